This design comes from an exercise in tuning for small area on the open sky130 flow, not from production work.
Where RTL was checked, it was by simulation tests only, not by an equivalence proof against the original.
Runs are listed by start time; runs that overlapped did not see each other's results, and the first one shown may already differ from the original design.
Some runs may be left out. An edit can pass the tests and still lose a function that they never use.
The RTL of runs 2, 7 and 8 was laid out without a check of its function.
Power figures rest on the tool's default switching activity, not on a simulated workload.

### flow/design.v
module IncrementalEncoder ( clk, A, B, I, Position, DataBus, Reset, SetCPR, SetPosition, EnableIndex );
	parameter buswidth = 32;
	input wire clk;
	input wire A, B, I;					 
	input wire Reset;					 
	input wire SetCPR;					 
	input wire SetPosition;				 
	input wire EnableIndex;				 
	input wire [buswidth-1:0] DataBus;	 
	output reg signed [buswidth-1:0] Position;		 
	reg [buswidth-1:0] CPR;		 
	reg CPR_enabled;			 
	reg A_q, B_q, I_q;
	wire dA = A ^ A_q;
	wire dB = B ^ B_q;
	wire cw  = (dA & ~dB & (A == B)) | (dB & ~dA & (A != B));
	wire ccw = (dA & ~dB & (A != B)) | (dB & ~dA & (A == B));
	wire index = I & ~I_q & EnableIndex;
	always @ (posedge clk) begin
		A_q <= A;
		B_q <= B;
		I_q <= I;
		if (Reset) begin
			Position <= 0;
			CPR <= 0;
			CPR_enabled <= 0;
		end else begin
			if (SetCPR) begin
				CPR <= DataBus;
				CPR_enabled <= 1'b1;
			end
			if (SetPosition)
				Position <= DataBus;
			else if (index)
				Position <= 0;	 
			else if (cw) begin
				if (CPR_enabled && (Position == CPR - 1))
					Position <= 0;
				else
					Position <= Position + 1;
			end else if (ccw) begin
				if (CPR_enabled && (Position == 0))
					Position <= CPR - 1;
				else
					Position <= Position - 1;
			end
		end
	end
endmodule
module Heracles_encoders (
	input wire clk,
	input wire Reset,
	input wire A1, input wire B1, input wire I1,
	input wire A2, input wire B2, input wire I2,
	input wire A3, input wire B3, input wire I3,
	input wire A4, input wire B4, input wire I4,
	input wire [15:0] DataBus,
	input wire SetCPR,
	input wire SetPosition,
	input wire EnableIndex,
	output wire [15:0] Position1,
	output wire [15:0] Position2,
	output wire [15:0] Position3,
	output wire [15:0] Position4
	);
	IncrementalEncoder #(16) E1(.clk(clk), .A(A1), .B(B1), .I(I1), .Position(Position1), .DataBus(DataBus), .Reset(Reset), .SetCPR(SetCPR), .SetPosition(SetPosition), .EnableIndex(EnableIndex));
	IncrementalEncoder #(16) E2(.clk(clk), .A(A2), .B(B2), .I(I2), .Position(Position2), .DataBus(DataBus), .Reset(Reset), .SetCPR(SetCPR), .SetPosition(SetPosition), .EnableIndex(EnableIndex));
	IncrementalEncoder #(16) E3(.clk(clk), .A(A3), .B(B3), .I(I3), .Position(Position3), .DataBus(DataBus), .Reset(Reset), .SetCPR(SetCPR), .SetPosition(SetPosition), .EnableIndex(EnableIndex));
	IncrementalEncoder #(16) E4(.clk(clk), .A(A4), .B(B4), .I(I4), .Position(Position4), .DataBus(DataBus), .Reset(Reset), .SetCPR(SetCPR), .SetPosition(SetPosition), .EnableIndex(EnableIndex));
endmodule
### flow/run.sh
#!/bin/bash
# synth_recipe.tcl (not shown) runs the flow's synth.tcl, then flattens the netlist and writes it again
# the make line also repeats each setting of config.mk as NAME=value (left out here)
make -C /OpenROAD-flow-scripts/flow DESIGN_CONFIG=/design/flow/config.mk WORK_HOME=/design/flow/orfs CLKGATE_MAP_FILE= SYNTH_SCRIPT=/design/flow/synth_recipe.tcl finish
### flow/config.mk
export PLATFORM = sky130hd
export DESIGN_NAME = Heracles_encoders
export DESIGN_NICKNAME = Heracles_encoders
export VERILOG_FILES = /design/flow/design.v
export SDC_FILE = /design/flow/constraint.sdc
export NUM_CORES = 4
export LEC_CHECK = 0
export CAP_MARGIN = 20
export CORE_MARGIN = 2
export CORE_UTILIZATION = 40
export SLEW_MARGIN = 20
### flow/constraint.sdc
create_clock -name core_clock -period 5.0 [get_ports {clk}]
set_input_delay 1.0000 -clock core_clock [delete_from_list [all_inputs] [get_ports {clk}]]
set_output_delay 1.0000 -clock core_clock [all_outputs]
set_load 0.01 [all_outputs]
==> impl_metrics.py, run 1 <==
metrics = {
    "synthesis": {
        "syn_avg_cell_area_um2": 7.14,
        "synthTopCellsByCount": "nor2_1, clkbuf_1, nand2_1, dfxtp_1, a21oi_1",
        "synth_area_um2": 9270,
        "ys_ff_latch": 93,
        "synthMostInstantiatedCell": "nor2_1",
        "synth_top_area_share_pct": 20.1,
        "synth-edff-count": 0,
        "syn_nets": 1348,
        "yosys_warnings": 1,
        "synth_top_flop_cell": "dfxtp_1",
        "ys_seq_area_share_pct": 20.1,
        "yosysUniqueCellTypes": 79,
        "synth_area_leader_cell": "dfxtp_1",
        "synth_area_leaders": "dfxtp_1, xnor2_1, nor2_1",
        "async_reset_ff_share_pct": 0,
        "netlist_instances": 1298,
    },
    "routing": {
        "routed_wl_mm": 39.5,
        "dr.first_iter.drc_count": 1393,
        "routedWlPerCell_um": 24.6,
        "viasPerCell": 6.58,
        "drc": 0,
        "ant_nets": 0,
        "num_vias": 10600,
        "drtPass1Iterations": 8,
    },
    "cts": {
        "hold_buffers": 0,
        "numCtsBuffers": 9,
        "clock-sinks": 93,
        "cts_setup_buffers": 0,
        "cts_max_level": 3,
        "cts.repair.resized": 0,
        "clk_path_buf_depth": 2,
        "cts_root_buffer": "clkbuf_16",
        "clock_latency_ps": 370,
        "path_clk_slew_ps": 80,
        "cts_tree": "done",
    },
    "grt": {
        "grt_max_degree": 51,
        "grtUsageTotal_pct": 32.3,
        "grt_pass1_vias": 9461,
        "antenna_found_initial": 0,
        "overflow": 0,
        "grt_pass1_wl_mm": 59.9,
    },
    "pwr": {
        "max-vdd-ir-drop_mv": 0.165,
        "leakagePower_nw": 3.88,
        "p_per_area_nw_per_um2": 312,
        "finalPower_mw": 3.32,
    },
    "floorplanning": {
        "start_util_pct": 40.8,
        "pin_count": 97,
        "die_width_um": 156,
        "core_um2": 22700,
        "die_area_um2": 24400,
        "rows": 55,
        "die_y_um": 156,
    },
    "sta": {
        "relSlewSlack_pct": 30.7,
        "tightest_slew_ps": 1020,
        "min_period_over_period_pct": 84.4,
        "clock_skew_ps": 10.3,
        "tns_ps": 0,
        "setup_violations": 0,
        "hold_violations": 0,
        "max_freq_mhz": 237,
        "fin_hold_ws_ps": 575,
        "finalMaxSlewViolations": 0,
        "worst_slack_ps": 778,
        "period_needed_ps": 4220,
        "rsz0062_at_grt": "no",
    },
    "min_path": {
        "hp-class": "flip-flop to flip-flop",
    },
    "final_layout": {
        "fin_nets": 1361,
        "syn_to_final_growth_pct": 14.7,
        "final_area_um2": 10600,
        "layout-drive-gt1-share_pct": 6.16,
        "regArea_um2": 1860,
        "multi_input_area_um2": 6740,
        "fillers": 2354,
    },
    "worst_setup_path": {
        "crit_arrival_ps": 4460,
        "end_kind": "flip-flop",
        "max_stage_delay_ps": 920,
        "required_ps": 5230,
        "cp.buffers_inverters": 1,
        "startpoint_type": "flip-flop",
        "path_max_fanout": 16,
        "crit_slowest_cell": "nor4_1",
        "path_delay_family": "simple AND/OR/NAND/NOR gates",
        "crit_type": "flip-flop to flip-flop",
        "cp_cell_sequence": "nor4_1 > and3_1 > xnor2_1 > buf_4 > xnor2_1 > or4_1 > or4_1 > a311oi_1 > o22ai_1",
    },
    "place": {
        "place_congestion": 0.972,
        "placed_area_um2": 10300,
        "numPortBuffers": 96,
        "pre_cts_ws_ps": 848,
        "hpwl_mm": 28.0,
    },
    "job": {
        "maxCapViolations": 0,
    },
    "outcome": {
        "status": "timing/DRC/antenna clean",
    },
}
==> worst reg2reg max path: cells and delay by family, from the launching register on <==
kind,cells,cell delay [ps]
XOR/XNOR,2,210
buffers and inverters,1,190
flip-flops,1,470
AND/OR/NAND/NOR,4,2740
AO/OA/AOI/OAI,2,490
==> cells in the final DEF, fill, tap and decap left out, types with 7 or more instances in the layout <==
master and instances:
xnor2_1 79, o22ai_1 19, o2111ai_1 7, a31oi_1 15, dfxtp_1 93, xor2_1 52, nor2_1 125, and2_1 9
nand2b_1 9, clkdlybuf4s50_1 94, clkbuf_16 9, a211o_1 7, nor2b_1 7, buf_4 34, mux2_2 7, o21ai_0 80
a311oi_1 23, xnor3_1 8, ha_1 17, or3_1 14, or4_1 19, a211oi_1 23, nand2_1 100, o221ai_1 10
nor4_1 23, mux2i_1 20, nor3_1 42, and3_1 14, nand3_1 70, o211ai_1 9, a21oi_1 89, a221oi_1 12
nand4_1 26, inv_1 43
==> per-stage QoR <==
| step | std cells | util (%) |
|---|---|---|
| after global placement | 1585 | 45.5 |
| after CTS | 1601 | 46.8 |
| after global routing | 1601 | 46.8 |
| final | 1603 | 46.8 |
| after detailed placement | 1585 | 45.5 |
| after floorplan | 1298 | - |
==> final timing paths <==
check / start / end / slack (ps) / cells past startpoint
max: E3.CPR[9] / E4.Position[1] / 780 / 9
min: E3.CPR[1] / E3.CPR[1] / 570 / 2
max reg2reg: E3.CPR[9] / E4.Position[1] / 780 / 9
min reg2reg: E3.CPR[1] / E3.CPR[1] / 570 / 2
==> area by class of cell <==
cell class	instances	area share, %
sequential	93	17.5
inverter	43	1.52
clock inverter	4	0.282
multi-input combinational	1034	63.4
antenna	2	0.0471
timing repair buffer	130	11.3
clock buffer	12	2.51
tap	285	3.35
==> logic make-up (layout without fill, tap and decap cells) <==
family                   count (synthesis)  in the layout  share of synthesized area (%)
other                                    0              2                              0
flip-flops                              93             93                           20.1
adder cells (fa/ha/maj)                 17             17                           2.30
buffers and inverters                  171            189                           7.36
multiplexers                            27             27                           3.01
XOR/XNOR                               140            140                           14.4
AO/OA/AOI/OAI                          356            356                           25.8
AND/OR/NAND/NOR                        494            494                           27.0
==> routing by layer <==
metal / vias to the layer above / share of wire [%] / GRT usage (%)
li1: 4798 / - / -
met1: 5055 / 42 / 45.7
met2: 614 / 43 / 47.1
met3: 83 / 11 / 6.51
met4: 0 / 4.1 / 14.7
met5: - / 0 / 0
==> where the power goes <==
group | total [mW] | switching (mW) | internal (mW)
clock network | 0.732 | 0.351 | 0.382
registers | 1.07 | 0.254 | 0.820
logic | 1.51 | 0.850 | 0.661
total | 3.32 | 1.45 | 1.86
==> registers in the layout (all words and copies together), names as in the netlist, 16 cells and up <==
register / cells
E2.Position: 16
E3.Position: 16
E1.Position: 16
E4.Position: 16
E3.CPR: 16
==> run 2, diff against run 1 <==
==> flow/design.v (replaced) <==
module IncrementalEncoder ( clk, A, B, I, Position, Load, Idle, EnableIndex, CPRm1, CPR_enabled );
	input wire clk;
	input wire A, B, I;
	input wire [15:0] Load;
	input wire Idle;
	input wire EnableIndex;
	input wire [15:0] CPRm1;
	input wire CPR_enabled;
	output reg [15:0] Position;
	reg A_q, AB_q, I_q;
	wire AB = A ^ B;
	wire step = AB ^ AB_q;
	wire ccw;
	enc_xnor2 u_dir (.A(A_q), .B(B), .Y(ccw));
	wire index = I & ~I_q & EnableIndex;
	wire live = Idle & ~index;
	wire [16:0] t, nt;
	wire [15:0] nxt;	 
	wire [15:0] eq;		 
	assign t[0] = step;
	genvar i;
	generate
		for (i = 0; i < 16; i = i + 1) begin : bit_
			wire q;
			if (i % 2 == 0) begin : even
				enc_xor2  u_q (.A(Position[i]), .B(ccw), .Y(q));		 
				enc_nand2 u_c (.A(t[i]), .B(q), .Y(nt[i+1]));
				enc_xor2  u_x (.A(Position[i]), .B(t[i]), .Y(nxt[i]));
			end else begin : odd
				enc_xnor2 u_q (.A(Position[i]), .B(ccw), .Y(q));		 
				enc_nor2  u_c (.A(nt[i]), .B(q), .Y(t[i+1]));
				enc_xnor2 u_x (.A(Position[i]), .B(nt[i]), .Y(nxt[i]));
			end
			enc_xnor2 u_e (.A(Position[i]), .B(CPRm1[i]), .Y(eq[i]));
		end
	endgenerate
	wire [3:0] neq4;
	enc_nand4 u_e0 (.A(eq[0]),  .B(eq[1]),  .C(eq[2]),  .D(eq[3]),  .Y(neq4[0]));
	enc_nand4 u_e1 (.A(eq[4]),  .B(eq[5]),  .C(eq[6]),  .D(eq[7]),  .Y(neq4[1]));
	enc_nand4 u_e2 (.A(eq[8]),  .B(eq[9]),  .C(eq[10]), .D(eq[11]), .Y(neq4[2]));
	enc_nand4 u_e3 (.A(eq[12]), .B(eq[13]), .C(eq[14]), .D(eq[15]), .Y(neq4[3]));
	wire at_top;
	enc_nor4 u_eq (.A(neq4[0]), .B(neq4[1]), .C(neq4[2]), .D(neq4[3]), .Y(at_top));
	wire wrap_dn = ccw & t[16];				 
	wire wrap_up = step & ~ccw & at_top;	 
	wire wrap = live & CPR_enabled & wrap_dn;
	wire keep = live & ~(CPR_enabled & (wrap_dn | wrap_up));	 
	wire [15:0] d;
	generate
		for (i = 0; i < 16; i = i + 1) begin : mux_
			enc_ao221 u_m (.A1(keep), .A2(nxt[i]), .B1(wrap), .B2(CPRm1[i]), .C1(Load[i]), .X(d[i]));
		end
	endgenerate
	always @ (posedge clk) begin
		A_q <= A;
		AB_q <= AB;
		I_q <= I;
		Position <= d;
	end
endmodule
module enc_xor2 (input wire A, input wire B, output wire Y);
	assign Y = A ^ B;
endmodule
module enc_xnor2 (input wire A, input wire B, output wire Y);
	assign Y = ~(A ^ B);
endmodule
module enc_nand2 (input wire A, input wire B, output wire Y);
	assign Y = ~(A & B);
endmodule
module enc_nor2 (input wire A, input wire B, output wire Y);
	assign Y = ~(A | B);
endmodule
module enc_nand4 (input wire A, input wire B, input wire C, input wire D, output wire Y);
	assign Y = ~(A & B & C & D);
endmodule
module enc_nor4 (input wire A, input wire B, input wire C, input wire D, output wire Y);
	assign Y = ~(A | B | C | D);
endmodule
module enc_ao221 (input wire A1, input wire A2, input wire B1, input wire B2, input wire C1, output wire X);
	assign X = (A1 & A2) | (B1 & B2) | C1;
endmodule
module Heracles_encoders (
	input wire clk,
	input wire Reset,
	input wire A1, input wire B1, input wire I1,
	input wire A2, input wire B2, input wire I2,
	input wire A3, input wire B3, input wire I3,
	input wire A4, input wire B4, input wire I4,
	input wire [15:0] DataBus,
	input wire SetCPR,
	input wire SetPosition,
	input wire EnableIndex,
	output wire [15:0] Position1,
	output wire [15:0] Position2,
	output wire [15:0] Position3,
	output wire [15:0] Position4
	);
	reg [15:0] CPRm1;
	reg CPR_enabled;
	always @ (posedge clk) begin
		if (SetCPR)
			CPRm1 <= DataBus - 16'd1;
		CPR_enabled <= !Reset && (CPR_enabled || SetCPR);
	end
	wire [15:0] Load = DataBus & {16{SetPosition & ~Reset}};
	wire Idle = ~Reset & ~SetPosition;
	IncrementalEncoder E1(.clk(clk), .A(A1), .B(B1), .I(I1), .Position(Position1), .Load(Load), .Idle(Idle), .EnableIndex(EnableIndex), .CPRm1(CPRm1), .CPR_enabled(CPR_enabled));
	IncrementalEncoder E2(.clk(clk), .A(A2), .B(B2), .I(I2), .Position(Position2), .Load(Load), .Idle(Idle), .EnableIndex(EnableIndex), .CPRm1(CPRm1), .CPR_enabled(CPR_enabled));
	IncrementalEncoder E3(.clk(clk), .A(A3), .B(B3), .I(I3), .Position(Position3), .Load(Load), .Idle(Idle), .EnableIndex(EnableIndex), .CPRm1(CPRm1), .CPR_enabled(CPR_enabled));
	IncrementalEncoder E4(.clk(clk), .A(A4), .B(B4), .I(I4), .Position(Position4), .Load(Load), .Idle(Idle), .EnableIndex(EnableIndex), .CPRm1(CPRm1), .CPR_enabled(CPR_enabled));
endmodule
==> flow/flow/run.sh (new file) <==
#!/bin/bash
# Layout flow: the standard flow (standard.sh) with two changes:
#  - synthesis maps the logic with an area-oriented ABC script (flow/abc_area.script)
#    instead of ORFS's speed script; everything else in synthesis is unchanged, so the
#    registers are those of the standard synthesis;
#  - the ports are buffered with the smallest buffer (buf_1).
# Each tool's output goes to the ORFS logs under orfs/logs and to flow_*.log here.
set -euo pipefail
W=$PWD
# ORFS synth.tcl with the ABC script replaced
sed "s#^source \$::env(SCRIPTS_DIR)/synth_preamble.tcl#source \$::env(SCRIPTS_DIR)/synth_preamble.tcl\nset abc_args [lreplace \$abc_args 1 1 $W/flow/abc_area.script]#" \
  $FLOW_HOME/scripts/synth.tcl > $W/flow_synth.tcl
grep -q "flow/abc_area.script" $W/flow_synth.tcl
# The standard flow's synthesis wrapper, sourcing the script above
sed "s#source \$::env(SCRIPTS_DIR)/synth.tcl#source $W/flow_synth.tcl#" $W/synth_recipe.tcl > $W/flow_synth_recipe.tcl
grep -q "flow_synth.tcl" $W/flow_synth_recipe.tcl
sed "s#SYNTH_SCRIPT=[^ ]*#SYNTH_SCRIPT=$W/flow_synth_recipe.tcl#" $W/standard.sh > $W/flow_standard.sh
grep -q "flow_synth_recipe.tcl" $W/flow_standard.sh
export BUFFER_PORTS_ARGS="-buffer_cell sky130_fd_sc_hd__buf_1"
bash $W/flow_standard.sh > $W/flow_standard.log 2>&1
==> flow/flow/abc_area.script (new file) <==
strash
&get -n
&fraig -x
&put
scorr
dc2
strash
&get -n
&dch -f
&nf -R 1000
&put
==> flow/standard.sh (new file) <==
#!/bin/bash
# synth_recipe.tcl (not shown) runs the flow's synth.tcl, then flattens the netlist and writes it again
# the make line also repeats each setting of config.mk as NAME=value (left out here)
make -C /OpenROAD-flow-scripts/flow DESIGN_CONFIG=/design/flow/config.mk WORK_HOME=/design/flow/orfs CLKGATE_MAP_FILE= SYNTH_SCRIPT=/design/flow/synth_recipe.tcl "${@:-finish}"
--- a/flow/config.mk
+++ b/flow/config.mk
@@ -8,4 +8,6 @@
 export CAP_MARGIN = 20
 export CORE_MARGIN = 2
 export CORE_UTILIZATION = 40
+export CTS_BUF_LIST = sky130_fd_sc_hd__clkbuf_8
 export SLEW_MARGIN = 20
+export SYNTH_HIERARCHICAL = 1
removed: flow/run.sh
==> run 2 against run 1 <==
Effect of this change:
- combinational power down 71%
- die area down 42%
- largest power group is now sequential cells
- first-iteration DRC count down 79%
- setup slack worse by 350 ps
- power down 40%
==> impl_metrics.py, run 2 <==
metrics = {
    "outcome": {
        "status": "timing/DRC/antenna clean",
    },
    "synthesis": {
        "synth_top_flop_cell": "dfxtp_1",
        "ys_ff_latch": 93,
        "synth_top_area_share_pct": 29.0,
        "synth-edff-count": 16,
        "syn_avg_cell_area_um2": 9.93,
        "yosysUniqueCellTypes": 22,
        "netlist_instances": 536,
        "synth_area_leader_cell": "dfxtp_1",
        "syn_nets": 570,
        "synth_area_um2": 5320,
        "async_reset_ff_share_pct": 0,
        "synthMostInstantiatedCell": "xnor2_1",
        "ys_seq_area_share_pct": 38.0,
        "synth_area_leaders": "dfxtp_1, xnor2_1, xor2_1",
        "yosys_warnings": 8,
        "synthTopCellsByCount": "xnor2_1, xor2_1, dfxtp_1, a221o_1, nand2_1",
    },
    "sta": {
        "tns_ps": 0,
        "clock_skew_ps": 15.1,
        "relSlewSlack_pct": 54.8,
        "period_needed_ps": 4570,
        "min_period_over_period_pct": 91.5,
        "finalMaxSlewViolations": 0,
        "rsz0062_at_grt": "no",
        "setup_violations": 0,
        "tightest_slew_ps": 673,
        "worst_slack_ps": 426,
        "hold_violations": 0,
        "max_freq_mhz": 219,
    },
    "worst_setup_path": {
        "crit_type": "input port to flip-flop",
        "r2r_start": "E2.A_q",
        "end_kind": "flip-flop",
        "startpoint_type": "input port",
        "ff2ff_setup_slack_ps": 920,
        "r2r-end": "E2.Position[7]",
        "required_ps": 5270,
        "crit_arrival_ps": 4840,
        "path_max_fanout": 9,
        "reg2reg_depth": 22,
    },
    "min_path": {
        "holdCritStartpoint": "CPR_enabled",
        "hp-class": "flip-flop to flip-flop",
        "min_to": "CPR_enabled",
        "min_delay_path_depth": 2,
    },
    "grt": {
        "grt_pass1_wl_mm": 25.0,
        "antenna_found_initial": 0,
        "grt_max_degree": 18,
        "grtUsageTotal_pct": 22.9,
        "grt_pass1_vias": 4532,
        "overflow": 0,
    },
    "cts": {
        "hold_buffers": 0,
        "cts_tree": "done",
        "path_clk_slew_ps": 90,
        "cts_root_buffer": "clkbuf_8",
        "cts_setup_buffers": 0,
        "cts.repair.resized": 0,
        "clock-sinks": 93,
        "numCtsBuffers": 9,
        "cts_max_level": 3,
        "clock_latency_ps": 390,
        "clk_path_buf_depth": 2,
    },
    "routing": {
        "drc": 0,
        "num_vias": 4572,
        "routedWlPerCell_um": 18.7,
        "drtPass1Iterations": 7,
        "routed_wl_mm": 15.9,
        "dr.first_iter.drc_count": 295,
        "ant_nets": 0,
        "viasPerCell": 5.37,
    },
    "final_layout": {
        "final_common_cell": "xnor2_1",
        "layout_common_cells": "xnor2_1, buf_1, xor2_1, dfxtp_1, a221o_1",
        "syn_to_final_growth_pct": 20.7,
        "fin_nets": 705,
        "n_antenna_cell": 0,
        "fillers": 1252,
        "layout-drive-gt1-share_pct": 8.14,
    },
    "floorplanning": {
        "rows": 42,
        "pin_count": 97,
        "die_width_um": 119,
        "core_um2": 13100,
        "die_y_um": 119,
        "start_util_pct": 40.5,
        "die_area_um2": 14200,
    },
    "pwr": {
        "leakagePower_nw": 2.41,
        "max-vdd-ir-drop_mv": 0.159,
        "finalPower_mw": 2.01,
        "p_per_area_nw_per_um2": 312,
    },
    "place": {
        "place_congestion": 0.899,
        "hpwl_mm": 12.3,
        "numPortBuffers": 96,
        "pre_cts_ws_ps": -223,
    },
    "job": {
        "maxCapViolations": 0,
    },
}
run 2: power breakdown:
part	switching, mW	internal, mW	total (mW)
registers	0.102	0.820	0.921
clock network	0.280	0.372	0.652
logic	0.218	0.214	0.432
total	0.600	1.41	2.01
run 2: per-stage QoR:
stage | hold slack [ps] | instances | cell area (um2) | utilization (%)
after global placement | 593 | 836 | 6140 | 46.7
after floorplan | 529 | 536 | 5350 | -
after detailed placement | 601 | 836 | 6140 | 46.8
final | 621 | 852 | 6420 | 48.9
after global routing | 656 | 852 | 6420 | 48.9
after CTS | 616 | 852 | 6400 | 48.7
run 2: cell type report:
| cell class | count | area [um2] | share of cell area (%) |
|---|---|---|---|
| inverter | 3 | 11.3 | 0.175 |
| clock inverter | 4 | 93.8 | 1.46 |
| sequential | 93 | 2020 | 31.5 |
| timing repair buffer | 124 | 572 | 8.91 |
| multi-input combinational | 440 | 3340 | 52.0 |
| tap | 176 | 220 | 3.43 |
| clock buffer | 12 | 165 | 2.57 |
run 2: per-layer routing:
layer	track usage, %	part of all wire (%)	up-vias
met3	4.26	5.7	30
met2	38.0	48	169
met4	6.99	2.2	0
met5	0	0	-
met1	30.2	45	2186
li1	-	-	2187
run 2: how the worst max path moves through the flow:
stage	to	slack, ps	startpoint
final	E2.Position[7]	430	B2
after global routing	E2.Position[2]	7	B2
after CTS	E1.Position[6]	170	B1
after detailed placement	E1.Position[5]	-220	B1
after global placement	E1.Position[5]	-170	B1
after floorplan	E1.Position[0]	240	B1
run 2: kinds of logic (layout without fill, tap and decap cells):
kind of cell,count (synthesis),in the layout,share of synthesized area [%]
AND/OR/NAND/NOR,149,149,13.2
adder cells (fa/ha/maj),1,1,0.235
buffers and inverters,3,143,0.212
flip-flops,93,93,38.0
XOR/XNOR,212,212,34.9
AO/OA/AOI/OAI,78,78,13.4
run 2: modules after synthesis, one instance, submodules excluded:
module              flops+latches  area [um2]  copies in the design  cells inside
Heracles_encoders              17         856                     1            76
IncrementalEncoder             19         435                     4            29
enc_ao221                       0        10.0                    64             1
enc_nand2                       0        3.75                    32             1
enc_nand4                       0        6.26                    16             1
enc_nor2                        0        3.75                    32             1
enc_nor4                        0        6.26                     4             1
enc_xnor2                       0        8.76                   132             1
enc_xor2                        0        8.76                    64             1
run 2: worst max-delay path, stage by stage:
cell and delay, ps:
buf_1 200, xor2_1 240, xor2_1 210, nand2_1 110, nor2_1 180, nand2_1 140, nor2_1 180, nand2_1 110
nor2_1 180, nand2_1 120, nor2_1 170, nand2_1 110, nor2_1 160, nand2_1 140, nor2_2 140, nand2_1 110
nor2_1 190, nand2_1 120, nor2_1 150, nand2_1 60, nand2_1 90, a21oi_2 160, buf_4 230, a221o_1 350
==> run 3, diff against run 2 <==
--- a/flow/design.v
+++ b/flow/design.v
@@ -14,26 +14,36 @@
 	enc_xnor2 u_dir (.A(A_q), .B(B), .Y(ccw));
 	wire index = I & ~I_q & EnableIndex;
 	wire live = Idle & ~index;
-	wire [16:0] t, nt;
+	wire [15:0] t, nt;
 	wire [15:0] nxt;	 
 	wire [15:0] eq;		 
 	assign t[0] = step;
 	genvar i;
 	generate
 		for (i = 0; i < 16; i = i + 1) begin : bit_
-			wire q;
 			if (i % 2 == 0) begin : even
-				enc_xor2  u_q (.A(Position[i]), .B(ccw), .Y(q));		 
+				wire q;		 
+				enc_xor2  u_q (.A(Position[i]), .B(ccw), .Y(q));
 				enc_nand2 u_c (.A(t[i]), .B(q), .Y(nt[i+1]));
 				enc_xor2  u_x (.A(Position[i]), .B(t[i]), .Y(nxt[i]));
 			end else begin : odd
-				enc_xnor2 u_q (.A(Position[i]), .B(ccw), .Y(q));		 
-				enc_nor2  u_c (.A(nt[i]), .B(q), .Y(t[i+1]));
+				if (i < 15) begin : carry
+					wire nq;	 
+					enc_xnor2 u_q (.A(Position[i]), .B(ccw), .Y(nq));
+					enc_nor2  u_c (.A(nt[i]), .B(nq), .Y(t[i+1]));
+				end
 				enc_xnor2 u_x (.A(Position[i]), .B(nt[i]), .Y(nxt[i]));
 			end
 			enc_xnor2 u_e (.A(Position[i]), .B(CPRm1[i]), .Y(eq[i]));
 		end
 	endgenerate
+	wire [3:0] zero4;
+	enc_nor4 u_z0 (.A(Position[0]),  .B(Position[1]),  .C(Position[2]),  .D(Position[3]),  .Y(zero4[0]));
+	enc_nor4 u_z1 (.A(Position[4]),  .B(Position[5]),  .C(Position[6]),  .D(Position[7]),  .Y(zero4[1]));
+	enc_nor4 u_z2 (.A(Position[8]),  .B(Position[9]),  .C(Position[10]), .D(Position[11]), .Y(zero4[2]));
+	enc_nor4 u_z3 (.A(Position[12]), .B(Position[13]), .C(Position[14]), .D(Position[15]), .Y(zero4[3]));
+	wire at_zero_n;
+	enc_nand4 u_z (.A(zero4[0]), .B(zero4[1]), .C(zero4[2]), .D(zero4[3]), .Y(at_zero_n));
 	wire [3:0] neq4;
 	enc_nand4 u_e0 (.A(eq[0]),  .B(eq[1]),  .C(eq[2]),  .D(eq[3]),  .Y(neq4[0]));
 	enc_nand4 u_e1 (.A(eq[4]),  .B(eq[5]),  .C(eq[6]),  .D(eq[7]),  .Y(neq4[1]));
@@ -41,7 +51,7 @@
 	enc_nand4 u_e3 (.A(eq[12]), .B(eq[13]), .C(eq[14]), .D(eq[15]), .Y(neq4[3]));
 	wire at_top;
 	enc_nor4 u_eq (.A(neq4[0]), .B(neq4[1]), .C(neq4[2]), .D(neq4[3]), .Y(at_top));
-	wire wrap_dn = ccw & t[16];				 
+	wire wrap_dn = step & ccw & ~at_zero_n;	 
 	wire wrap_up = step & ~ccw & at_top;	 
 	wire wrap = live & CPR_enabled & wrap_dn;
 	wire keep = live & ~(CPR_enabled & (wrap_dn | wrap_up));	 
@@ -70,6 +80,9 @@
 module enc_nor2 (input wire A, input wire B, output wire Y);
 	assign Y = ~(A | B);
 endmodule
+module enc_or2n (input wire A, input wire B_N, output wire Y);
+	assign Y = A | ~B_N;
+endmodule
 module enc_nand4 (input wire A, input wire B, input wire C, input wire D, output wire Y);
 	assign Y = ~(A & B & C & D);
 endmodule
@@ -97,9 +110,26 @@
 	);
 	reg [15:0] CPRm1;
 	reg CPR_enabled;
+	wire [15:0] DataBus_m1;
+	wire [15:0] o, no;
+	assign o[1] = DataBus[0];
+	assign DataBus_m1[0] = ~DataBus[0];
+	enc_xnor2 u_d1 (.A(DataBus[1]), .B(o[1]), .Y(DataBus_m1[1]));
+	genvar i;
+	generate
+		for (i = 2; i < 16; i = i + 1) begin : dec_
+			if (i % 2 == 0) begin : even
+				enc_nor2  u_o (.A(o[i-1]), .B(DataBus[i-1]), .Y(no[i]));
+				enc_xor2  u_d (.A(DataBus[i]), .B(no[i]), .Y(DataBus_m1[i]));
+			end else begin : odd
+				enc_or2n  u_o (.A(DataBus[i-1]), .B_N(no[i-1]), .Y(o[i]));
+				enc_xnor2 u_d (.A(DataBus[i]), .B(o[i]), .Y(DataBus_m1[i]));
+			end
+		end
+	endgenerate
 	always @ (posedge clk) begin
 		if (SetCPR)
-			CPRm1 <= DataBus - 16'd1;
+			CPRm1 <= DataBus_m1;
 		CPR_enabled <= !Reset && (CPR_enabled || SetCPR);
 	end
 	wire [15:0] Load = DataBus & {16{SetPosition & ~Reset}};
--- a/flow/flow/run.sh
+++ b/flow/flow/run.sh
@@ -3,7 +3,8 @@
 #  - synthesis maps the logic with an area-oriented ABC script (flow/abc_area.script)
 #    instead of ORFS's speed script; everything else in synthesis is unchanged, so the
 #    registers are those of the standard synthesis;
-#  - the ports are buffered with the smallest buffer (buf_1).
+#  - the ports are buffered with the smallest buffer (buf_1);
+#  - the clock tree uses clkbuf_8 and no dummy loads.
 # Each tool's output goes to the ORFS logs under orfs/logs and to flow_*.log here.
 set -euo pipefail
 W=$PWD
@@ -17,4 +18,6 @@
 sed "s#SYNTH_SCRIPT=[^ ]*#SYNTH_SCRIPT=$W/flow_synth_recipe.tcl#" $W/standard.sh > $W/flow_standard.sh
 grep -q "flow_synth_recipe.tcl" $W/flow_standard.sh
 export BUFFER_PORTS_ARGS="-buffer_cell sky130_fd_sc_hd__buf_1"
+# Clock tree: clkbuf_8 buffers and no dummy loads.
+export CTS_ARGS="-sink_clustering_enable -repair_clock_nets -buf_list sky130_fd_sc_hd__clkbuf_8 -dont_use_dummy_load"
 bash $W/flow_standard.sh > $W/flow_standard.log 2>&1
==> flow/config.mk (replaced) <==
export PLATFORM = sky130hd
export DESIGN_NAME = Heracles_encoders
export DESIGN_NICKNAME = Heracles_encoders
export VERILOG_FILES = /design/flow/design.v
export SDC_FILE = /design/flow/constraint.sdc
export NUM_CORES = 4
export LEC_CHECK = 0
export CAP_MARGIN = 0
export CORE_MARGIN = 2
export CORE_UTILIZATION = 40
export GPL_TIMING_DRIVEN = 0
export SLEW_MARGIN = 0
export SYNTH_HIERARCHICAL = 1
==> run 3 against run 2 <==
Effect of this change:
- still clean
- global-route usage shrank 0.63 points
- power shrank 11%
- clock skew grew 0.79 ps
- sequential power grew 1%
- hold slack lost 89 ps
- count of clock-buffer cells in the layout shrank 3
- fmax grew 5.4%
- critical path type unchanged
- largest cell class unchanged
==> impl_metrics.py, run 3 <==
metrics = {
    "synthesis": {
        "synth_fa_ha_area_share_pct": 0,
        "yosys_warnings": 8,
        "synth-compound-area-share_pct": 12.9,
        "syn_avg_cell_area_um2": 10.0,
        "ys_seq_area_share_pct": 37.7,
        "synth-xor-area-share_pct": 35.1,
        "syn_nets": 568,
        "synth_area_leader_cell": "dfxtp_1",
        "synth_top_flop_cell": "dfxtp_1",
        "async_reset_ff_share_pct": 0,
        "synth_top_family_by_area": "XOR/XNOR gates",
        "synth-edff-count": 16,
        "synth_area_um2": 5360,
        "yosysUniqueCellTypes": 16,
        "synth_top_area_share_pct": 28.7,
        "synthTopCellsByCount": "xnor2_1, xor2_1, dfxtp_1, a221o_1, nor2_1",
        "synthSimpleGateAreaFrac_pct": 14.2,
        "synth.area.mux_share_pct": 0,
        "netlist_instances": 535,
        "synth_area_leaders": "dfxtp_1, xnor2_1, xor2_1",
        "synthMostInstantiatedCell": "xnor2_1",
        "ys_ff_latch": 93,
    },
    "outcome": {
        "status": "timing/DRC/antenna clean",
    },
    "cts": {
        "cts_max_level": 3,
        "cts_tree": "done",
        "clock-sinks": 93,
        "numCtsBuffers": 9,
        "cts_root_buffer": "clkbuf_8",
        "path_clk_slew_ps": 70,
        "cts_setup_buffers": 0,
        "hold_buffers": 0,
        "clock_latency_ps": 390,
        "cts.repair.resized": 0,
        "clk_path_buf_depth": 2,
    },
    "sta": {
        "clock_skew_ps": 15.9,
        "tightest_slew_ps": 1350,
        "tns_ps": 0,
        "max_freq_mhz": 230,
        "finalMaxSlewViolations": 0,
        "period_needed_ps": 4340,
        "relSlewSlack_pct": 9.52,
        "rsz0062_at_grt": "no",
        "setup_violations": 0,
        "hold_violations": 0,
        "min_period_over_period_pct": 86.8,
    },
    "routing": {
        "viasPerCell": 5.47,
        "dr.first_iter.drc_count": 373,
        "drtPass1Iterations": 5,
        "routed_wl_mm": 15.8,
        "ant_nets": 0,
        "drc": 0,
        "routedWlPerCell_um": 19.2,
        "num_vias": 4508,
    },
    "worst_setup_path": {
        "crit_arrival_ps": 4610,
        "reg2reg_depth": 19,
        "path_max_fanout": 8,
        "required_ps": 5270,
        "startpoint_type": "input port",
        "end_kind": "flip-flop",
        "crit_type": "input port to flip-flop",
        "ff2ff_setup_slack_ps": 1120,
        "r2r_start": "E4.A_q",
        "r2r-end": "E4.Position[15]",
    },
    "job": {
        "maxCapViolations": 0,
    },
    "floorplanning": {
        "die_width_um": 120,
        "die_y_um": 120,
        "core_um2": 13200,
        "pin_count": 97,
        "start_util_pct": 40.7,
        "rows": 42,
        "die_area_um2": 14300,
    },
    "final_layout": {
        "final_util_pct": 47.3,
        "layout-drive-gt1-share_pct": 4.32,
        "syn_to_final_growth_pct": 16.4,
        "final_common_cell": "xnor2_1",
        "multi_input_area_um2": 3390,
        "layout_common_cells": "xnor2_1, buf_1, xor2_1, dfxtp_1, a221o_1",
        "n_antenna_cell": 0,
        "regArea_um2": 2020,
        "fillers": 1277,
        "fin_nets": 683,
    },
    "grt": {
        "grtUsageTotal_pct": 22.2,
        "grt_max_degree": 18,
        "grt_pass1_vias": 4162,
        "overflow": 0,
        "grt_pass1_wl_mm": 24.0,
        "antenna_found_initial": 0,
    },
    "pwr": {
        "leakagePower_nw": 2.24,
        "p_per_area_nw_per_um2": 287,
        "max-vdd-ir-drop_mv": 0.131,
    },
    "min_path": {
        "hp-class": "flip-flop to flip-flop",
        "holdCritStartpoint": "CPR_enabled",
        "min_to": "CPR_enabled",
        "min_delay_path_depth": 2,
    },
    "place": {
        "numPortBuffers": 96,
        "hpwl_mm": 11.8,
        "place_congestion": 0.822,
    },
}
==> run 3: cell types whose count changed after synthesis, sizes merged, moves of 5 or more <==
cell and change:
o21ai -5, nand2b +5, or3 -5, nand2 -10, nor4 +13
==> run 3: layout make-up <==
class	count	share of cell area, %
inverters	1	0.0601
flip-flops and latches	93	32.4
well taps	176	3.53
repair buffers	104	7.66
clock buffers	9	1.98
multi-input cells	441	54.4
==> run 3: metal layers <==
| layer | track usage (%) | share of wire, % | wire (um) | vias up |
|---|---|---|---|---|
| met3 | 3.04 | 6.0 | 942 | 28 |
| met4 | 9.49 | 2.7 | 421 | 0 |
| met1 | 30.4 | 45 | 7050 | 2178 |
| met2 | 35.2 | 47 | 7410 | 156 |
| met5 | 0 | 0 | 0 | - |
| li1 | - | - | - | 2146 |
==> run 3: kinds of logic after synthesis <==
logic type | Yosys count
flops | 93
xor+xnor | 215
compound gates | 72
simple gates | 154
buf+inv | 1
==> run 3: modules after synthesis (local to each module, per instance), excerpt <==
module             area, um2  cells
enc_xnor2               8.76      1
enc_or2n                6.26      1
enc_nor2                3.75      1
Heracles_encoders        622     38
enc_nand2               3.75      1
enc_ao221               10.0      1
enc_nor4                6.26      1
enc_xor2                8.76      1
==> run 3: how the worst max path moves through the flow <==
stage / start / to / slack, ps / cells after the start
after floorplan: B1 / E1.Position[15] / 340 / 19
after global placement: B1 / E1.Position[15] / -920 / 20
after detailed placement: B4 / E4.Position[15] / 300 / 20
after CTS: B4 / E4.Position[15] / 690 / 20
after global routing: B1 / E1.Position[15] / 310 / 20
final: B4 / E4.Position[15] / 660 / 20
==> run 3: through the flow <==
stage               std cells  power, mW  hold WS, ps  area [um2]  setup WS [ps]
global placement          807       1.36          514        5940           -918
CTS                       824       1.80          530        6230            694
global route              824       1.88          567        6240            311
finish                    824       1.79          532        6240            659
floorplan                 535       1.23          482        5360            343
detailed placement        815       1.39          517        6110            302
==> run 3: critical path, cell delays in order <==
cell	delay, ps
buf_1	120
xnor2_2	560
xor2_1	190
nand2_1	100
nor2_1	180
nand2_1	110
nor2_1	210
nand2_1	120
nor2_1	170
nand2_1	110
nor2_1	270
nand2_1	150
nor2_1	170
nand2_1	100
nor2_1	200
nand2_1	130
nor2_1	170
nand2_1	90
xnor2_1	140
a221o_1	310
==> run 3: power by group <==
group	total [mW]	internal, mW	switching, mW
registers	0.934	0.821	0.113
logic	0.443	0.219	0.224
clock network	0.416	0.162	0.254
total	1.79	1.20	0.592
==> run 4, diff against run 3 <==
--- a/flow/config.mk
+++ b/flow/config.mk
@@ -5,9 +5,8 @@
 export SDC_FILE = /design/flow/constraint.sdc
 export NUM_CORES = 4
 export LEC_CHECK = 0
-export CAP_MARGIN = 0
+export CAP_MARGIN = 20
 export CORE_MARGIN = 2
 export CORE_UTILIZATION = 40
-export GPL_TIMING_DRIVEN = 0
-export SLEW_MARGIN = 0
+export SLEW_MARGIN = 20
 export SYNTH_HIERARCHICAL = 1
==> run 4 against run 3 <==
Effect of this change:
- still clean
- combinational power decreased by 2%
- via count increased by 1.9%
- sequential cell count unchanged
- critical path depth unchanged
- sequential share of layout area increased by 0.065 points
- largest power group unchanged
==> impl_metrics.py, run 4 <==
metrics = {
    "worst_setup_path": {
        "reg2reg_depth": 19,
        "path_max_fanout": 3,
        "r2r_start": "E4.A_q",
        "r2r-end": "E4.Position[15]",
        "end_kind": "flip-flop",
        "startpoint_type": "input port",
        "crit_type": "input port to flip-flop",
        "crit_slowest_cell": "xor2_1",
        "required_ps": 5260,
        "ff2ff_setup_slack_ps": 1320,
        "max_stage_delay_ps": 320,
        "crit_arrival_ps": 4500,
        "path_common_cell": "nand2_1",
        "cp_cell_sequence": "buf_1 > xor2_1 > xor2_1 > nand2_1 > nor2_1 > nand2_1 > nor2_1 > nand2_1 > nor2_1 > nand2_1 > nor2_1 > nand2_1 > nor2_1 > nand2_1 > nor2_1 > nand2_1 > nor2_1 > nand2_1 > xnor2_1 > a221o_1",
    },
    "pwr": {
        "max-vdd-ir-drop_mv": 0.105,
        "p_per_area_nw_per_um2": 287,
        "finalPower_mw": 1.79,
        "leakagePower_nw": 2.25,
    },
    "sta": {
        "fin_hold_ws_ps": 538,
        "min_period_over_period_pct": 84.8,
        "hold_violations": 0,
        "period_needed_ps": 4240,
        "tightest_slew_ps": 852,
        "max_freq_mhz": 236,
        "rsz0062_at_grt": "no",
        "relSlewSlack_pct": 43.1,
        "finalMaxSlewViolations": 0,
        "setup_violations": 0,
        "clock_skew_ps": 17.6,
        "tns_ps": 0,
    },
    "cts": {
        "cts_max_level": 3,
        "clock_latency_ps": 390,
        "numCtsBuffers": 9,
        "cts.repair.resized": 0,
        "hold_buffers": 0,
        "clk_path_buf_depth": 2,
        "clock-sinks": 93,
        "cts_root_buffer": "clkbuf_8",
        "cts_setup_buffers": 0,
        "path_clk_slew_ps": 70,
        "cts_tree": "done",
    },
    "grt": {
        "grt_pass1_vias": 4419,
        "antenna_found_initial": 0,
        "grt_max_degree": 18,
        "grt_pass1_wl_mm": 25.0,
        "grtUsageTotal_pct": 22.9,
        "overflow": 0,
    },
    "final_layout": {
        "final_area_um2": 6230,
        "final_common_cell": "xnor2_1",
        "fin_nets": 689,
        "final_util_pct": 47.2,
        "n_antenna_cell": 0,
        "layout-drive-gt1-share_pct": 4.74,
        "syn_to_final_growth_pct": 16.2,
        "layout_common_cells": "xnor2_1, buf_1, xor2_1, dfxtp_1, a221o_1",
    },
    "synthesis": {
        "synth_top_flop_cell": "dfxtp_1",
        "synthMostInstantiatedCell": "xnor2_1",
        "ys_seq_area_share_pct": 37.7,
        "yosysUniqueCellTypes": 16,
        "synth_top_area_share_pct": 28.7,
        "synth_area_leader_cell": "dfxtp_1",
        "syn_nets": 568,
        "synth-edff-count": 16,
        "ys_ff_latch": 93,
        "netlist_instances": 535,
        "synth_area_um2": 5360,
        "syn_avg_cell_area_um2": 10.0,
        "synthTopCellsByCount": "xnor2_1, xor2_1, dfxtp_1, a221o_1, nor2_1",
        "yosys_warnings": 8,
        "synth_area_leaders": "dfxtp_1, xnor2_1, xor2_1",
        "async_reset_ff_share_pct": 0,
    },
    "floorplanning": {
        "die_area_um2": 14300,
        "die_width_um": 120,
        "pin_count": 97,
        "rows": 42,
        "start_util_pct": 40.7,
        "die_y_um": 120,
        "core_um2": 13200,
    },
    "place": {
        "hpwl_mm": 11.8,
        "numPortBuffers": 96,
        "placed_area_um2": 6110,
        "place_congestion": 0.865,
    },
    "routing": {
        "routedWlPerCell_um": 19.4,
        "dr.first_iter.drc_count": 344,
        "routed_wl_mm": 16.1,
        "viasPerCell": 5.53,
        "drtPass1Iterations": 5,
        "drc": 0,
        "ant_nets": 0,
        "num_vias": 4592,
    },
    "outcome": {
        "status": "timing/DRC/antenna clean",
    },
    "min_path": {
        "hp-class": "flip-flop to flip-flop",
        "min_delay_path_depth": 2,
        "min_to": "CPR_enabled",
        "holdCritStartpoint": "CPR_enabled",
    },
    "job": {
        "maxCapViolations": 0,
    },
}
==> run 4: kinds of logic after synthesis <==
kind of cell / count (synthesis) / share of synthesized area, %
xor+xnor: 215 / 35.1
simple gates: 154 / 14.2
flops: 93 / 37.7
compound gates: 72 / 12.9
buf+inv: 1 / 0.0699
==> run 4: metrics by stage <==
| step | cells | setup WS, ps |
|---|---|---|
| 2_1_floorplan | 535 | 343 |
| 3_3_place_gp | 821 | 428 |
| 3_5_place_dp | 821 | 364 |
| 4_1_cts | 830 | 737 |
| 5_1_grt | 830 | 424 |
| 6_report | 830 | 759 |
==> run 4: report_power, final <==
group / switching (mW) / internal (mW)
logic: 0.221 / 0.213
registers: 0.116 / 0.821
clock network: 0.258 / 0.162
total: 0.595 / 1.20
==> run 4: worst max path at each step <==
| stage | start | endpoint | slack (ps) | depth (start not counted) |
|---|---|---|---|---|
| finish | B4 | E4.Position[15] | 760 | 20 |
| CTS | B4 | E4.Position[15] | 740 | 20 |
| floorplan | B1 | E1.Position[15] | 340 | 19 |
| global placement | B4 | E4.Position[15] | 430 | 20 |
| detailed placement | B4 | E4.Position[15] | 360 | 20 |
| global route | B4 | E4.Position[15] | 420 | 20 |
==> run 4: worst max-delay path, delay by kind of cell <==
| kind | cells | cell delay [ps] |
|---|---|---|
| compound gates | 1 | 310 |
| buf+inv | 1 | 160 |
| xor+xnor | 3 | 680 |
| simple gates | 15 | 2330 |
==> run 4: Yosys stat by module, one instance, submodules excluded, a selection <==
module              flops+latches  times used  cells inside  cell area, um2
enc_nand2                       0          32             1            3.75
enc_nor2                        0          35             1            3.75
enc_nand4                       0          20             1            6.26
enc_xor2                        0          71             1            8.76
Heracles_encoders              17           1            38             622
enc_or2n                        0           7             1            6.26
IncrementalEncoder             19           4            28             435
enc_ao221                       0          64             1            10.0
enc_xnor2                       0         136             1            8.76
==> run 4: routing by layer <==
layer	vias to the layer above	global-route usage [%]	wire length (um)
met5	-	0	0
met4	0	9.49	361
met3	24	2.76	925
met2	165	37.4	7550
met1	2244	30.8	7300
li1	2159	-	-
==> run 4: final cells by class <==
| cell class | instances | area (um2) |
|---|---|---|
| fill | 1269 | 6960 |
| timing repair buffer | 110 | 465 |
| sequential | 93 | 2020 |
| tap | 176 | 220 |
| inverter | 1 | 3.75 |
| multi-input combinational | 441 | 3390 |
| clock buffer | 9 | 124 |
==> run 5, diff against run 4 <==
--- a/flow/config.mk
+++ b/flow/config.mk
@@ -7,6 +7,6 @@
 export LEC_CHECK = 0
 export CAP_MARGIN = 20
 export CORE_MARGIN = 2
-export CORE_UTILIZATION = 40
+export CORE_UTILIZATION = 65
 export SLEW_MARGIN = 20
 export SYNTH_HIERARCHICAL = 1
==> run 5 against run 4 <==
Effect of this change:
- count of clock-buffer cells in the layout unchanged
- wire length down 4.9%
- setup slack worse by 13 ps
==> impl_metrics.py, run 5 <==
metrics = {
    "outcome": {
        "status": "timing/DRC/antenna clean",
    },
    "worst_setup_path": {
        "path_max_fanout": 3,
        "end_kind": "flip-flop",
        "crit_slowest_cell": "xor2_1",
        "crit_start": "B4",
        "crit_type": "input port to flip-flop",
        "cp_cell_sequence": "buf_1 > xor2_1 > xor2_1 > nand2_1 > nor2_1 > nand2_1 > nor2_1 > nand2_1 > nor2_1 > nand2_1 > nor2_1 > nand2_1 > nor2_1 > nand2_1 > nor2_1 > nand2_1 > nor2_1 > nand2_1 > xnor2_1 > a221o_1",
        "startpoint_type": "input port",
        "r2r_start": "E4.A_q",
        "max_stage_delay_ps": 320,
        "cp.buffers_inverters": 1,
        "path_delay_family": "simple AND/OR/NAND/NOR gates",
        "required_ps": 5250,
        "crit_arrival_ps": 4500,
        "path_common_cell": "nand2_1",
    },
    "sta": {
        "finalMaxSlewViolations": 0,
        "tns_ps": 0,
        "setup_violations": 0,
        "max_freq_mhz": 235,
        "rsz0062_at_grt": "no",
        "min_period_over_period_pct": 85.1,
        "worst_slack_ps": 746,
        "clock_skew_ps": 25.2,
        "period_needed_ps": 4250,
        "tightest_slew_ps": 1040,
        "relSlewSlack_pct": 30.7,
        "hold_violations": 0,
    },
    "grt": {
        "grt_pass1_vias": 4427,
        "grt_pass1_wl_mm": 23.7,
        "antenna_found_initial": 0,
        "grtUsageTotal_pct": 35.1,
        "overflow": 0,
        "grt_max_degree": 17,
    },
    "cts": {
        "clock_latency_ps": 370,
        "clock-sinks": 93,
        "path_clk_slew_ps": 80,
        "hold_buffers": 0,
        "cts_tree": "done",
        "cts_root_buffer": "clkbuf_8",
        "cts_max_level": 3,
        "cts_setup_buffers": 0,
        "cts.repair.resized": 0,
        "clk_path_buf_depth": 2,
        "numCtsBuffers": 9,
    },
    "synthesis": {
        "synth-edff-count": 16,
        "synth_top_flop_cell": "dfxtp_1",
        "synthMostInstantiatedCell": "xnor2_1",
        "synth_area_leaders": "dfxtp_1, xnor2_1, xor2_1",
        "async_reset_ff_share_pct": 0,
        "yosysUniqueCellTypes": 16,
        "synth_area_um2": 5360,
        "syn_nets": 568,
        "synth_area_leader_cell": "dfxtp_1",
        "ys_ff_latch": 93,
        "netlist_instances": 535,
        "synth_top_area_share_pct": 28.7,
        "yosys_warnings": 8,
        "ys_seq_area_share_pct": 37.7,
        "synthTopCellsByCount": "xnor2_1, xor2_1, dfxtp_1, a221o_1, nor2_1",
        "syn_avg_cell_area_um2": 10.0,
    },
    "final_layout": {
        "fin_cells": 757,
        "final_common_cell": "xnor2_1",
        "n_antenna_cell": 0,
        "fin_nets": 687,
        "fillers": 607,
        "syn_to_final_growth_pct": 14.5,
        "final_util_pct": 75.9,
        "layout-drive-gt1-share_pct": 4.45,
        "layout_common_cells": "xnor2_1, buf_1, xor2_1, dfxtp_1, a221o_1",
    },
    "pwr": {
        "finalPower_mw": 1.77,
        "max-vdd-ir-drop_mv": 0.161,
        "leakagePower_nw": 2.24,
        "p_per_area_nw_per_um2": 289,
    },
    "min_path": {
        "hp-class": "flip-flop to flip-flop",
        "holdCritStartpoint": "CPR_enabled",
    },
    "routing": {
        "dr.first_iter.drc_count": 331,
        "drc": 0,
        "num_vias": 4656,
        "viasPerCell": 6.15,
        "routed_wl_mm": 15.3,
        "drtPass1Iterations": 5,
        "ant_nets": 0,
        "routedWlPerCell_um": 20.3,
    },
    "place": {
        "hpwl_mm": 11.1,
        "place_congestion": 0.908,
        "pre_cts_ws_ps": 415,
        "dp.cells": 748,
        "numPortBuffers": 96,
    },
    "floorplanning": {
        "die_width_um": 94.8,
        "die_y_um": 94.8,
        "pin_count": 97,
        "rows": 33,
        "core_um2": 8090,
        "start_util_pct": 66.3,
        "die_area_um2": 8990,
    },
    "job": {
        "maxCapViolations": 0,
    },
}
run 5: worst paths after layout:
kind | to | slack [ps] | depth (start not counted)
min reg2reg | CPR_enabled | 530 | 2
min | CPR_enabled | 530 | 2
max reg2reg | E4.Position[15] | 1220 | 19
max | E4.Position[15] | 750 | 20
run 5: kinds of logic (layout without fill, tap and decap cells):
| kind of cell | Yosys count | count (layout) | share of synthesized area [%] |
|---|---|---|---|
| simple gates | 154 | 154 | 14.2 |
| flops | 93 | 93 | 37.7 |
| buf+inv | 1 | 118 | 0.0699 |
| xor+xnor | 215 | 215 | 35.1 |
| compound gates | 72 | 72 | 12.9 |
run 5: per-stage QoR:
stage / cell area (um2) / hold slack, ps
after floorplan: 5360 / 482
after global placement: 5990 / 527
after detailed placement: 6020 / 521
after CTS: 6140 / 534
after global routing: 6140 / 609
final: 6140 / 531
run 5: where the power goes:
group          total (mW)  switching (mW)  internal, mW  leakage (nW)
logic               0.437           0.225         0.212          1.38
clock network       0.400           0.239         0.162        0.0647
registers           0.936           0.115         0.821         0.795
total                1.77           0.578          1.19          2.24
run 5: metal layers:
layer	share of wire, %	global-route usage, %	routed length (um)
met1	42	47.6	6420
met2	47	55.8	7180
met3	8.6	5.67	1310
met4	2.8	14.0	434
met5	0	0	0
run 5: final cells by class:
class | count | area [um2] | share of cell area [%]
Tap cell | 105 | 131 | 2.14
Inverter | 1 | 3.75 | 0.0611
Clock buffer | 9 | 124 | 2.02
Sequential cell | 93 | 2020 | 32.9
Timing Repair Buffer | 108 | 458 | 7.46
Multi-Input combinational cell | 441 | 3400 | 55.4
run 5: worst register-to-register path, stage by stage, from the launching register on:
cell	delay [ps]
dfxtp_1	340
xnor2_2	190
buf_4	350
xnor2_1	130
nor2_1	200
nand2_1	120
nor2_1	200
nand2_1	120
nor2_1	170
nand2_1	120
nor2_1	230
nand2_1	140
nor2_1	180
nand2_1	150
nor2_1	210
nand2_1	130
nor2_1	170
nand2_1	90
xnor2_1	130
a221o_1	300
run 5: modules after synthesis (local to each module, per instance), a selection:
module | times used | flops+latches | cells inside
enc_nand2 | 32 | 0 | 1
enc_or2n | 7 | 0 | 1
enc_ao221 | 64 | 0 | 1
enc_nor4 | 20 | 0 | 1
IncrementalEncoder | 4 | 19 | 28
enc_xnor2 | 136 | 0 | 1
Heracles_encoders | 1 | 17 | 38
==> run 6, diff against run 5 <==
--- a/flow/flow/run.sh
+++ b/flow/flow/run.sh
@@ -19,5 +19,5 @@
 grep -q "flow_synth_recipe.tcl" $W/flow_standard.sh
 export BUFFER_PORTS_ARGS="-buffer_cell sky130_fd_sc_hd__buf_1"
 # Clock tree: clkbuf_8 buffers and no dummy loads.
-export CTS_ARGS="-sink_clustering_enable -repair_clock_nets -buf_list sky130_fd_sc_hd__clkbuf_8 -dont_use_dummy_load"
+export CTS_ARGS="-sink_clustering_enable -sink_clustering_size 16 -repair_clock_nets -buf_list sky130_fd_sc_hd__clkbuf_8 -dont_use_dummy_load"
 bash $W/flow_standard.sh > $W/flow_standard.log 2>&1
--- a/flow/config.mk
+++ b/flow/config.mk
@@ -7,6 +7,6 @@
 export LEC_CHECK = 0
 export CAP_MARGIN = 20
 export CORE_MARGIN = 2
-export CORE_UTILIZATION = 65
+export CORE_UTILIZATION = 40
 export SLEW_MARGIN = 20
 export SYNTH_HIERARCHICAL = 1
==> run 6 against run 5 <==
Effect of this change:
- still clean on timing, DRC and antenna
- die area increased by 60%
- combinational power shrank 0.9%
- sequential cell count stayed put
- sequential power about the same
- power is 1.0% higher
- critical path type unchanged
==> impl_metrics.py, run 6 <==
metrics = {
    "synthesis": {
        "netlist_instances": 535,
        "synth_top_flop_cell": "dfxtp_1",
        "syn_avg_cell_area_um2": 10.0,
        "yosys_warnings": 8,
        "synth_top_area_share_pct": 28.7,
        "synthTopCellsByCount": "xnor2_1, xor2_1, dfxtp_1, a221o_1, nor2_1",
        "yosysUniqueCellTypes": 16,
        "ys_seq_area_share_pct": 37.7,
        "ys_ff_latch": 93,
        "synth_area_um2": 5360,
        "synth_area_leaders": "dfxtp_1, xnor2_1, xor2_1",
        "synth_area_leader_cell": "dfxtp_1",
        "async_reset_ff_share_pct": 0,
        "synth-edff-count": 16,
        "syn_nets": 568,
        "synthMostInstantiatedCell": "xnor2_1",
    },
    "floorplanning": {
        "start_util_pct": 40.7,
        "rows": 42,
        "core_um2": 13200,
        "die_area_um2": 14300,
        "die_y_um": 120,
        "pin_count": 97,
        "die_width_um": 120,
    },
    "worst_setup_path": {
        "startpoint_type": "input port",
        "r2r-end": "E4.Position[15]",
        "path_depth": 20,
        "crit_slowest_cell": "xor2_1",
        "crit_start": "B4",
        "path_delay_family": "simple AND/OR/NAND/NOR gates",
        "crit_arrival_ps": 4500,
        "path_max_fanout": 3,
        "path_common_cell": "nand2_1",
        "r2r_start": "E4.A_q",
        "crit_type": "input port to flip-flop",
        "ff2ff_setup_slack_ps": 1320,
        "cp_cell_sequence": "buf_1 > xor2_1 > xor2_1 > nand2_1 > nor2_1 > nand2_1 > nor2_1 > nand2_1 > nor2_1 > nand2_1 > nor2_1 > nand2_1 > nor2_1 > nand2_1 > nor2_1 > nand2_1 > nor2_1 > nand2_1 > xnor2_1 > a221o_1",
        "crit_end": "E4.Position[15]",
        "max_stage_delay_ps": 320,
        "reg2reg_depth": 19,
        "required_ps": 5260,
        "cp.buffers_inverters": 1,
        "end_kind": "flip-flop",
    },
    "min_path": {
        "min_delay_path_depth": 2,
        "hp-class": "flip-flop to flip-flop",
    },
    "pwr": {
        "p_clk_share_pct": 23.5,
        "netSwitchingFraction_pct": 33.2,
        "comb_power_share_pct": 24.2,
        "leakagePower_nw": 2.25,
        "seq_power_share_pct": 52.3,
        "max-vdd-ir-drop_mv": 0.105,
        "finalPower_mw": 1.79,
        "p_per_area_nw_per_um2": 287,
        "power_switching_mw": 0.595,
        "intPower_mw": 1.20,
    },
    "final_layout": {
        "layout-drive-gt1-share_pct": 4.74,
        "syn_to_final_growth_pct": 16.2,
        "layout_common_cells": "xnor2_1, buf_1, xor2_1, dfxtp_1, a221o_1",
        "n_antenna_cell": 0,
        "fin_nets": 689,
        "fin_cells": 830,
        "final_common_cell": "xnor2_1",
    },
    "place": {
        "hpwl_mm": 11.8,
        "pre_cts_ws_ps": 364,
        "place_congestion": 0.865,
        "dp.cells": 821,
        "numPortBuffers": 96,
    },
    "cts": {
        "cts_root_buffer": "clkbuf_8",
        "cts.repair.resized": 0,
        "clock_latency_ps": 390,
        "path_clk_slew_ps": 70,
        "clock-sinks": 93,
        "clk_path_buf_depth": 2,
        "cts_tree": "done",
        "hold_buffers": 0,
        "numCtsBuffers": 9,
        "cts_max_level": 3,
        "cts_setup_buffers": 0,
    },
    "sta": {
        "min_period_over_period_pct": 84.8,
        "relSlewSlack_pct": 43.1,
        "period_needed_ps": 4240,
        "worst_slack_ps": 759,
        "max_freq_mhz": 236,
        "tightest_slew_ps": 852,
        "clock_skew_ps": 17.6,
        "finalMaxSlewViolations": 0,
        "hold_violations": 0,
        "setup_violations": 0,
        "tns_ps": 0,
        "fin_hold_ws_ps": 538,
        "rsz0062_at_grt": "no",
    },
    "grt": {
        "antenna_found_initial": 0,
        "grtUsageTotal_pct": 22.9,
        "grt_pass1_vias": 4419,
        "grt_pass1_wl_mm": 25.0,
        "grt_max_degree": 18,
        "overflow": 0,
    },
    "outcome": {
        "status": "timing/DRC/antenna clean",
    },
    "routing": {
        "drc": 0,
        "num_vias": 4592,
        "routed_wl_mm": 16.1,
        "dr.first_iter.drc_count": 344,
        "viasPerCell": 5.53,
        "drtPass1Iterations": 5,
        "routedWlPerCell_um": 19.4,
        "ant_nets": 0,
    },
    "job": {
        "maxCapViolations": 0,
    },
}
## run 6: through the flow
step / cell area, um2 / util (%)
global placement: 6100 / 46.2
global route: 6230 / 47.2
detailed placement: 6110 / 46.3
finish: 6230 / 47.2
CTS: 6230 / 47.2
floorplan: 5360 / -
## run 6: per-module statistics from Yosys (local to each module, per instance)
module | cells inside | area, um2
Heracles_encoders | 38 | 622
IncrementalEncoder | 28 | 435
enc_ao221 | 1 | 10.0
enc_nand2 | 1 | 3.75
enc_nand4 | 1 | 6.26
enc_nor2 | 1 | 3.75
enc_nor4 | 1 | 6.26
enc_or2n | 1 | 6.26
enc_xnor2 | 1 | 8.76
enc_xor2 | 1 | 8.76
## run 6: power by group through the flow
stage | clock network (mW) | registers, mW | logic, mW
2_1_floorplan | 0 | 0.940 | 0.290
3_3_place_gp | 0 | 0.952 | 0.424
3_5_place_dp | 0 | 0.954 | 0.430
4_1_cts | 0.424 | 0.937 | 0.433
5_1_grt | 0.449 | 0.948 | 0.473
6_report | 0.420 | 0.937 | 0.433
## run 6: worst min path at each step
stage	from	endpoint	slack (ps)
floorplan	CPR_enabled	CPR_enabled	480
global placement	CPR_enabled	CPR_enabled	530
detailed placement	CPR_enabled	CPR_enabled	530
CTS	CPR_enabled	CPR_enabled	540
global route	CPR_enabled	CPR_enabled	560
finish	CPR_enabled	CPR_enabled	540
## run 6: final cells by class
class,count,area [um2]
fill,1269,6960
sequential,93,2020
timing repair buffer,110,465
inverter,1,3.75
clock buffer,9,124
multi-input combinational,441,3390
tap,176,220
## run 6: metal layers
layer	vias up	wire, um	share of wire, %	global-route usage (%)
li1	2159	-	-	-
met3	24	925	5.7	2.76
met4	0	361	2.2	9.49
met5	-	0	0	0
met1	2244	7300	45	30.8
met2	165	7550	47	37.4
## run 6: worst min-delay path: stages (launching register included)
cell and delay (ps):
dfxtp_1 360, nor2_1 100, nor2_1 40
## run 6: kinds of logic after synthesis
| logic type | synth area share, % |
|---|---|
| xor+xnor | 35.1 |
| flops | 37.7 |
| buf+inv | 0.0699 |
| compound gates | 12.9 |
| simple gates | 14.2 |
==> run 7, diff against run 6 <==
--- a/flow/design.v
+++ b/flow/design.v
@@ -10,8 +10,9 @@
 	reg A_q, AB_q, I_q;
 	wire AB = A ^ B;
 	wire step = AB ^ AB_q;
-	wire ccw;
-	enc_xnor2 u_dir (.A(A_q), .B(B), .Y(ccw));
+	wire cw, ccw;
+	enc_xor2 u_dir (.A(A_q), .B(B), .Y(cw));
+	enc_inv u_ccw (.A(cw), .Y(ccw));
 	wire index = I & ~I_q & EnableIndex;
 	wire live = Idle & ~index;
 	wire [15:0] t, nt;
@@ -52,9 +53,12 @@
 	wire at_top;
 	enc_nor4 u_eq (.A(neq4[0]), .B(neq4[1]), .C(neq4[2]), .D(neq4[3]), .Y(at_top));
 	wire wrap_dn = step & ccw & ~at_zero_n;	 
-	wire wrap_up = step & ~ccw & at_top;	 
-	wire wrap = live & CPR_enabled & wrap_dn;
-	wire keep = live & ~(CPR_enabled & (wrap_dn | wrap_up));	 
+	wire wrap_up = step & cw & at_top;		 
+	wire wrap_n = ~(live & CPR_enabled & wrap_dn);
+	wire keep_n = ~(live & ~(CPR_enabled & (wrap_dn | wrap_up)));
+	wire wrap, keep;
+	enc_inv u_wrap (.A(wrap_n), .Y(wrap));		 
+	enc_inv u_keep (.A(keep_n), .Y(keep));		 
 	wire [15:0] d;
 	generate
 		for (i = 0; i < 16; i = i + 1) begin : mux_
@@ -73,6 +77,9 @@
 endmodule
 module enc_xnor2 (input wire A, input wire B, output wire Y);
 	assign Y = ~(A ^ B);
+endmodule
+module enc_inv (input wire A, output wire Y);
+	assign Y = ~A;
 endmodule
 module enc_nand2 (input wire A, input wire B, output wire Y);
 	assign Y = ~(A & B);
--- a/flow/flow/run.sh
+++ b/flow/flow/run.sh
@@ -19,5 +19,5 @@
 grep -q "flow_synth_recipe.tcl" $W/flow_standard.sh
 export BUFFER_PORTS_ARGS="-buffer_cell sky130_fd_sc_hd__buf_1"
 # Clock tree: clkbuf_8 buffers and no dummy loads.
-export CTS_ARGS="-sink_clustering_enable -sink_clustering_size 16 -repair_clock_nets -buf_list sky130_fd_sc_hd__clkbuf_8 -dont_use_dummy_load"
+export CTS_ARGS="-sink_clustering_enable -repair_clock_nets -buf_list sky130_fd_sc_hd__clkbuf_8 -dont_use_dummy_load"
 bash $W/flow_standard.sh > $W/flow_standard.log 2>&1
==> run 7 against run 6 <==
Effect of this change:
- final cell count rose by 1.2%
- design area fell by 0.84%
- register-to-register slack got worse by 150 ps
- die area rose by 0.90%
- highest routed layer unchanged
- combinational power barely moved
==> impl_metrics.py, run 7 <==
metrics = {
    "worst_setup_path": {
        "path_max_fanout": 15,
        "reg2reg_depth": 20,
        "crit_slowest_cell": "a221o_1",
        "crit_type": "input port to flip-flop",
        "cp_cell_sequence": "buf_1 > xor2_1 > clkinv_1 > buf_4 > xnor2_1 > nor2_1 > nand2_1 > nor2_1 > nand2_1 > nor2_1 > nand2_1 > nor2_1 > nand2_1 > nor2_1 > nand2_1 > nor2_1 > nand2_1 > nor2_1 > nand2_1 > xnor2_1 > a221o_1",
        "end_kind": "flip-flop",
        "startpoint_type": "input port",
        "max_stage_delay_ps": 310,
        "required_ps": 5270,
        "crit_arrival_ps": 4530,
    },
    "routing": {
        "viasPerCell": 5.35,
        "ant_nets": 0,
        "routedWlPerCell_um": 19.0,
        "dr.first_iter.drc_count": 303,
        "drc": 0,
        "drtPass1Iterations": 4,
        "num_vias": 4491,
        "routed_wl_mm": 15.9,
    },
    "sta": {
        "rsz0062_at_grt": "no",
        "tns_ps": 0,
        "worst_slack_ps": 739,
        "hold_violations": 0,
        "setup_violations": 0,
        "tightest_slew_ps": 700,
        "clock_skew_ps": 16.3,
        "period_needed_ps": 4260,
        "fin_hold_ws_ps": 607,
        "finalMaxSlewViolations": 0,
        "max_freq_mhz": 235,
        "relSlewSlack_pct": 52.9,
        "min_period_over_period_pct": 85.2,
    },
    "pwr": {
        "comb_power_share_pct": 24.2,
        "finalPower_mw": 1.78,
        "p_per_area_nw_per_um2": 289,
        "max-vdd-ir-drop_mv": 0.169,
        "intPower_mw": 1.19,
        "netSwitchingFraction_pct": 33.1,
        "p_clk_share_pct": 23.4,
        "seq_power_share_pct": 52.4,
        "power_switching_mw": 0.590,
        "leakagePower_nw": 2.22,
    },
    "cts": {
        "clock_latency_ps": 390,
        "path_clk_slew_ps": 90,
        "numCtsBuffers": 9,
        "clock-sinks": 93,
        "hold_buffers": 0,
        "clk_path_buf_depth": 2,
        "cts_root_buffer": "clkbuf_8",
        "cts_max_level": 3,
        "cts_setup_buffers": 0,
        "cts.repair.resized": 0,
        "cts_tree": "done",
    },
    "synthesis": {
        "yosysUniqueCellTypes": 15,
        "yosys_warnings": 8,
        "synthMostInstantiatedCell": "xnor2_1",
        "synth_top_area_share_pct": 28.5,
        "synth_area_um2": 5410,
        "ys_ff_latch": 93,
        "ys_seq_area_share_pct": 37.4,
        "synth-edff-count": 16,
        "async_reset_ff_share_pct": 0,
        "netlist_instances": 551,
        "synthTopCellsByCount": "xnor2_1, xor2_1, dfxtp_1, a221o_1, nand2_1",
        "synth_top_flop_cell": "dfxtp_1",
        "synth_area_leaders": "dfxtp_1, xnor2_1, xor2_1",
        "syn_avg_cell_area_um2": 9.82,
        "syn_nets": 584,
        "synth_area_leader_cell": "dfxtp_1",
    },
    "grt": {
        "grt_max_degree": 18,
        "antenna_found_initial": 0,
        "grtUsageTotal_pct": 22.5,
        "grt_pass1_wl_mm": 24.6,
        "grt_pass1_vias": 4472,
        "overflow": 0,
    },
    "place": {
        "numPortBuffers": 96,
        "pre_cts_ws_ps": 364,
        "placed_area_um2": 6050,
        "place_congestion": 0.836,
        "dp.cells": 831,
        "hpwl_mm": 11.7,
    },
    "final_layout": {
        "fin_nets": 699,
        "final_util_pct": 46.6,
        "final_area_um2": 6180,
        "layout-drive-gt1-share_pct": 2.56,
        "fillers": 1353,
        "layout_common_cells": "xnor2_1, buf_1, xor2_1, dfxtp_1, a221o_1",
        "fin_cells": 840,
        "syn_to_final_growth_pct": 14.1,
        "final_common_cell": "xnor2_1",
        "n_antenna_cell": 0,
    },
    "min_path": {
        "min_delay_path_depth": 2,
        "hp-class": "flip-flop to flip-flop",
    },
    "floorplanning": {
        "pin_count": 97,
        "core_um2": 13200,
        "die_area_um2": 14500,
        "die_width_um": 120,
        "die_y_um": 120,
        "rows": 42,
        "start_util_pct": 40.9,
    },
    "outcome": {
        "status": "timing/DRC/antenna clean",
    },
    "job": {
        "maxCapViolations": 0,
    },
}
## run 7: cell types whose count changed after synthesis, sizes merged
cell    before  now
clkinv       1   13
a211oi       4    0
nand2       40   44
nand2b       7   11
nor2b        5    1
o21ai        4    8
xnor2      136  132
xor2        79   83
## run 7: cells by family after synthesis
group | count (synthesis) | share of synthesized area [%]
DFF | 93 | 37.4
and+or+nand+nor | 158 | 14.4
xor gates and xnor gates | 215 | 34.8
buffers and inverters | 13 | 0.902
AOI/OAI and AO/OA | 72 | 12.6
## run 7: power groups by stage
stage	combinational, mW	clock (mW)	sequential [mW]
after global placement	0.420	0	0.951
final	0.431	0.418	0.934
after floorplan	0.290	0	0.940
after CTS	0.430	0.420	0.935
after global routing	0.471	0.448	0.946
after detailed placement	0.427	0	0.953
## run 7: worst paths after layout
check	from	endpoint	slack [ps]
max reg2reg	E2.A_q	E2.Position[15]	1170
min	CPR_enabled	CPR_enabled	610
min reg2reg	CPR_enabled	CPR_enabled	610
max	B2	E2.Position[15]	740
## run 7: critical path: cells and delay by family
| family | cells | cell delay (ps) |
|---|---|---|
| xor gates and xnor gates | 3 | 530 |
| AOI/OAI and AO/OA | 1 | 310 |
| buffers and inverters | 3 | 510 |
| and+or+nand+nor | 14 | 2170 |
## run 7: routing by layer
| metal | global-route usage (%) | up-vias | routed length [um] |
|---|---|---|---|
| met5 | 0 | - | 0 |
| met1 | 30.3 | 2158 | 7250 |
| li1 | - | 2193 | - |
| met4 | 8.50 | 0 | 396 |
| met3 | 3.82 | 20 | 885 |
| met2 | 36.1 | 120 | 7410 |
## run 7: Yosys stat by module, one instance, submodules excluded, a selection
| module | flops+latches | cell area, um2 | copies in the design | cells |
|---|---|---|---|---|
| enc_inv | 0 | 3.75 | 12 | 1 |
| enc_nand4 | 0 | 6.26 | 20 | 1 |
| enc_nor2 | 0 | 3.75 | 35 | 1 |
| enc_nand2 | 0 | 3.75 | 32 | 1 |
| IncrementalEncoder | 19 | 437 | 4 | 29 |
| enc_xnor2 | 0 | 8.76 | 132 | 1 |
| enc_xor2 | 0 | 8.76 | 75 | 1 |
| Heracles_encoders | 17 | 622 | 1 | 38 |
| enc_ao221 | 0 | 10.0 | 64 | 1 |
## run 7: area by class of cell
class,instances,area (um2),share of cell area (%)
multi-input cells,445,3340,54.1
flip-flops and latches,93,2020,32.7
repair buffers,104,420,6.81
well taps,176,220,3.56
clock buffers,9,124,2.01
inverters,13,48.8,0.790
==> run 8, diff against run 7 <==
--- a/flow/config.mk
+++ b/flow/config.mk
@@ -8,5 +8,6 @@
 export CAP_MARGIN = 20
 export CORE_MARGIN = 2
 export CORE_UTILIZATION = 40
+export GPL_TIMING_DRIVEN = 0
 export SLEW_MARGIN = 20
 export SYNTH_HIERARCHICAL = 1
==> run 8 against run 7 <==
Effect of this change:
- final cell count did not move
- core utilization increased by 0.22 points
- global-route usage is 0.28 points lower
==> impl_metrics.py, run 8 <==
metrics = {
    "routing": {
        "viasPerCell": 5.36,
        "dr.first_iter.drc_count": 243,
        "routedWlPerCell_um": 19.0,
        "drc": 0,
        "ant_nets": 0,
        "num_vias": 4503,
        "drtPass1Iterations": 5,
        "routed_wl_mm": 16.0,
    },
    "sta": {
        "max_freq_mhz": 213,
        "clock_skew_ps": 13.3,
        "setup_violations": 0,
        "hold_violations": 0,
        "finalMaxSlewViolations": 0,
        "tightest_slew_ps": 802,
        "period_needed_ps": 4690,
        "min_period_over_period_pct": 93.7,
        "relSlewSlack_pct": 46.3,
    },
    "synthesis": {
        "ys_ff_latch": 93,
        "synthTopCellsByCount": "xnor2_1, xor2_1, dfxtp_1, a221o_1, nand2_1",
        "yosys_warnings": 8,
        "ys_seq_area_share_pct": 37.4,
        "syn_nets": 584,
        "synth_area_um2": 5410,
        "synth-edff-count": 16,
        "async_reset_ff_share_pct": 0,
        "synth_area_leaders": "dfxtp_1, xnor2_1, xor2_1",
        "yosysUniqueCellTypes": 15,
        "synth_top_flop_cell": "dfxtp_1",
        "synthMostInstantiatedCell": "xnor2_1",
        "syn_avg_cell_area_um2": 9.82,
        "synth_area_leader_cell": "dfxtp_1",
        "netlist_instances": 551,
        "synth_top_area_share_pct": 28.5,
    },
    "pwr": {
        "finalPower_mw": 1.78,
        "p_per_area_nw_per_um2": 287,
        "max-vdd-ir-drop_mv": 0.129,
        "leakagePower_nw": 2.22,
    },
    "min_path": {
        "holdCritStartpoint": "CPR_enabled",
        "hp-class": "flip-flop to flip-flop",
        "min_to": "CPR_enabled",
        "min_delay_path_depth": 2,
    },
    "grt": {
        "grt_max_degree": 17,
        "antenna_found_initial": 0,
        "grtUsageTotal_pct": 22.2,
        "grt_pass1_wl_mm": 24.1,
        "overflow": 0,
        "grt_pass1_vias": 4295,
    },
    "floorplanning": {
        "core_um2": 13200,
        "die_area_um2": 14500,
        "rows": 42,
        "die_width_um": 120,
        "pin_count": 97,
        "die_y_um": 120,
        "start_util_pct": 40.9,
    },
    "final_layout": {
        "layout-drive-gt1-share_pct": 3.46,
        "fin_nets": 699,
        "final_util_pct": 46.9,
        "final_common_cell": "xnor2_1",
        "n_antenna_cell": 0,
        "syn_to_final_growth_pct": 14.7,
        "layout_common_cells": "xnor2_1, buf_1, xor2_1, dfxtp_1, a221o_1",
        "fillers": 1317,
    },
    "worst_setup_path": {
        "end_kind": "flip-flop",
        "reg2reg_depth": 20,
        "required_ps": 5270,
        "crit_type": "input port to flip-flop",
        "startpoint_type": "input port",
        "r2r-end": "E2.Position[15]",
        "r2r_start": "E2.A_q",
        "ff2ff_setup_slack_ps": 770,
        "crit_arrival_ps": 4950,
        "path_max_fanout": 16,
    },
    "cts": {
        "path_clk_slew_ps": 80,
        "cts_tree": "done",
        "clk_path_buf_depth": 2,
        "cts_root_buffer": "clkbuf_8",
        "clock-sinks": 93,
        "clock_latency_ps": 380,
        "cts_max_level": 3,
        "numCtsBuffers": 9,
    },
    "place": {
        "place_congestion": 0.833,
        "numPortBuffers": 96,
        "hpwl_mm": 11.4,
    },
    "job": {
        "maxCapViolations": 0,
    },
    "outcome": {
        "status": "timing/DRC/antenna clean",
    },
}
## run 8: per-layer routing
metal	GRT usage [%]	wire length, um	part of all wire (%)	vias to the layer above
met2	35.1	7350	46	146
met5	0	0	0	-
met3	3.96	925	5.8	27
met4	8.94	410	2.6	0
li1	-	-	-	2184
met1	30.0	7300	46	2146
## run 8: how the worst max path moves through the flow
stage               startpoint              end  slack, ps  cells past startpoint
floorplan                   B1  E1.Position[15]        800                     20
global placement            B3  E3.Position[15]       -230                     21
detailed placement          B3  E3.Position[15]       -300                     21
CTS                         B3  E3.Position[15]         90                     21
global route                B4  E4.Position[15]         -6                     21
finish                      B2  E2.Position[15]        310                     21
## run 8: per-module statistics from Yosys (local to each module, per instance), a selection
module / cells / flip-flops and latches / cell area [um2] / copies in the design
enc_nand4: 1 / 0 / 6.26 / 20
enc_ao221: 1 / 0 / 10.0 / 64
IncrementalEncoder: 29 / 19 / 437 / 4
enc_inv: 1 / 0 / 3.75 / 12
enc_xor2: 1 / 0 / 8.76 / 75
enc_nand2: 1 / 0 / 3.75 / 32
## run 8: per-stage QoR
stage	std cells	worst slack (ps)	cell area, um2	setup TNS, ps	hold slack (ps)
floorplan	551	797	5410	0	482
global placement	823	-229	5990	-725	578
detailed placement	824	-304	6010	-1360	590
CTS	833	86.1	6130	0	605
global route	840	-5.53	6210	-5.53	655
finish	840	313	6210	0	603
## run 8: repair_timing
| action | in CTS | in global routing |
|---|---|---|
| resized for setup | 0 | 5 |
| setup buffers | 0 | 7 |
| hold buffers | 0 | 0 |
| endpoints found under the setup margin | 0 | 11 |
## run 8: power breakdown
group	switching (mW)	internal, mW	total [mW]
sequential	0.114	0.821	0.935
combinational	0.222	0.211	0.433
clock	0.251	0.162	0.413
total	0.587	1.19	1.78
## run 8: logic make-up after synthesis
| group | count (synthesis) | synth area share [%] |
|---|---|---|
| AOI/OAI and AO/OA | 72 | 12.6 |
| xor gates and xnor gates | 215 | 34.8 |
| buffers and inverters | 13 | 0.902 |
| DFF | 93 | 37.4 |
| and+or+nand+nor | 158 | 14.4 |
## run 8: layout make-up
type | count | area [um2] | area share (%)
Inverter | 13 | 63.8 | 1.03
Timing Repair Buffer | 104 | 424 | 6.83
Clock buffer | 9 | 124 | 2.00
Tap cell | 176 | 220 | 3.55
Multi-Input combinational cell | 445 | 3350 | 54.0
Sequential cell | 93 | 2020 | 32.6
## run 8: critical path, stage by stage
cell and delay [ps]:
buf_1 160, xor2_2 240, clkinvlp_4 490, xor2_1 310, nand2_1 110, nor2_1 160
nand2_1 110, nor2_1 210, nand2_1 120, nor2_1 180, nand2_1 120, nor2_1 240
nand2_1 130, nor2_1 160, nand2_1 110, nor2_1 250, nand2_1 130, nor2_1 180
nand2_1 90, xnor2_1 130, a221o_1 310
==> run 9, diff against run 8 <==
--- a/flow/design.v
+++ b/flow/design.v
@@ -10,9 +10,11 @@
 	reg A_q, AB_q, I_q;
 	wire AB = A ^ B;
 	wire step = AB ^ AB_q;
-	wire cw, ccw;
+	wire cw;
+	wire [1:0] ccw;
 	enc_xor2 u_dir (.A(A_q), .B(B), .Y(cw));
-	enc_inv u_ccw (.A(cw), .Y(ccw));
+	enc_inv u_ccw0 (.A(cw), .Y(ccw[0]));
+	enc_inv u_ccw1 (.A(cw), .Y(ccw[1]));
 	wire index = I & ~I_q & EnableIndex;
 	wire live = Idle & ~index;
 	wire [15:0] t, nt;
@@ -24,13 +26,13 @@
 		for (i = 0; i < 16; i = i + 1) begin : bit_
 			if (i % 2 == 0) begin : even
 				wire q;		 
-				enc_xor2  u_q (.A(Position[i]), .B(ccw), .Y(q));
+				enc_xor2  u_q (.A(Position[i]), .B(ccw[i/8]), .Y(q));
 				enc_nand2 u_c (.A(t[i]), .B(q), .Y(nt[i+1]));
 				enc_xor2  u_x (.A(Position[i]), .B(t[i]), .Y(nxt[i]));
 			end else begin : odd
 				if (i < 15) begin : carry
 					wire nq;	 
-					enc_xnor2 u_q (.A(Position[i]), .B(ccw), .Y(nq));
+					enc_xnor2 u_q (.A(Position[i]), .B(ccw[i/8]), .Y(nq));
 					enc_nor2  u_c (.A(nt[i]), .B(nq), .Y(t[i+1]));
 				end
 				enc_xnor2 u_x (.A(Position[i]), .B(nt[i]), .Y(nxt[i]));
@@ -52,7 +54,7 @@
 	enc_nand4 u_e3 (.A(eq[12]), .B(eq[13]), .C(eq[14]), .D(eq[15]), .Y(neq4[3]));
 	wire at_top;
 	enc_nor4 u_eq (.A(neq4[0]), .B(neq4[1]), .C(neq4[2]), .D(neq4[3]), .Y(at_top));
-	wire wrap_dn = step & ccw & ~at_zero_n;	 
+	wire wrap_dn = step & ~cw & ~at_zero_n;	 
 	wire wrap_up = step & cw & at_top;		 
 	wire wrap_n = ~(live & CPR_enabled & wrap_dn);
 	wire keep_n = ~(live & ~(CPR_enabled & (wrap_dn | wrap_up)));
--- a/flow/config.mk
+++ b/flow/config.mk
@@ -8,6 +8,5 @@
 export CAP_MARGIN = 20
 export CORE_MARGIN = 2
 export CORE_UTILIZATION = 40
-export GPL_TIMING_DRIVEN = 0
 export SLEW_MARGIN = 20
 export SYNTH_HIERARCHICAL = 1
==> run 9 against run 8 <==
Effect of this change:
- wire length shrank 11%
- still clean on timing, DRC and antenna
- via count grew 0.16%
- hold slack gained 17 ps
- die area is essentially flat
- core utilization shrank 0.52 points
- clock skew grew 13 ps
- largest power group unchanged
- non-clock buffer count shrank 6
- count of clock-buffer cells in the layout is the same
- setup slack gained 320 ps
- sequential power is essentially flat
==> impl_metrics.py, run 9 <==
metrics = {
    "outcome": {
        "status": "timing/DRC/antenna clean",
    },
    "cts": {
        "numCtsBuffers": 9,
        "cts_setup_buffers": 0,
        "cts_root_buffer": "clkbuf_8",
        "cts.repair.resized": 0,
        "hold_buffers": 0,
        "clock_latency_ps": 380,
        "cts_max_level": 3,
        "clock-sinks": 93,
        "clk_path_buf_depth": 2,
        "path_clk_slew_ps": 90,
        "cts_tree": "done",
    },
    "pwr": {
        "max-vdd-ir-drop_mv": 0.145,
        "p_per_area_nw_per_um2": 287,
        "leakagePower_nw": 2.19,
    },
    "grt": {
        "grt_pass1_wl_mm": 22.4,
        "grtUsageTotal_pct": 19.9,
        "grt_max_degree": 18,
        "overflow": 0,
        "grt_pass1_vias": 4373,
        "antenna_found_initial": 0,
    },
    "min_path": {
        "holdCritStartpoint": "CPR_enabled",
        "hp-class": "flip-flop to flip-flop",
    },
    "floorplanning": {
        "rows": 42,
        "pin_count": 97,
        "core_um2": 13200,
        "die_width_um": 120,
        "die_y_um": 120,
        "start_util_pct": 40.9,
        "die_area_um2": 14500,
    },
    "synthesis": {
        "netlist_instances": 555,
        "syn_nets": 588,
        "synth_top_area_share_pct": 28.5,
        "yosysUniqueCellTypes": 15,
        "ys_seq_area_share_pct": 37.3,
        "yosys_warnings": 8,
        "synthMostInstantiatedCell": "xnor2_1",
        "synth_area_leaders": "dfxtp_1, xnor2_1, xor2_1",
        "synth_area_leader_cell": "dfxtp_1",
        "ys_ff_latch": 93,
        "async_reset_ff_share_pct": 0,
        "synthTopCellsByCount": "xnor2_1, xor2_1, dfxtp_1, a221o_1, nand2_1",
        "synth_top_flop_cell": "dfxtp_1",
        "synth_area_um2": 5420,
        "synth-edff-count": 16,
        "syn_avg_cell_area_um2": 9.76,
    },
    "routing": {
        "dr.first_iter.drc_count": 297,
        "num_vias": 4510,
        "drtPass1Iterations": 7,
        "ant_nets": 0,
        "viasPerCell": 5.38,
        "routed_wl_mm": 14.2,
        "routedWlPerCell_um": 16.9,
        "drc": 0,
    },
    "worst_setup_path": {
        "path_max_fanout": 8,
        "ff2ff_setup_slack_ps": 1070,
        "end_kind": "flip-flop",
        "crit_start": "B3",
        "r2r_start": "E3.A_q",
        "crit_end": "E3.Position[15]",
        "required_ps": 5260,
        "r2r-end": "E3.Position[15]",
        "crit_arrival_ps": 4630,
        "reg2reg_depth": 20,
        "crit_type": "input port to flip-flop",
        "startpoint_type": "input port",
    },
    "place": {
        "place_congestion": 0.951,
        "numPortBuffers": 96,
        "hpwl_mm": 11.2,
        "dp.cells": 829,
    },
    "final_layout": {
        "fin_cells": 838,
        "final_common_cell": "xnor2_1",
        "fin_nets": 697,
        "layout-drive-gt1-share_pct": 1.66,
        "final_util_pct": 46.3,
        "layout_common_cells": "xnor2_1, buf_1, xor2_1, dfxtp_1, a221o_1",
        "n_antenna_cell": 0,
        "syn_to_final_growth_pct": 13.3,
    },
    "sta": {
        "tns_ps": 0,
        "clock_skew_ps": 26.8,
        "period_needed_ps": 4370,
        "hold_violations": 0,
        "min_period_over_period_pct": 87.3,
        "rsz0062_at_grt": "no",
        "fin_hold_ws_ps": 620,
        "relSlewSlack_pct": 40.1,
        "max_freq_mhz": 229,
        "setup_violations": 0,
        "finalMaxSlewViolations": 0,
        "tightest_slew_ps": 898,
    },
    "job": {
        "maxCapViolations": 0,
    },
}
==> run 9: how the worst min path moves through the flow <==
stage | endpoint | slack [ps] | cells past startpoint
2_1_floorplan | CPR_enabled | 480 | 2
3_3_place_gp | CPR_enabled | 600 | 2
3_5_place_dp | CPR_enabled | 610 | 2
4_1_cts | CPR_enabled | 630 | 2
5_1_grt | E3.Position[15] | 680 | 2
6_report | CPR_enabled | 620 | 2
==> run 9: per-stage QoR <==
step                      area (um2)  setup WS, ps  total power, mW
after global placement          6010           499             1.35
after detailed placement        6010           303             1.36
after floorplan                 5420           947             1.23
after CTS                       6140           687             1.77
final                           6140           633             1.76
after global routing            6140           220             1.85
==> run 9: power breakdown <==
part	internal (mW)	switching, mW
clock	0.162	0.249
sequential	0.821	0.114
combinational	0.204	0.210
==> run 9: Yosys stat by module, one instance, submodules excluded <==
| module | copies in the design | cells | flops+latches |
|---|---|---|---|
| enc_nand2 | 32 | 1 | 0 |
| enc_ao221 | 64 | 1 | 0 |
| enc_nor2 | 35 | 1 | 0 |
| enc_nand4 | 20 | 1 | 0 |
| enc_xor2 | 75 | 1 | 0 |
| enc_or2n | 7 | 1 | 0 |
| Heracles_encoders | 1 | 38 | 17 |
| enc_nor4 | 20 | 1 | 0 |
| IncrementalEncoder | 4 | 29 | 19 |
| enc_xnor2 | 132 | 1 | 0 |
| enc_inv | 16 | 1 | 0 |
==> run 9: critical path: stages <==
cell	delay, ps
buf_1	130
xor2_1	320
clkinv_1	380
xor2_1	280
nand2_1	110
nor2_1	190
nand2_1	110
nor2_1	180
nand2_1	130
nor2_1	170
nand2_1	110
nor2_1	180
nand2_1	110
nor2_1	170
nand2_1	110
nor2_1	160
nand2_1	120
nor2_1	160
nand2_1	90
xnor2_1	130
a221o_1	300
==> run 9: cell type report <==
| class | instances | area, um2 |
|---|---|---|
| fillers | 1274 | 7110 |
| multi-input cells | 445 | 3330 |
| flip-flops and latches | 93 | 2020 |
| repair buffers | 98 | 375 |
| well taps | 176 | 220 |
| clock buffers | 9 | 124 |
| inverters | 17 | 63.8 |
==> run 9: metal layers <==
metal	track usage, %	routed length (um)	up-vias
li1	-	-	2178
met4	10.8	538	0
met5	0	0	-
met1	25.8	6310	2168
met3	2.97	807	30
met2	31.8	6510	134
==> run 9: cell families (layout without fill, tap and decap cells) <==
family          count (synthesis)  in the layout  share of synthesized area [%]
xor+xnor                      215            215                           34.8
simple gates                  158            158                           14.2
flops                          93             93                           37.3
compound gates                 72             72                           12.6
buf+inv                        17            124                           1.18

-- what the ideal ports hide --
How much do the figures lean on ideal ports? The routed layouts below were timed once more, with nothing changed but the port constraints.
Step 1: set_driving_cell puts a clkbuf_16 on clk and a buf_2 on each other input, an assumption about the parent block.
Step 2 times the ports against the registers' clock, not the clock port: input delays grow and output delays shrink by t, the midpoint of the rising clock arrivals with the driver on.
Slacks: ideal / step 1 / step 2; pairs: ideal / step 1.
run | shift t [ns] | setup WS [ns] | latest minus earliest clock arrival (ns) | worst register clock-pin slew, ns | worst data-port slew with drivers (ns)
run 1 | 0.408 | 0.778 / 0.778 / 0.778 | 0.012 / 0.011 | 0.08 / 0.08 | 0.04
run 2 | 0.412 | 0.426 / 0.436 / 0.024 | 0.015 / 0.015 | 0.10 / 0.10 | 0.04
run 3 | 0.417 | 0.659 / 0.678 / 0.261 | 0.016 / 0.016 | 0.09 / 0.09 | 0.03
run 4 | 0.414 | 0.759 / 0.775 / 0.361 | 0.017 / 0.018 | 0.09 / 0.09 | 0.03
run 5 | 0.389 | 0.746 / 0.754 / 0.366 | 0.025 / 0.025 | 0.09 / 0.09 | 0.03
run 6 | 0.414 | 0.759 / 0.775 / 0.361 | 0.017 / 0.018 | 0.09 / 0.09 | 0.03
run 7 | 0.416 | 0.739 / 0.752 / 0.336 | 0.016 / 0.017 | 0.09 / 0.09 | 0.03
run 8 | 0.408 | 0.313 / 0.324 / -0.084 | 0.013 / 0.014 | 0.09 / 0.09 | 0.03
run 9 | 0.403 | 0.633 / 0.646 / 0.243 | 0.027 / 0.027 | 0.09 / 0.09 | 0.03
Met with ideal ports but missed after step 2: setup timing in run 8. For run 7, which loses most, drivers alone change the setup slack by +0.013 ns; drivers and shift together by -0.403 ns.
